Context: an optimization exercise on an open-source flow, tuned for small area. The choices shown serve that exercise and are no tape-out recipe. Function was checked by simulation only, so behaviour that the tests miss may differ from the original. Runs are listed by start time; runs that overlapped did not see each other's results, and the first one shown may already differ from the original design. Some runs may be left out. An edit can pass the tests and still lose a function that they never use. Power and IR drop assume default switching activity.

`flow/config.mk`:
```
export PLATFORM = sky130hd
export DESIGN_NAME = top
export DESIGN_NICKNAME = top
export VERILOG_FILES = /design/flow/design.v
export SDC_FILE = /design/flow/constraint.sdc
export NUM_CORES = 4
export LEC_CHECK = 0
export CAP_MARGIN = 20
export CORE_MARGIN = 2
export CORE_UTILIZATION = 40
export SLEW_MARGIN = 20
```
`flow/constraint.sdc`:
```
create_clock -name core_clock -period 83.333 [get_ports {clk}]
set_input_delay 16.6666 -clock core_clock [delete_from_list [all_inputs] [get_ports {clk}]]
set_output_delay 16.6666 -clock core_clock [all_outputs]
set_load 0.01 [all_outputs]
```
`flow/design.v`:
```
module memory #(
    parameter CHANNEL = 0    
) (
    input logic clk,
    input logic rst,
    input logic [63:0] seed,
    input logic [5:0] read_address,
    input logic [63:0] next_state,
    output logic [63:0] curr_state,
    output logic [7:0] read_data,
    input logic write_board_state,
    input logic writing_board_done
);
    logic [7:0] memh_read [7:0];
    logic [63:0] t_curr_state;
    logic [7:0] mem [0:63];
    logic [5:0] write_board_counter;
    logic write_board_state_prev;
    generate
        if (CHANNEL == 0) begin : g_red
            initial $readmemh("red.hex", memh_read);
        end else if (CHANNEL == 1) begin : g_green
            initial $readmemh("green.hex", memh_read);
        end else begin : g_blue
            initial $readmemh("blue.hex", memh_read);
        end
    endgenerate
    always_ff @(posedge clk) begin
        if (rst) begin
            write_board_state_prev <= 1'b0;
            t_curr_state <= seed;
            write_board_counter <= 0;
        end
        else begin
            write_board_state_prev <= write_board_state;
            if (t_curr_state == 64'b0 && write_board_counter == 0) begin
                for (int i = 7; i >= 0; i--) begin
                    for (int j = 7; j >= 0; j--) begin
                        t_curr_state[i * 8 + j] <= memh_read[i][j];
                    end
                end
            end
            if (write_board_state_prev && !write_board_state) begin
                if (write_board_counter == 63) begin
                    t_curr_state <= next_state;
                    write_board_counter <= 0;
                end else begin
                    write_board_counter <= write_board_counter + 1;
                end
            end
        end
    end
    always_ff @(posedge clk) begin
        for (int i = 0; i < 64; i++) begin
            if (t_curr_state[i] == 1'b1) begin
                mem[i] <= 8'b11110000;
            end else begin
                mem[i] <= 8'b00000000;
            end
        end
        read_data <= mem[read_address];
    end
    assign curr_state = t_curr_state;
endmodule
module led_matrix (
    input logic clk, 
    input logic rst,
    input logic serial_in, 
    input logic transmit, 
    output logic ws2812b_out, 
    output logic shift
);
    localparam IDLE = 1'b0;
    localparam TRANSMITTING = 1'b1;
    localparam T0_CYCLE_COUNT = 4'd5;
    localparam T1_CYCLE_COUNT = 4'd10;
    localparam MAX_CYCLE_COUNT = 4'd15;
    logic state;
    logic [3:0] cycle_count;
    logic bit_being_sent;
    always_ff @(posedge clk) begin
        if (rst) begin
            state <= IDLE;
            cycle_count <= 4'd0;
            bit_being_sent <= 1'b0;
        end
        else begin
            case (state)
                IDLE:
                    if (transmit == 1'b1) begin
                        state <= TRANSMITTING;
                        cycle_count <= 4'd0;
                        bit_being_sent <= serial_in;
                    end
                TRANSMITTING:
                    if (transmit == 1'b0) begin
                        state <= IDLE;
                    end
                    else if (cycle_count == MAX_CYCLE_COUNT - 1) begin
                        cycle_count <= 4'd0;
                        bit_being_sent <= serial_in;
                    end
                    else begin
                        cycle_count <= cycle_count + 1;
                    end
            endcase
        end
    end
    always_comb begin
        if (state == TRANSMITTING)
            if (bit_being_sent == 1'b0)
                ws2812b_out = (cycle_count < T0_CYCLE_COUNT);
            else
                ws2812b_out = (cycle_count < T1_CYCLE_COUNT);
        else
            ws2812b_out = 1'b0;
    end
    assign shift = (state == TRANSMITTING) && (cycle_count == 4'd0);
endmodule
module controller (
    input logic clk, 
    input logic rst,
    output logic load_sreg, 
    output logic transmit_pixel, 
    output logic [5:0] pixel
);
    localparam TRANSMIT_FRAME       = 1'b0;
    localparam IDLE                 = 1'b1;
    localparam [2:0] READ_CH_VALS   = 3'b001;
    localparam [2:0] LOAD_SREG      = 3'b010;
    localparam [2:0] TRANSMIT_PIXEL = 3'b100;
    localparam [8:0] TRANSMIT_CYCLES    = 9'd360;        
    localparam [19:0] IDLE_CYCLES       = 20'd351832;    
    logic state;
    logic next_state;
    logic [2:0] transmit_phase;
    logic [2:0] next_transmit_phase;
    logic [5:0] pixel_counter;
    logic [8:0] transmit_counter;
    logic [19:0] idle_counter;
    logic transmit_pixel_done;
    logic idle_done;
    assign transmit_pixel_done = (transmit_counter == TRANSMIT_CYCLES - 1);
    assign idle_done = (idle_counter == IDLE_CYCLES - 1);
    always_ff @(posedge clk) begin
        if (rst) begin
            state <= IDLE;
            transmit_phase <= READ_CH_VALS;
        end
        else begin
            state <= next_state;
            transmit_phase <= next_transmit_phase;
        end
    end
    always_comb begin
        next_state = state;
        case (state)
            TRANSMIT_FRAME:
                if ((pixel_counter == 6'd0) && (transmit_pixel_done))
                    next_state = IDLE;
                else
                    next_state = TRANSMIT_FRAME;
            IDLE:
                if (idle_done)
                    next_state = TRANSMIT_FRAME;
                else
                    next_state = IDLE;
        endcase
    end
    always_comb begin
        next_transmit_phase = READ_CH_VALS;
        if (state == TRANSMIT_FRAME) begin
            case (transmit_phase)
                READ_CH_VALS:
                    next_transmit_phase = LOAD_SREG;
                LOAD_SREG:
                    next_transmit_phase = TRANSMIT_PIXEL;
                TRANSMIT_PIXEL:
                    next_transmit_phase = transmit_pixel_done ? READ_CH_VALS : TRANSMIT_PIXEL;
                default:
                    next_transmit_phase = READ_CH_VALS;
            endcase
        end
    end
    always_ff @(posedge clk) begin
        if (rst) begin
            pixel_counter <= 6'd63;
        end
        else if ((state == TRANSMIT_FRAME) && transmit_pixel_done) begin
            pixel_counter <= pixel_counter - 1;
        end
    end
    always_ff @(posedge clk) begin
        if (rst) begin
            transmit_counter <= 9'd0;
        end
        else if (transmit_phase == TRANSMIT_PIXEL) begin
            transmit_counter <= transmit_counter + 1;
        end
        else begin
            transmit_counter <= 9'd0;
        end
    end
    always_ff @(posedge clk) begin
        if (rst) begin
            idle_counter <= IDLE_CYCLES - 3;
        end
        else if (state == IDLE) begin
            idle_counter <= idle_counter + 1;
        end
        else begin
            idle_counter <= 20'd0;
        end
    end
    assign pixel = pixel_counter;
    assign load_sreg = (transmit_phase == LOAD_SREG);
    assign transmit_pixel = (transmit_phase == TRANSMIT_PIXEL);
endmodule
module game (
    input logic clk,
    input logic rst,
    input logic [63:0] board,
    input logic write_board_state,
    output logic [63:0] next_state,
    output logic writing_board_done
);
logic [63:0] t_next_state;
logic [2:0] above_row, below_row, left_col, right_col;
logic [2:0] row, col;
logic pos;
logic upper_left, upper_mid, upper_right,
      left, right, lower_left, lower_mid,
      lower_right;
logic [5:0] counter;
logic busy;
logic [3:0] neighbors;
assign row = counter[5:3];
assign col = counter[2:0];
always_comb begin
    above_row = (row == 0) ? 7 : row - 1;
    below_row = (row == 7) ? 0 : row + 1;
    left_col  = (col == 0) ? 7 : col - 1;
    right_col = (col == 7) ? 0 : col + 1;
    pos = board[counter];
    upper_left = board[above_row * 8 + left_col];
    upper_mid = board[above_row * 8 + col];
    upper_right = board[above_row * 8 + right_col];
    left = board[row * 8 + left_col];
    right = board[row * 8 + right_col];
    lower_left = board[below_row * 8 + left_col];
    lower_mid = board[below_row * 8 + col];
    lower_right = board[below_row * 8 + right_col];
    neighbors = upper_left + upper_mid + upper_right + left +
                right + lower_left + lower_mid + lower_right;
end
    always_ff @(posedge clk) begin
        if (rst) begin
            counter <= 6'd0;
            busy <= 1'b0;
            writing_board_done <= 1'b0;
            t_next_state <= 64'd0;
        end else if (busy) begin
            if ((((neighbors == 2 || neighbors == 3) && pos == 1'b1)) 
            ||  (((neighbors == 3) && pos == 1'b0))) begin
                    t_next_state[counter] <= 1'b1;
            end else if (neighbors < 4'd2 || neighbors >= 4'd4) begin
                    t_next_state[counter] <= 1'b0;
            end
            counter <= counter - 1;
            writing_board_done <= 1'b0;
            if (counter == 0)
                busy <= 1'b0;
        end else if (write_board_state) begin
            counter <= 63;
            busy <= 1'b1;
            writing_board_done <= 1'b1;
        end
    end
    assign next_state = t_next_state;
endmodule
module top(
    input logic         clk,
    input logic         rst,
    input logic [63:0]  seed_r,
    input logic [63:0]  seed_g,
    input logic [63:0]  seed_b,
    output logic        _48b, 
    output logic        _45a
);
    logic [7:0] red_data;
    logic [63:0] red_board;
    logic [63:0] next_red_board;
    logic [7:0] green_data;
    logic [63:0] green_board;
    logic [63:0] next_green_board;
    logic [7:0] blue_data;
    logic [63:0] blue_board;
    logic [63:0] next_blue_board;
    logic red_writing_board_done;
    logic green_writing_board_done;
    logic blue_writing_board_done;
    logic [5:0] pixel;
    logic [5:0] address;
    logic [23:0] shift_reg;
    logic load_sreg;
    logic transmit_pixel;
    logic shift;
    logic ws2812b_out;
    assign address = pixel;
    memory #(
        .CHANNEL        (0)
    ) red_memory (
        .clk            (clk), 
        .rst            (rst),
        .seed           (seed_r),
        .read_address   (address),
        .next_state     (next_red_board),
        .curr_state     (red_board),
        .read_data      (red_data),
        .write_board_state (transmit_pixel),
        .writing_board_done (red_writing_board_done)
    );
    memory #(
        .CHANNEL        (1)
    ) green_memory (
        .clk            (clk), 
        .rst            (rst),
        .seed           (seed_g),
        .read_address   (address),
        .next_state     (next_green_board),
        .curr_state     (green_board),
        .read_data      (green_data),
        .write_board_state (transmit_pixel),
        .writing_board_done (green_writing_board_done)
    );
    memory #(
        .CHANNEL        (2)
    ) blue_memory (
        .clk            (clk), 
        .rst            (rst),
        .seed           (seed_b),
        .read_address   (address),
        .next_state     (next_blue_board),
        .curr_state     (blue_board), 
        .read_data      (blue_data),
        .write_board_state (transmit_pixel),
        .writing_board_done (blue_writing_board_done)
    );
    led_matrix led_matrix_push (
        .clk            (clk), 
        .rst            (rst),
        .serial_in      (shift_reg[23]), 
        .transmit       (transmit_pixel), 
        .ws2812b_out    (ws2812b_out), 
        .shift          (shift)
    );
    controller main_controller (
        .clk            (clk), 
        .rst            (rst),
        .load_sreg      (load_sreg), 
        .transmit_pixel (transmit_pixel), 
        .pixel          (pixel)
    );
    game red_game (
        .clk (clk),
        .rst (rst),
        .board (red_board),
        .next_state (next_red_board),
        .write_board_state (transmit_pixel),
        .writing_board_done (red_writing_board_done)
    );
    game green_game (
        .clk (clk),
        .rst (rst),
        .board (green_board),
        .next_state (next_green_board),
        .write_board_state (transmit_pixel),
        .writing_board_done (green_writing_board_done)
    );
    game blue_game (
        .clk (clk),
        .rst (rst),
        .board (blue_board),
        .next_state (next_blue_board),
        .write_board_state (transmit_pixel),
        .writing_board_done (blue_writing_board_done)
    );
    always_ff @(posedge clk) begin
        if (rst) begin
            shift_reg <= 24'd0;
        end
        else if (load_sreg) begin
            shift_reg <= { green_data, red_data, blue_data };
        end
        else if (shift) begin
            shift_reg <= { shift_reg[22:0], 1'b0 };
        end
    end
    assign _48b = ws2812b_out;
    assign _45a = ~ws2812b_out;
endmodule
```
`flow/blue.hex`:
```
08
08
08
00
00
00
00
00
```
`flow/green.hex`:
```
00
00
00
00
00
70
00
00
```
`flow/red.hex`:
```
00
00
70
00
00
00
00
00
```
`flow/run.sh`:
```
#!/bin/bash
# synth_recipe.tcl (not shown) runs the flow's synth.tcl, then flattens the netlist and writes it again
# the make line also repeats each setting of config.mk as NAME=value (left out here)
make -C /OpenROAD-flow-scripts/flow DESIGN_CONFIG=/design/flow/config.mk WORK_HOME=/design/flow/orfs CLKGATE_MAP_FILE= SYNTH_SCRIPT=/design/flow/synth_recipe.tcl finish
```
==> results of run 1 <==
Yosys cell counts, types with 16 or more instances:
library cell               instances
sky130_fd_sc_hd__nand4_1          37
sky130_fd_sc_hd__nand2_1         399
sky130_fd_sc_hd__xnor2_1          30
sky130_fd_sc_hd__nand2b_1        182
sky130_fd_sc_hd__mux2i_1         311
sky130_fd_sc_hd__a211oi_1        120
sky130_fd_sc_hd__nor2b_1          33
sky130_fd_sc_hd__mux2_2           38
sky130_fd_sc_hd__xor2_1           29
sky130_fd_sc_hd__ha_1             55
sky130_fd_sc_hd__a31oi_1          61
sky130_fd_sc_hd__a22oi_1         166
sky130_fd_sc_hd__a21oi_1         130
sky130_fd_sc_hd__clkbuf_1        217
sky130_fd_sc_hd__nor4_1           52
sky130_fd_sc_hd__inv_1            70
sky130_fd_sc_hd__a221oi_1         19
sky130_fd_sc_hd__mux4_2          121
sky130_fd_sc_hd__nor2_1          149
sky130_fd_sc_hd__and3_1           30
sky130_fd_sc_hd__buf_1            16
sky130_fd_sc_hd__o21ai_0         246
sky130_fd_sc_hd__dfxtp_1         683
sky130_fd_sc_hd__nand3_1          69
sky130_fd_sc_hd__o211ai_1         34
sky130_fd_sc_hd__a21o_1           17
sky130_fd_sc_hd__and2_1           20
sky130_fd_sc_hd__buf_2            59
sky130_fd_sc_hd__nor3_1           95
cell usage in the layout, fill, tap and decap left out, types with 13 or more instances in the layout:
master and count:
sky130_fd_sc_hd__nand2b_1 181, sky130_fd_sc_hd__bufinv_16 13, sky130_fd_sc_hd__o21ai_0 246, sky130_fd_sc_hd__a311oi_1 13, sky130_fd_sc_hd__clkbuf_8 15, sky130_fd_sc_hd__clkbuf_16 79, sky130_fd_sc_hd__xor2_1 29, sky130_fd_sc_hd__a22oi_1 166
sky130_fd_sc_hd__o211ai_1 34, sky130_fd_sc_hd__and3_1 30, sky130_fd_sc_hd__nor3_1 95, sky130_fd_sc_hd__nor4_1 51, sky130_fd_sc_hd__mux2i_1 311, sky130_fd_sc_hd__nand3_1 68, sky130_fd_sc_hd__xnor2_1 30, sky130_fd_sc_hd__nand2_1 397
sky130_fd_sc_hd__a31oi_1 61, sky130_fd_sc_hd__mux2_2 38, sky130_fd_sc_hd__inv_1 70, sky130_fd_sc_hd__nand4_1 37, sky130_fd_sc_hd__a21oi_1 127, sky130_fd_sc_hd__buf_4 49, sky130_fd_sc_hd__and2_1 20, sky130_fd_sc_hd__dfxtp_1 682
sky130_fd_sc_hd__a211oi_1 120, sky130_fd_sc_hd__nor2b_1 33, sky130_fd_sc_hd__a21o_1 17, sky130_fd_sc_hd__ha_1 55, sky130_fd_sc_hd__clkinv_2 13, sky130_fd_sc_hd__nor2_1 147, sky130_fd_sc_hd__mux4_2 121, sky130_fd_sc_hd__a221oi_1 19
sky130_fd_sc_hd__clkdlybuf4s50_1 194
where the power goes:
group | total, mW | switching [mW] | internal (mW)
Combinational | 0.104 | 0.0597 | 0.0444
Sequential | 0.377 | 0.0291 | 0.347
Clock | 0.371 | 0.143 | 0.228
kinds of logic (layout without fill, tap and decap cells):
group | Yosys count | count (layout) | share of synthesized area
buf+inv | 385 | 457 | 0.0469
flops | 683 | 683 | 0.392
mux | 470 | 470 | 0.180
compound gates | 914 | 914 | 0.173
other cells | 0 | 1 | 0
xor+xnor | 59 | 59 | 0.0148
simple gates | 1153 | 1153 | 0.166
fa+ha+maj | 67 | 67 | 0.0266
metrics by stage:
step / util / std cells / power, mW / hold WS, ps / setup slack (ps)
after global routing: 0.464 / 4958 / 0.879 / 446 / 64220
after detailed placement: 0.432 / 4820 / 0.486 / 412 / 63850
final: 0.464 / 4959 / 0.851 / 431 / 64440
after floorplan: - / 3731 / 0.443 / 367 / 65160
after CTS: 0.464 / 4958 / 0.854 / 426 / 64410
after global placement: 0.432 / 4820 / 0.484 / 417 / 63880
layer usage:
metal	up-vias	GRT usage	wire length, um
li1	13763	-	-
met3	219	0.0395	8070
met2	1169	0.391	52600
met1	14267	0.346	49700
met4	0	0.0799	3610
met5	-	0	0
area by class of cell:
type | instances | share of cell area
Clock buffer | 101 | 0.0550
Timing Repair Buffer | 245 | 0.0584
Inverter | 74 | 0.00692
Multi-Input combinational cell | 2663 | 0.489
Antenna cell | 1 | 0.0000623
Tap cell | 1155 | 0.0360
Sequential cell | 683 | 0.340
Clock inverter | 37 | 0.0140
worst max path at each step:
| stage | startpoint | end | slack, ps | cells past startpoint |
|---|---|---|---|---|
| detailed placement | rst | main_controller.transmit_counter[1] | 63850 | 6 |
| floorplan | rst | blue_memory.write_board_counter[0] | 65160 | 6 |
| finish | led_matrix_push.cycle_count[0] | _48b | 64440 | 6 |
| global placement | rst | main_controller.transmit_counter[1] | 63880 | 6 |
| CTS | led_matrix_push.cycle_count[0] | _48b | 64410 | 6 |
| global route | rst | main_controller.transmit_counter[1] | 64220 | 6 |
==> insert_results.sql, run 1 <==
INSERT INTO impl_metrics (metric_group, metric, value, unit) VALUES
('flow_run', 'drv.max_cap_violation_count', '0', ''),
('detailed_routing', 'drt-total-wl', '114', 'mm'),
('detailed_routing', 'post_drt_wl_per_cell', '23.0', 'um'),
('detailed_routing', 'detail_route.first_pass.iterations', '6', ''),
('layout', 'fillers', '8276', ''),
('synth', 'synth.avg_cell_area', '9.34', 'um^2'),
('sta', 'layout_worst_path_cycle_share', '0.227', ''),
('synth', 'syn-cell-area', '34800', 'um^2'),
('die', 'floorplan.initialDensity', '0.403', ''),
('sta', 'timing_worst_slew_pin_value', '1090', 'ps'),
('worst_setup_path', 'rr_worst_depth', '22', ''),
('worst_setup_path', 'worst_path_slowest_cell', 'sky130_fd_sc_hd__clkdlybuf4s50_1', ''),
('worst_hold_path', 'timing.hold.worst_path_depth', '0', ''),
('cts', 'cts-root-buf', 'sky130_fd_sc_hd__clkbuf_16', ''),
('synth', 'synthesis.nets', '3992', ''),
('worst_setup_path', 'regToRegSetupSlack', '74540', 'ps'),
('placement', 'postPlaceCellArea', '37400', 'um^2'),
('worst_setup_path', 'timing.critical_path.slowest_cell_delay', '520', 'ps'),
('detailed_routing', 'via_count', '29418', ''),
('sta', 'timing.slew.headroom', '0.276', ''),
('layout', 'layout-area-overhead-vs-synth', '15.3', '%'),
('placement', 'routabilityCongestion', '0.913', ''),
('synth', 'cells_taking_the_most_area_after_synthesis', 'sky130_fd_sc_hd__dfxtp_1 39%, sky130_fd_sc_hd__mux2i_1 8.9%, sky130_fd_sc_hd__mux4_2 7.8%', ''),
('worst_setup_path', 'setup.worst_path.end_class', 'output port', ''),
('sta', 'fin_worst_skew', '33.6', 'ps'),
('worst_hold_path', 'hold_path.startpoint', 'blue_memory.t_curr_state[11]', ''),
('sta', 'final_period_minus_worst_setup_slack', '18890', 'ps'),
('worst_setup_path', 'worstPathCellList', 'or2_2 > a21oi_1 > a21oi_1 > nand2b_1 > inv_1 > clkdlybuf4s50_1', ''),
('worst_setup_path', 'worstSetupStartpointType', 'flip-flop', ''),
('synth', 'yosys_warnings', '10', ''),
('global_routing', 'global_route_wire_length_before_repair', '174', 'mm'),
('layout', 'design_area', '40200', 'um^2'),
('layout', 'multi_input_area', '19600', 'um^2'),
('worst_setup_path', 'worst_ep_arrival_time', '2220', 'ps'),
('global_routing', 'grt_total_ovfl', '0', ''),
('synth', 'ys_ff_latch', '683', ''),
('synth', 'synth_sequential_area_ratio', '0.392', ''),
('detailed_routing', 'antenna_left', '0', ''),
('sta', 'timing_max_transition_violations_final', '0', ''),
('cts', 'clk_pin_slew_worst_paths', '60', 'ps'),
('layout', 'number_of_nets_in_the_layout', '4005', ''),
('synth', 'synth_area_leader_cell', 'sky130_fd_sc_hd__dfxtp_1', ''),
('placement', 'detailedPlacementHpwl', '78.9', 'mm'),
('global_routing', 'global_route.usage.total', '0.247', ''),
('synth', 'yosys.area.top_type_share', '0.392', ''),
('cts', 'post_cts_buffers', '0', ''),
('global_routing', 'antenna_found_initial', '0', ''),
('sta', 'finalSetupViolCount', '0', ''),
('status', 'status', 'no timing/DRC/antenna violations', ''),
('die', 'row_count', '108', ''),
('sta', 'setup_repair_after_global_routing_missed_its_margin', 'false', ''),
('worst_setup_path', 'worst_ep_required_time', '66670', 'ps'),
('worst_setup_path', 'critical_path.reg2reg.startpoint', 'red_game.counter[1]', ''),
('worst_hold_path', 'worst_hold_path_type', 'reg -> reg', ''),
('synth', 'count_of_cell_types_in_the_netlist', '83', ''),
('worst_setup_path', 'critical_path_start_end_classification', 'reg -> out', ''),
('sta', 'tns', '0', 'ps'),
('synth', 'synth-async-reset-ratio', '0', ''),
('synth', 'syn-instance-count', '3731', ''),
('synth', 'synth-edff-count', '0', ''),
('layout', 'final_layout_size_suffix_gt1_frac', '0.102', ''),
('worst_setup_path', 'timing.critical_path.mode_cell', 'sky130_fd_sc_hd__a21oi_1', ''),
('sta', 'max_freq', '52.9', 'MHz'),
('die', 'dieWidth', '299', 'um'),
('global_routing', 'grt_start_max_net_pins', '257', ''),
('sta', 'finalHoldViolations', '0', ''),
('cts', 'number_of_buffers_created_by_cts', '77', ''),
('cts', 'cts_sinks', '683', ''),
('detailed_routing', 'first_iter_violations', '2943', ''),
('cts', 'clock_latency', '650', 'ps'),
('cts', 'cts.hold.buffers_added', '0', '');
==> inputs of run 2 (changes only) <==
==> flow/design.v (replaced) <==
module top(
    input  logic        clk,
    input  logic        rst,
    input  logic [63:0] seed_r,
    input  logic [63:0] seed_g,
    input  logic [63:0] seed_b,
    output logic        _48b,
    output logic        _45a
);
    logic [191:0] ring;
    logic [7:0]   ph;
    logic [8:0]   h;
    logic         s0;
    logic [7:0]   b0;
    logic [3:0]   j;         
    logic [4:0]   i;         
    logic [10:0]  k;         
    logic         p_r, p_g, p_b;
    logic         q_r, q_g, q_b;
    logic         acc, cmp;  
    logic [2:0]   f;         
    logic [5:0] q;
    logic [1:0] ch;
    logic [2:0] a, b;
    assign q  = ph[5:0];
    assign ch = ph[7:6];
    assign a  = ph[5:3];
    assign b  = ph[2:0];
    logic q_last, ph_last;
    assign q_last  = (q == 6'd63);
    assign ph_last = q_last & ch[1];
    logic a0, a7, b0c, b7;
    assign a0  = (a == 3'd0);
    assign a7  = (a == 3'd7);
    assign b0c = (b == 3'd0);
    assign b7  = (b == 3'd7);
    logic n1, n2, n3, n4, n5, n6, n7, n8;
    always_comb begin
        n1 = b0c ? ring[7] : h[0];
        n2 = b7  ? h[6]    : ring[1];
        n3 = a0  ? ring[56] : h[7];
        n4 = a0  ? (b0c ? ring[63] : ring[55]) : (b0c ? h[0] : h[8]);
        n5 = a0  ? (b7  ? ring[49] : ring[57]) : (b7  ? s0   : h[6]);
        n6 = a7  ? b0[0] : ring[8];
        n7 = a7  ? b0[7] : (b0c ? ring[15] : ring[7]);
        n8 = a7  ? b0[1] : (b7  ? ring[1]  : ring[9]);
    end
    logic [3:0] cnt;
    assign cnt = 4'(n1) + 4'(n2) + 4'(n3) + 4'(n4) + 4'(n5) + 4'(n6) + 4'(n7) + 4'(n8);
    logic life;
    assign life = (cnt == 4'd3) | (ring[0] & (cnt == 4'd2));
    logic pat;
    always_comb begin
        case (ch)
            2'd0:    pat = (q == 6'd41) | (q == 6'd42) | (q == 6'd43);
            2'd1:    pat = (q == 6'd17) | (q == 6'd18) | (q == 6'd19);
            default: pat = (q == 6'd44) | (q == 6'd52) | (q == 6'd60);
        endcase
    end
    logic f_cur;
    assign f_cur = (ch == 2'd0) ? f[0] : ((ch == 2'd1) ? f[1] : f[2]);
    logic ins;
    assign ins = cmp ? life : (ring[0] | (~acc & ~f_cur & pat));
    logic slot_end, frame_end, bit_end, gap;
    assign bit_end   = (j == 4'd14);
    assign gap       = (i == 5'd24);
    assign slot_end  = gap & (j == 4'd1);
    assign frame_end = (k == 11'd1035) & (i == 5'd21) & bit_end;
    logic trig;
    assign trig = (k == 11'd64);
    logic capt;
    assign capt = (q == k[5:0]) & (ch == (q_last ? 2'd1 : 2'd2)) & ~k[10];
    always_ff @(posedge clk) begin
        if (rst) begin
            for (int n = 0; n < 64; n++) begin
                ring[n]       <= seed_r[63 - n];
                ring[64 + n]  <= seed_g[63 - n];
                ring[128 + n] <= seed_b[63 - n];
            end
        end else begin
            ring <= {ins, ring[191:1]};
        end
    end
    always_ff @(posedge clk) begin
        h  <= {h[7:0], ring[0]};
        s0 <= b0c ? h[7] : s0;
        b0 <= {a0 ? ring[0] : b0[0], b0[7:1]};
    end
    always_ff @(posedge clk) begin
        if (rst) begin
            ph <= 8'd0;
        end else begin
            ph[5:0] <= q + 6'd1;
            if (q_last)
                ph[7:6] <= ch[1] ? 2'd0 : ch + 2'd1;
        end
    end
    always_ff @(posedge clk) begin
        if (rst) begin
            acc <= 1'b1;
            cmp <= 1'b0;
            f   <= 3'd0;
        end else begin
            if (ph_last) begin
                if (acc) begin
                    acc <= 1'b0;
                    cmp <= 1'b0;
                end else if (trig) begin
                    acc <= 1'b1;
                    cmp <= 1'b1;
                    f   <= 3'd0;
                end
            end
            if (acc && ins) begin
                if (ch == 2'd0) f[0] <= 1'b1;
                if (ch == 2'd1) f[1] <= 1'b1;
                if (ch == 2'd2) f[2] <= 1'b1;
            end
        end
    end
    always_ff @(posedge clk) begin
        if (rst) begin
            k <= 11'd1035;
            i <= 5'd21;
            j <= 4'd9;
        end else begin
            if (frame_end || slot_end) begin
                j <= 4'd0;
                i <= 5'd0;
            end else if (bit_end) begin
                j <= 4'd0;
                i <= i + 5'd1;
            end else begin
                j <= j + 4'd1;
            end
            if (frame_end)
                k <= 11'd0;
            else if (slot_end)
                k <= k + 11'd1;
        end
    end
    always_ff @(posedge clk) begin
        if (capt) begin
            q_r <= ring[65];
            q_g <= ring[129];
            q_b <= ring[1];
        end
    end
    always_ff @(posedge clk) begin
        if (rst) begin
            p_r <= seed_r[63];
            p_g <= seed_g[63];
            p_b <= seed_b[63];
        end else if (gap) begin
            p_r <= q_r;
            p_g <= q_g;
            p_b <= q_b;
        end
    end
    logic disp, bitv, out;
    assign disp = (k[10:6] == 5'd0) & ~gap;
    always_comb begin
        case (i[4:3])
            2'd0:    bitv = p_g;
            2'd1:    bitv = p_r;
            default: bitv = p_b;
        endcase
        bitv = bitv & ~i[2];
    end
    assign out = disp & ((j < 4'd5) | (bitv & (j < 4'd10)));
    assign _48b = out;
    assign _45a = ~out;
endmodule
removed: flow/blue.hex
removed: flow/green.hex
removed: flow/red.hex
==> run 2 against run 1 <==
  * Clock skew down 23 ps
  * Still clean
  * Critical endpoint unchanged
  * Cell count fell by 76%
  * Design area fell by 70%
  * Clock power decreased by 67%
==> insert_results.sql, run 2 <==
INSERT INTO impl_metrics (metric_group, metric, value, unit) VALUES
('status', 'status', 'no timing/DRC/antenna violations', ''),
('detailed_routing', 'detail_route.first_pass.iterations', '4', ''),
('global_routing', 'global_route_wire_length_before_repair', '31.1', 'mm'),
('placement', 'place.detailed.instances', '1149', ''),
('layout', 'design_area', '12000', 'um^2'),
('cts', 'number_of_buffers_created_by_cts', '27', ''),
('synth', 'ys_ff_latch', '249', ''),
('flow_run', 'drv.max_cap_violation_count', '0', ''),
('sta', 'timing_worst_slew_pin_value', '841', 'ps'),
('synth', 'syn-instance-count', '709', ''),
('power_and_ir_drop', 'total_leakage_power', '4.76', 'nW'),
('layout', 'largest-register', 'ring', ''),
('sta', 'setup_repair_after_global_routing_missed_its_margin', 'false', ''),
('synth', 'yosys.area.top_type_share', '0.538', ''),
('die', 'ioPinCount', '196', ''),
('worst_setup_path', 'worstSetupStartpointType', 'flip-flop', ''),
('detailed_routing', 'drt-vias-per-instance', '4.82', ''),
('synth', 'synth-async-reset-ratio', '0', ''),
('sta', 'finalSetupViolCount', '0', ''),
('placement', 'buffer_ports.inserted', '195', ''),
('layout', 'mostFrequentLayoutCell', 'sky130_fd_sc_hd__dfxtp_1', ''),
('global_routing', 'globalRouteMet3Util', '0.0724', ''),
('synth', 'synthMostInstantiatedCell', 'sky130_fd_sc_hd__dfxtp_1', ''),
('synth', 'count_of_cell_types_in_the_netlist', '53', ''),
('sta', 'timing.slew.headroom', '0.439', ''),
('die', 'dieWidth', '154', 'um'),
('synth', 'cells_taking_the_most_area_after_synthesis', 'sky130_fd_sc_hd__dfxtp_1 54%, sky130_fd_sc_hd__mux2_2 24%, sky130_fd_sc_hd__ha_1 2.5%', ''),
('die', 'die_height', '154', 'um'),
('layout', 'final_cell_mix', '242 x sky130_fd_sc_hd__dfxtp_1, 194 x sky130_fd_sc_hd__clkdlybuf4s50_1, 191 x sky130_fd_sc_hd__mux2_2', ''),
('worst_setup_path', 'path_max_fanout', '10', ''),
('cts', 'cts-root-buf', 'sky130_fd_sc_hd__clkbuf_16', ''),
('synth', 'synth-edff-count', '7', ''),
('sta', 'finalHoldViolations', '0', ''),
('layout', 'number_of_nets_in_the_layout', '1114', ''),
('power_and_ir_drop', 'pwr_density_cell', '24.1', 'nW/um^2'),
('sta', 'fin_worst_skew', '10.4', 'ps'),
('global_routing', 'groute.layer.met1.usage', '0.184', ''),
('layout', 'layout-area-overhead-vs-synth', '33.6', '%'),
('synth', 'synth.avg_cell_area', '12.7', 'um^2'),
('worst_hold_path', 'worst_hold_path_type', 'reg -> reg', ''),
('placement', 'detailedPlacementHpwl', '13.6', 'mm'),
('die', 'floorplan.initialDensity', '0.410', ''),
('layout', 'final_layout_size_suffix_gt1_frac', '0.267', ''),
('synth', 'dominantRegCellSynth', 'sky130_fd_sc_hd__dfxtp_1', ''),
('detailed_routing', 'first_iter_violations', '236', ''),
('cts', 'clockBufferDepth', '3', ''),
('global_routing', 'global_route.usage.total', '0.161', ''),
('cts', 'htree_num_levels', '1', ''),
('placement', 'routabilityCongestion', '0.803', ''),
('global_routing', 'first_global_vias', '6209', ''),
('layout', 'max_reg_flops', '192', ''),
('worst_setup_path', 'worst_ep_required_time', '66670', 'ps'),
('cts', 'post_cts_resized', '0', ''),
('global_routing', 'groute.layer.met2.usage', '0.270', ''),
('global_routing', 'grt_total_ovfl', '0', ''),
('placement', 'postPlaceCellArea', '11100', 'um^2'),
('cts', 'tritoncts_clock_tree', 'yes', ''),
('synth', 'syn-cell-area', '9010', 'um^2'),
('synth', 'synth_sequential_area_ratio', '0.561', ''),
('layout', 'final_core_utilization', '0.548', ''),
('die', 'die_area', '23700', 'um^2'),
('detailed_routing', 'drt-total-wl', '19.1', 'mm'),
('sta', 'timing_max_transition_violations_final', '0', ''),
('sta', 'holdWs', '325', 'ps'),
('sta', 'layout_worst_path_cycle_share', '0.230', ''),
('die', 'placeableCoreArea', '22000', 'um^2'),
('detailed_routing', 'remaining_drc_errors', '0', ''),
('worst_setup_path', 'critical_path_start_end_classification', 'reg -> out', ''),
('global_routing', 'grt_start_max_net_pins', '107', ''),
('placement', 'dpl_worst_slack', '64040', 'ps'),
('sta', 'final_period_minus_worst_setup_slack', '19150', 'ps'),
('detailed_routing', 'post_drt_wl_per_cell', '15.9', 'um'),
('cts', 'post_cts_buffers', '0', ''),
('cts', 'clock_latency', '530', 'ps'),
('detailed_routing', 'antenna_left', '0', ''),
('synth', 'yosys_warnings', '1', ''),
('power_and_ir_drop', 'power.ir.vdd_worst', '0.0136', 'mV'),
('synth', 'netlist_top_cells_count', '242 x sky130_fd_sc_hd__dfxtp_1, 191 x sky130_fd_sc_hd__mux2_2, 25 x sky130_fd_sc_hd__inv_1', ''),
('detailed_routing', 'via_count', '5764', ''),
('synth', 'synth_area_leader_cell', 'sky130_fd_sc_hd__dfxtp_1', ''),
('die', 'row_count', '54', ''),
('cts', 'cts_sinks', '249', ''),
('power_and_ir_drop', 'p_total', '290', 'uW'),
('global_routing', 'antenna_found_initial', '3', ''),
('cts', 'clk_pin_slew_worst_paths', '60', 'ps'),
('global_routing', 'layer_carrying_the_most_global_route_usage', 'met2', ''),
('cts', 'cts.hold.buffers_added', '0', ''),
('layout', 'final_cell_count_no_fill', '1197', ''),
('layout', 'largest_registers', 'ring (192), k (11), h (9)', ''),
('worst_setup_path', 'worst_ep_arrival_time', '2480', 'ps'),
('sta', 'max_freq', '52.2', 'MHz'),
('worst_setup_path', 'setup.worst_path.end_class', 'output port', ''),
('sta', 'tns', '0', 'ps'),
('sta', 'setup_slack', '64180', 'ps'),
('synth', 'synthesis.nets', '925', '');
## run 2: cell types whose count changed after synthesis, sizes merged, moves of 132 or more
cell    delta
mux2i    -306
mux2     +153
nor2     -132
clkbuf   -198
nand2b   -179
nand2    -377
o21ai    -229
a22oi    -166
dfxtp    -441
## run 2: layout make-up
| class | instances | area, um^2 |
|---|---|---|
| fillers | 1866 | 9920 |
| well taps | 280 | 350 |
| diodes | 2 | 5.00 |
| multi-input cells | 398 | 3650 |
| clock buffers | 38 | 778 |
| repair buffers | 197 | 1970 |
| clock inverters | 8 | 135 |
| inverters | 25 | 93.8 |
| flip-flops and latches | 249 | 5050 |
## run 2: power breakdown
group | switching [mW] | internal [mW] | leakage, nW
combinational | 0.0116 | 0.0212 | 2.21
clock | 0.0469 | 0.0744 | 0.450
sequential | 0.00419 | 0.131 | 2.10
## run 2: kinds of logic (layout without fill, tap and decap cells)
| kind of cell | Yosys count | in the layout | share of synthesized area |
|---|---|---|---|
| mux | 198 | 198 | 0.249 |
| xor+xnor | 23 | 23 | 0.0224 |
| compound gates | 49 | 49 | 0.0333 |
| fa+ha+maj | 22 | 22 | 0.0339 |
| flops | 249 | 249 | 0.561 |
| other cells | 0 | 2 | 0 |
| simple gates | 106 | 106 | 0.0662 |
| buf+inv | 62 | 268 | 0.0339 |
## run 2: metal layers
metal  vias up  routed length, um
met5         -                 26
met4         4                465
met3        42               1880
met2       158               9140
met1      2715               7550
li1       2845                  -
## run 2: path summary, 6_finish.rpt
check        startpoint    end  slack (ps)  depth (start not counted)
max                i[0]   _48b       64180                          6
min               b0[3]  b0[2]         320                          0
max reg2reg       ph[3]   f[2]       78220                         13
min reg2reg       b0[3]  b0[2]         320                          0
## run 2: critical path: stages (launching register included)
cell and delay, ps:
sky130_fd_sc_hd__dfxtp_1 430, sky130_fd_sc_hd__inv_1 70, sky130_fd_sc_hd__ha_1 220, sky130_fd_sc_hd__nand4b_2 270, sky130_fd_sc_hd__nand4_1 160, sky130_fd_sc_hd__o21ba_2 270
sky130_fd_sc_hd__clkdlybuf4s50_1 530
==> inputs of run 3 (changes only) <==
==> flow/flow/run.sh (new file) <==
#!/bin/bash
# Standard ORFS layout with two changes: the port buffers are buf_1 cells
# and the clock tree uses small buffers without dummy loads.
set -o pipefail
cp standard.sh standard_sh.log
export BUFFER_PORTS_ARGS="-buffer_cell sky130_fd_sc_hd__buf_1"
export CTS_ARGS="-sink_clustering_enable -repair_clock_nets -dont_use_dummy_load -buf_list sky130_fd_sc_hd__clkbuf_4"
bash standard.sh > standard.log 2>&1
==> flow/standard.sh (new file) <==
#!/bin/bash
# synth_recipe.tcl (not shown) runs the flow's synth.tcl, then flattens the netlist and writes it again
# the make line also repeats each setting of config.mk as NAME=value (left out here)
make -C /OpenROAD-flow-scripts/flow DESIGN_CONFIG=/design/flow/config.mk WORK_HOME=/design/flow/orfs CLKGATE_MAP_FILE= SYNTH_SCRIPT=/design/flow/synth_recipe.tcl "${@:-finish}"
removed: flow/run.sh
==> run 3 against run 2 <==
  * Clock power is 35% lower
  * Fmax is 1.9% higher
  * Still clean
  * Global-route usage is 1.0 points lower
  * Critical endpoint unchanged
  * Power is 17% lower
  * Highest routed layer unchanged
  * Design area is 14% lower
  * Cell count is 1.7% higher
  * Via count is 0.52% higher
  * Die area stayed put
  * Sequential power hardly changed
==> insert_results.sql, run 3 <==
INSERT INTO impl_metrics (metric_group, metric, value, unit) VALUES
('global_routing', 'global_route.usage.total', '0.151', ''),
('layout', 'final_layout_size_suffix_gt1_frac', '0.290', ''),
('layout', 'layout-area-overhead-vs-synth', '15.5', '%'),
('die', 'ioPinCount', '196', ''),
('die', 'row_count', '54', ''),
('global_routing', 'first_global_vias', '6008', ''),
('power_and_ir_drop', 'power.ir.vdd_worst', '0.0119', 'mV'),
('die', 'die_area', '23700', 'um^2'),
('layout', 'max_reg_flops', '192', ''),
('sta', 'timing.slew.headroom', '0.321', ''),
('detailed_routing', 'antenna_left', '0', ''),
('status', 'status', 'no timing/DRC/antenna violations', ''),
('detailed_routing', 'drt-total-wl', '17.6', 'mm'),
('worst_setup_path', 'worst_path_slowest_cell', 'sky130_fd_sc_hd__dfxtp_1', ''),
('cts', 'clockBufferDepth', '3', ''),
('power_and_ir_drop', 'pwr_density_cell', '23.0', 'nW/um^2'),
('power_and_ir_drop', 'total_leakage_power', '4.09', 'nW'),
('layout', 'final_core_utilization', '0.474', ''),
('cts', 'clock_latency', '630', 'ps'),
('sta', 'final_period_minus_worst_setup_slack', '18790', 'ps'),
('sta', 'finalSetupViolCount', '0', ''),
('synth', 'synth.avg_cell_area', '12.7', 'um^2'),
('synth', 'yosys.area.top_type_share', '0.538', ''),
('cts', 'cts.hold.buffers_added', '0', ''),
('detailed_routing', 'remaining_drc_errors', '0', ''),
('sta', 'timing_max_transition_violations_final', '0', ''),
('synth', 'dominantRegCellSynth', 'sky130_fd_sc_hd__dfxtp_1', ''),
('cts', 'clk_pin_slew_worst_paths', '50', 'ps'),
('flow_run', 'drv.max_cap_violation_count', '0', ''),
('worst_hold_path', 'hold_path.startpoint', 'b0[3]', ''),
('global_routing', 'global_route_wire_length_before_repair', '28.6', 'mm'),
('sta', 'fin_worst_skew', '51.8', 'ps'),
('synth', 'synth-async-reset-ratio', '0', ''),
('sta', 'layout_worst_path_cycle_share', '0.225', ''),
('worst_setup_path', 'critical_path.reg2reg.startpoint', 'ph[3]', ''),
('placement', 'routabilityCongestion', '0.782', ''),
('detailed_routing', 'amount_of_wire_on_met3_after_detailed_routing', '1.68', 'mm'),
('cts', 'htree_num_levels', '3', ''),
('cts', 'number_of_buffers_created_by_cts', '68', ''),
('layout', 'largest-register', 'ring', ''),
('cts', 'cts_sinks', '249', ''),
('synth', 'post_synth_fa_ha_maj_area_fraction', '0.0339', ''),
('worst_setup_path', 'worst_ep_arrival_time', '2120', 'ps'),
('synth', 'ys_ff_latch', '249', ''),
('global_routing', 'antenna_found_initial', '1', ''),
('synth', 'count_of_cell_types_in_the_netlist', '53', ''),
('worst_setup_path', 'timing.critical_path.slowest_cell_delay', '410', 'ps'),
('detailed_routing', 'dr.max_layer_used', 'met5', ''),
('worst_setup_path', 'timing.critical_path.max_delay_family', 'simple AND/OR/NAND/NOR gates', ''),
('worst_setup_path', 'worst_ep_required_time', '66670', 'ps'),
('worst_setup_path', 'worstPathCellList', 'inv_1 > ha_1 > nand4b_2 > nand4_1 > o21ba_2 > buf_1', ''),
('cts', 'cts-root-buf', 'sky130_fd_sc_hd__clkbuf_4', ''),
('die', 'die_height', '154', 'um'),
('detailed_routing', 'post_drt_wl_per_cell', '14.5', 'um'),
('detailed_routing', 'first_iter_violations', '201', ''),
('detailed_routing', 'drt-vias-per-instance', '4.76', ''),
('synth', 'netlist_top_cells_count', '242 x sky130_fd_sc_hd__dfxtp_1, 191 x sky130_fd_sc_hd__mux2_2, 25 x sky130_fd_sc_hd__inv_1', ''),
('synth', 'yosys_warnings', '1', ''),
('layout', 'mostFrequentLayoutCell', 'sky130_fd_sc_hd__dfxtp_1', ''),
('global_routing', 'grt_start_max_net_pins', '85', ''),
('synth', 'synth-compound-area-share', '0.0333', ''),
('sta', 'setup_repair_after_global_routing_missed_its_margin', 'false', ''),
('synth', 'synth-edff-count', '7', ''),
('synth', 'synth.area.mux_share', '0.249', ''),
('worst_setup_path', 'path_max_fanout', '10', ''),
('cts', 'tritoncts_clock_tree', 'yes', ''),
('synth', 'synth_sequential_area_ratio', '0.561', ''),
('die', 'placeableCoreArea', '22000', 'um^2'),
('detailed_routing', 'via_count', '5794', ''),
('layout', 'number_of_nets_in_the_layout', '1155', ''),
('placement', 'detailedPlacementHpwl', '12.2', 'mm'),
('synth', 'synth_xor_area_frac', '0.0224', ''),
('cts', 'post_cts_buffers', '0', ''),
('sta', 'timing_worst_slew_pin_value', '1020', 'ps'),
('synth', 'synth_top_family_by_area', 'multiplexers', ''),
('sta', 'tns', '0', 'ps'),
('sta', 'finalHoldViolations', '0', ''),
('detailed_routing', 'detail_route.first_pass.iterations', '4', ''),
('global_routing', 'grt_total_ovfl', '0', ''),
('synth', 'synthMostInstantiatedCell', 'sky130_fd_sc_hd__dfxtp_1', ''),
('worst_setup_path', 'setup.worst_path.end_class', 'output port', ''),
('layout', 'antennaDiodeCount', '0', ''),
('detailed_routing', 'met2WireLength', '7.94', 'mm'),
('worst_setup_path', 'setup.worst_path.start', 'i[0]', ''),
('worst_setup_path', 'critical_path_buf_inv_count', '2', ''),
('layout', 'largest_registers', 'ring (192), k (11), h (9)', ''),
('synth', 'syn-cell-area', '9010', 'um^2'),
('worst_hold_path', 'worst_hold_path_type', 'reg -> reg', ''),
('die', 'dieWidth', '154', 'um'),
('worst_setup_path', 'critical_path_start_end_classification', 'reg -> out', ''),
('worst_setup_path', 'worstSetupStartpointType', 'flip-flop', ''),
('synth', 'synthesis.nets', '925', ''),
('synth', 'synth_area_leader_cell', 'sky130_fd_sc_hd__dfxtp_1', ''),
('synth', 'synthSimpleGateAreaFrac', '0.0662', ''),
('synth', 'cells_taking_the_most_area_after_synthesis', 'sky130_fd_sc_hd__dfxtp_1 54%, sky130_fd_sc_hd__mux2_2 24%, sky130_fd_sc_hd__ha_1 2.5%', ''),
('placement', 'buffer_ports.inserted', '195', ''),
('synth', 'syn-instance-count', '709', ''),
('detailed_routing', 'route.layer.met1.wl', '7.48', 'mm'),
('cts', 'post_cts_resized', '0', ''),
('layout', 'fillers', '2064', ''),
('sta', 'max_freq', '53.2', 'MHz'),
('die', 'floorplan.initialDensity', '0.410', ''),
('layout', 'final_cell_mix', '242 x sky130_fd_sc_hd__dfxtp_1, 194 x sky130_fd_sc_hd__buf_1, 191 x sky130_fd_sc_hd__mux2_2', '');
-- run 3: cell count changes in the layout (fill, tap and decap cells not counted), sizes merged, moves of 3 or more --
cell | before | now
buf | 2 | 196
bufinv | 3 | 0
clkbuf | 39 | 69
clkdlybuf4s50 | 194 | 0
inv | 28 | 25
-- run 3: layer usage --
layer,track usage,vias up
met5,0,-
met4,0.0748,2
met3,0.0730,45
met2,0.233,172
met1,0.174,2641
li1,-,2934
-- run 3: final timing paths --
kind,endpoint,slack (ps),depth (start not counted)
worst max-delay path,_48b,64550,6
worst max register to register,f[2],78360,13
worst min register to register,b0[2],320,0
worst min-delay path,b0[2],320,0
-- run 3: power by group --
part	internal (mW)	switching (mW)	leakage [nW]	total, mW
logic	0.0152	0.0106	1.68	0.0258
registers	0.131	0.00407	2.10	0.135
clock network	0.0371	0.0416	0.313	0.0786
-- run 3: cell type report --
class	count	area [um^2]	area share
Tap cell	280	350	0.0337
Sequential cell	249	5050	0.486
Multi-Input combinational cell	398	3650	0.351
Timing Repair Buffer	197	751	0.0721
Inverter	25	93.8	0.00901
Clock buffer	68	510	0.0490
-- run 3: stage by stage --
stage	power (mW)	hold WS [ps]	cell area [um^2]	setup WS [ps]	instances
6_report	0.240	319	10400	64550	1217
3_3_place_gp	0.163	311	9900	64590	1149
2_1_floorplan	0.156	310	9010	65450	709
4_1_cts	0.245	320	10400	64490	1217
5_1_grt	0.254	330	10400	64390	1217
3_5_place_dp	0.164	313	9900	64610	1149
-- run 3: logic make-up (layout without fill, tap and decap cells) --
kind of cell,after synthesis,in the layout
DFF,249,249
muxes,198,198
and+or+nand+nor,106,106
buffers and inverters,62,290
AOI/OAI and AO/OA,49,49
xor gates and xnor gates,23,23
adders and majority gates,22,22
==> inputs of run 4 (changes only) <==
==> flow/design.v (replaced) <==
module top(
    input  logic        clk,
    input  logic        rst,
    input  logic [63:0] seed_r,
    input  logic [63:0] seed_g,
    input  logic [63:0] seed_b,
    output logic        _48b,
    output logic        _45a
);
    logic [191:0] rn;        
    logic [7:0]   ph;
    logic [8:0]   h;         
    logic         s0;
    logic [7:0]   b0;
    logic [3:0]   j;         
    logic [4:0]   i;         
    logic [5:0]   kl;        
    logic [4:0]   kh;        
    logic         p_r, p_g, p_b;    
    logic         q_r, q_g, q_b;    
    logic         acc, cmp;  
    logic [2:0]   f;         
    logic         nrst;
    logic [191:0] seedv;
    logic         ins_raw;
    always_comb
        for (int n = 0; n < 64; n++) begin
            seedv[n]       = seed_r[63 - n];
            seedv[64 + n]  = seed_g[63 - n];
            seedv[128 + n] = seed_b[63 - n];
        end
    rinv    u_rinv (.a(rst), .y(nrst));
    ringreg u_ring (.clk(clk), .rst(rst), .nrst(nrst), .seed(seedv), .ins(ins_raw), .rn(rn));
    logic [5:0] q;
    logic [1:0] ch;
    logic [2:0] a, b;
    logic       pp;
    assign q  = ph[5:0];
    assign ch = ph[7:6];
    assign a  = ph[5:3];
    assign b  = ph[2:0];
    assign pp = ~ph[0];
    logic q_last, ph_last;
    assign q_last  = (q == 6'd63);
    assign ph_last = q_last & ch[1];
    logic a0, a7, b0c, b7;
    assign a0  = (a == 3'd0);
    assign a7  = (a == 3'd7);
    assign b0c = (b == 3'd0);
    assign b7  = (b == 3'd7);
    logic n1, n2, n3, n4, n5, n6, n7, n8;
    always_comb begin
        n1 = b0c ? rn[7] : ~h[0];
        n2 = b7  ? ~h[6] : rn[1];
        n3 = a0  ? rn[56] : h[7];
        n4 = a0  ? (b0c ? rn[63] : rn[55]) : (b0c ? ~h[0] : ~h[8]);
        n5 = a0  ? (b7  ? rn[49] : rn[57]) : (b7  ? ~s0   : ~h[6]);
        n6 = a7  ? b0[0]  : rn[8];
        n7 = a7  ? ~b0[7] : (b0c ? rn[15] : rn[7]);
        n8 = a7  ? ~b0[1] : (b7  ? rn[1]  : rn[9]);
    end
    logic [3:0] cnt;
    assign cnt = 4'(n1) + 4'(n2) + 4'(n3) + 4'(n4) + 4'(n5) + 4'(n6) + 4'(n7) + 4'(n8);
    logic life;
    assign life = pp ? ((cnt == 4'd5) | (~rn[0] & (cnt == 4'd6)))
                     : ((cnt == 4'd3) | ( rn[0] & (cnt == 4'd2)));
    logic pat;
    always_comb begin
        case (ch)
            2'd0:    pat = (q == 6'd41) | (q == 6'd42) | (q == 6'd43);
            2'd1:    pat = (q == 6'd17) | (q == 6'd18) | (q == 6'd19);
            default: pat = (q == 6'd44) | (q == 6'd52) | (q == 6'd60);
        endcase
    end
    logic f_cur;
    assign f_cur = (ch == 2'd0) ? f[0] : ((ch == 2'd1) ? f[1] : f[2]);
    logic ins;
    assign ins     = cmp ? life : ((rn[0] ^ pp) | (~acc & ~f_cur & pat));
    assign ins_raw = ins ^ pp;
    localparam logic [3:0] J0 = 4'd1, J1 = 4'd2, J9 = 4'd11, J14 = 4'd8;
    localparam logic [4:0] K0 = 5'd1, K1 = 5'd2, K16 = 5'd24;
    logic j_lt5, j_lt10;
    always_comb begin
        case (j)
            4'd1, 4'd2, 4'd4, 4'd9, 4'd3:     begin j_lt5 = 1'b1; j_lt10 = 1'b1; end
            4'd6, 4'd13, 4'd10, 4'd5, 4'd11:  begin j_lt5 = 1'b0; j_lt10 = 1'b1; end
            default:                          begin j_lt5 = 1'b0; j_lt10 = 1'b0; end
        endcase
    end
    logic slot_end, frame_end, bit_end, gap, kl_last;
    assign bit_end   = (j == J14);
    assign gap       = (i == 5'd24);
    assign slot_end  = gap & (j == J1);
    assign kl_last   = (kl == 6'd63);
    assign frame_end = (kh == K16) & (kl == 6'd11) & (i == 5'd21) & bit_end;
    logic trig;
    assign trig = (kh == K1) & (kl == 6'd0);
    logic capt;
    assign capt = (q == kl) & (ch == (q_last ? 2'd1 : 2'd2)) & (kh != K16);
    always_ff @(posedge clk) begin
        h  <= {h[7:0], rn[0]};
        s0 <= b0c ? h[7] : s0;
        b0 <= {a0 ? rn[0] : b0[0], b0[7:1]};
    end
    always_ff @(posedge clk) begin
        if (rst) begin
            ph <= 8'd0;
        end else begin
            ph[5:0] <= q + 6'd1;
            if (q_last)
                ph[7:6] <= ch[1] ? 2'd0 : ch + 2'd1;
        end
    end
    always_ff @(posedge clk) begin
        if (rst) begin
            acc <= 1'b1;
            cmp <= 1'b0;
            f   <= 3'd0;
        end else begin
            if (ph_last) begin
                if (acc) begin
                    acc <= 1'b0;
                    cmp <= 1'b0;
                end else if (trig) begin
                    acc <= 1'b1;
                    cmp <= 1'b1;
                    f   <= 3'd0;
                end
            end
            if (acc && ins) begin
                if (ch == 2'd0) f[0] <= 1'b1;
                if (ch == 2'd1) f[1] <= 1'b1;
                if (ch == 2'd2) f[2] <= 1'b1;
            end
        end
    end
    always_ff @(posedge clk) begin
        if (rst) begin
            kh <= K16;
            kl <= 6'd11;
            i  <= 5'd21;
            j  <= J9;
        end else begin
            if (frame_end || slot_end) begin
                j <= J0;
                i <= 5'd0;
            end else begin
                j <= {j[2:0], j[3] ^ j[2]};
                if (bit_end)
                    i <= i + 5'd1;
            end
            if (frame_end) begin
                kh <= K0;
                kl <= 6'd0;
            end else if (slot_end) begin
                kl <= kl + 6'd1;
                if (kl_last)
                    kh <= {kh[3:0], kh[4] ^ kh[2]};
            end
        end
    end
    always_ff @(posedge clk) begin
        if (capt) begin
            q_r <= rn[65];
            q_g <= rn[129];
            q_b <= rn[1];
        end
    end
    always_ff @(posedge clk) begin
        if (rst) begin
            p_r <= seed_r[63];
            p_g <= seed_g[63];
            p_b <= seed_b[63];
        end else if (gap) begin
            p_r <= q_r;
            p_g <= q_g;
            p_b <= q_b;
        end
    end
    logic disp, bitv, out;
    assign disp = (kh == K0) & ~gap;
    always_comb begin
        case (i[4:3])
            2'd0:    bitv = p_g;
            2'd1:    bitv = p_r;
            default: bitv = p_b;
        endcase
        bitv = (bitv ^ kl[0]) & ~i[2];
    end
    assign out = disp & (j_lt5 | (bitv & j_lt10));
    assign _48b = out;
    assign _45a = ~out;
endmodule
module rinv (
    input  logic a,
    output logic y
);
    assign y = ~a;
endmodule
module ringreg (
    input  logic         clk,
    input  logic         rst,
    input  logic         nrst,
    input  logic [191:0] seed,
    input  logic         ins,
    output logic [191:0] rn
);
    logic [191:0] nxt;
    assign nxt = {ins, rn[191:1]};
    always_ff @(posedge clk)
        rn <= ~(({192{nrst}} | seed) & ({192{rst}} | nxt));
endmodule
==> flow/flow/run.sh (replaced) <==
#!/bin/bash
# Standard ORFS layout (standard.sh) with two changes: the port
# buffers are buf_1 cells, and the clock tree is built from clkbuf_4 cells
# in small sink clusters, without dummy loads.
set -o pipefail
export BUFFER_PORTS_ARGS="-buffer_cell sky130_fd_sc_hd__buf_1"
export CTS_ARGS="-sink_clustering_enable -repair_clock_nets -dont_use_dummy_load -buf_list sky130_fd_sc_hd__clkbuf_4 -sink_clustering_size 10 -sink_clustering_max_diameter 60"
bash standard.sh > standard.log 2>&1
--- a/flow/config.mk
+++ b/flow/config.mk
@@ -9,3 +9,5 @@
 export CORE_MARGIN = 2
 export CORE_UTILIZATION = 40
 export SLEW_MARGIN = 20
+export SYNTH_HIERARCHICAL = 1
+export SYNTH_MINIMUM_KEEP_SIZE = 0
==> run 4 against run 3 <==
  * Largest power group unchanged
  * Design area is 12% lower
  * Via count is 1.4% higher
  * Critical endpoint is now _45a
  * Highest routed layer is now met4
  * Clock skew is 4.8 ps lower
  * Power is 13% lower
  * Still clean
==> insert_results.sql, run 4 <==
INSERT INTO impl_metrics (metric_group, metric, value, unit) VALUES
('die', 'row_count', '52', ''),
('synth', 'yosys_warnings', '8', ''),
('layout', 'max_reg_flops', '192', ''),
('sta', 'max_freq', '51.9', 'MHz'),
('power_and_ir_drop', 'netSwitchingPower', '51.6', 'uW'),
('global_routing', 'grt_total_ovfl', '0', ''),
('power_and_ir_drop', 'power.share.switching', '0.247', ''),
('sta', 'fin_worst_skew', '47.0', 'ps'),
('worst_setup_path', 'worstSetupStartpointType', 'flip-flop', ''),
('power_and_ir_drop', 'share_comb_of_total_power', '0.113', ''),
('layout', 'largest-register', 'u_ring.rn', ''),
('die', 'ioPinCount', '196', ''),
('synth', 'yosys.area.top_type_share', '0.590', ''),
('synth', 'cells_taking_the_most_area_after_synthesis', 'sky130_fd_sc_hd__dfxtp_1 59%, sky130_fd_sc_hd__o22ai_1 15%, sky130_fd_sc_hd__buf_6 2.7%', ''),
('cts', 'clockBufferDepth', '3', ''),
('cts', 'number_of_buffers_created_by_cts', '29', ''),
('die', 'die_height', '147', 'um'),
('synth', 'synth-edff-count', '7', ''),
('layout', 'final_layout_size_suffix_gt1_frac', '0.0566', ''),
('detailed_routing', 'post_drt_wl_per_cell', '15.9', 'um'),
('status', 'status', 'no timing/DRC/antenna violations', ''),
('synth', 'syn-cell-area', '8210', 'um^2'),
('worst_setup_path', 'timing.critical_path.slowest_cell_delay', '650', 'ps'),
('worst_hold_path', 'worst_hold_path_type', 'reg -> reg', ''),
('sta', 'holdWs', '317', 'ps'),
('worst_setup_path', 'setup.worst_path.end_class', 'output port', ''),
('power_and_ir_drop', 'pwr-share-clk', '0.246', ''),
('layout', 'mostFrequentLayoutCell', 'sky130_fd_sc_hd__dfxtp_1', ''),
('synth', 'synth-async-reset-ratio', '0', ''),
('detailed_routing', 'drt-vias-per-instance', '5.08', ''),
('synth', 'count_of_cell_types_in_the_netlist', '56', ''),
('layout', 'largest_registers', 'u_ring.rn (192), h (9)', ''),
('flow_run', 'drv.max_cap_violation_count', '0', ''),
('cts', 'clock_latency', '620', 'ps'),
('global_routing', 'global_route.usage.total', '0.166', ''),
('cts', 'tritoncts_clock_tree', 'yes', ''),
('sta', 'setup_repair_after_global_routing_missed_its_margin', 'false', ''),
('power_and_ir_drop', 'power.ir.vdd_worst', '0.0150', 'mV'),
('global_routing', 'global_route_wire_length_before_repair', '29.2', 'mm'),
('die', 'floorplan.initialDensity', '0.407', ''),
('detailed_routing', 'via_count', '5878', ''),
('synth', 'netlist_top_cells_count', '242 x sky130_fd_sc_hd__dfxtp_1, 192 x sky130_fd_sc_hd__o22ai_1, 28 x sky130_fd_sc_hd__inv_1', ''),
('placement', 'buffer_ports.inserted', '195', ''),
('worst_setup_path', 'worstPathCellList', 'inv_1 > ha_1 > nand4b_2 > o21ai_0 > or4b_2 > a211o_1 > buf_1', ''),
('global_routing', 'grt_start_max_net_pins', '107', ''),
('power_and_ir_drop', 'total_leakage_power', '3.42', 'nW'),
('sta', 'finalHoldViolations', '0', ''),
('power_and_ir_drop', 'seq_power_share', '0.641', ''),
('synth', 'synthMostInstantiatedCell', 'sky130_fd_sc_hd__dfxtp_1', ''),
('cts', 'htree_num_levels', '1', ''),
('cts', 'post_cts_buffers', '0', ''),
('layout', 'final_cell_mix', '242 x sky130_fd_sc_hd__dfxtp_1, 194 x sky130_fd_sc_hd__buf_1, 192 x sky130_fd_sc_hd__o22ai_1', ''),
('worst_setup_path', 'worst_ep_required_time', '66670', 'ps'),
('detailed_routing', 'detail_route.first_pass.iterations', '4', ''),
('power_and_ir_drop', 'cell_internal_power', '158', 'uW'),
('synth', 'synthesis.nets', '926', ''),
('power_and_ir_drop', 'pwr_density_cell', '22.9', 'nW/um^2'),
('worst_setup_path', 'worst_path_slowest_cell', 'sky130_fd_sc_hd__or4b_2', ''),
('detailed_routing', 'drt-total-wl', '18.3', 'mm'),
('global_routing', 'antenna_found_initial', '2', ''),
('worst_setup_path', 'regToRegSetupSlack', '78110', 'ps'),
('worst_setup_path', 'path_max_fanout', '4', ''),
('synth', 'dominantRegCellSynth', 'sky130_fd_sc_hd__dfxtp_1', ''),
('sta', 'finalSetupViolCount', '0', ''),
('sta', 'tns', '0', 'ps'),
('cts', 'post_cts_resized', '0', ''),
('die', 'die_area', '21700', 'um^2'),
('die', 'placeableCoreArea', '20200', 'um^2'),
('die', 'dieWidth', '147', 'um'),
('synth', 'synth_area_leader_cell', 'sky130_fd_sc_hd__dfxtp_1', ''),
('layout', 'number_of_nets_in_the_layout', '1100', ''),
('sta', 'timing_worst_slew_pin_value', '1060', 'ps'),
('sta', 'timing_max_transition_violations_final', '0', ''),
('sta', 'layout_worst_path_cycle_share', '0.231', ''),
('global_routing', 'first_global_vias', '5810', ''),
('placement', 'routabilityCongestion', '0.769', ''),
('cts', 'cts-root-buf', 'sky130_fd_sc_hd__clkbuf_4', ''),
('synth', 'synth.avg_cell_area', '11.5', 'um^2'),
('worst_setup_path', 'worst_ep_arrival_time', '2590', 'ps'),
('synth', 'ys_ff_latch', '249', ''),
('cts', 'clk_pin_slew_worst_paths', '110', 'ps'),
('detailed_routing', 'antenna_left', '0', ''),
('cts', 'cts_sinks', '249', ''),
('placement', 'detailedPlacementHpwl', '12.3', 'mm'),
('sta', 'timing.slew.headroom', '0.293', ''),
('synth', 'synth_sequential_area_ratio', '0.616', ''),
('worst_setup_path', 'critical_path_start_end_classification', 'reg -> out', ''),
('synth', 'syn-instance-count', '712', ''),
('detailed_routing', 'first_iter_violations', '276', ''),
('layout', 'layout-area-overhead-vs-synth', '11.4', '%'),
('detailed_routing', 'remaining_drc_errors', '0', ''),
('sta', 'final_period_minus_worst_setup_slack', '19260', 'ps'),
('cts', 'cts.hold.buffers_added', '0', '');
==> run 4: cell count changes after synthesis, sizes merged, moves of 5 or more <==
cell    before  now
o21bai       1    6
buf         18   45
clkbuf      19   10
mux2       191    7
nand2       22   13
nor2b        3    8
o21ai       19    6
o22ai        0  192
nor4         8    1
==> run 4: path summary, 6_finish.rpt <==
check	end	cells after the start	startpoint
max	_45a	7	i[0]
min	h[3]	0	h[2]
max reg2reg	u_ring.rn[191]	15	ph[3]
min reg2reg	h[3]	0	h[2]
==> run 4: logic make-up after synthesis <==
group	count (synthesis)	share of synthesized area
flops	249	0.616
simple gates	90	0.0619
fa+ha+maj	21	0.0354
mux	17	0.0248
compound gates	232	0.181
buf+inv	83	0.0602
xor+xnor	20	0.0213
==> run 4: per-module statistics from Yosys, one instance, submodules excluded <==
module / flops+latches / cells inside / area (um^2) / times used
top: 57 / 285 / 2820 / 1
ringreg: 192 / 426 / 5380 / 1
rinv: 0 / 1 / 3.75 / 1
==> run 4: per-stage QoR <==
stage	utilization	setup slack [ps]	std cells	power, mW	cell area [um^2]
floorplan	-	64900	712	0.153	8210
global placement	0.442	64530	1125	0.160	8920
detailed placement	0.442	64510	1125	0.160	8920
CTS	0.453	63990	1154	0.213	9140
global route	0.453	63830	1155	0.222	9140
finish	0.453	64080	1156	0.209	9140
==> run 4: metal layers <==
layer	global-route usage	up-vias	share of wire
li1	-	2965	-
met1	0.216	2731	0.44
met2	0.253	148	0.44
met3	0.0637	34	0.088
met4	0.0567	0	0.024
met5	0	-	0
==> run 4: layout make-up <==
class,count,area [um^2]
sequential,249,5050
antenna,2,5.00
fill,2021,11000
inverter,28,110
tap,270,338
timing repair buffer,198,758
multi-input combinational,380,2660
clock buffer,29,218
==> run 4: power by group through the flow <==
stage / Clock, mW / Sequential [mW] / Combinational, mW
2_1_floorplan: 0 / 0.135 / 0.0182
3_3_place_gp: 0 / 0.137 / 0.0229
3_5_place_dp: 0 / 0.137 / 0.0238
4_1_cts: 0.0546 / 0.134 / 0.0239
5_1_grt: 0.0594 / 0.135 / 0.0270
6_report: 0.0513 / 0.134 / 0.0237
==> run 4: worst max-delay path: cells and delay by family, from the launching register on <==
family | cells | cell delay (ps)
AOI/OAI and AO/OA | 2 | 340
adders and majority gates | 1 | 210
DFF | 1 | 400
and+or+nand+nor | 2 | 770
buffers and inverters | 2 | 220
==> inputs of run 5 (changes only) <==
--- a/flow/design.v
+++ b/flow/design.v
@@ -59,11 +59,8 @@
         n7 = a7  ? ~b0[7] : (b0c ? rn[15] : rn[7]);
         n8 = a7  ? ~b0[1] : (b7  ? rn[1]  : rn[9]);
     end
-    logic [3:0] cnt;
-    assign cnt = 4'(n1) + 4'(n2) + 4'(n3) + 4'(n4) + 4'(n5) + 4'(n6) + 4'(n7) + 4'(n8);
     logic life;
-    assign life = pp ? ((cnt == 4'd5) | (~rn[0] & (cnt == 4'd6)))
-                     : ((cnt == 4'd3) | ( rn[0] & (cnt == 4'd2)));
+    gol u_gol(.n({n1,n2,n3,n4,n5,n6,n7,n8}), .c(rn[0]), .pp(pp), .life(life));
     logic pat;
     always_comb begin
         case (ch)
@@ -89,9 +86,9 @@
     end
     logic slot_end, frame_end, bit_end, gap, kl_last;
     assign bit_end   = (j == J14);
-    assign gap       = (i == 5'd24);
-    assign slot_end  = gap & (j == J1);
-    assign kl_last   = (kl == 6'd63);
+    assign gap       = i[4] & i[3];
+    assign slot_end  = gap & j[1];
+    assign kl_last   = &kl;
     assign frame_end = (kh == K16) & (kl == 6'd11) & (i == 5'd21) & bit_end;
     logic trig;
     assign trig = (kh == K1) & (kl == 6'd0);
@@ -135,29 +132,10 @@
         end
     end
     always_ff @(posedge clk) begin
-        if (rst) begin
-            kh <= K16;
-            kl <= 6'd11;
-            i  <= 5'd21;
-            j  <= J9;
-        end else begin
-            if (frame_end || slot_end) begin
-                j <= J0;
-                i <= 5'd0;
-            end else begin
-                j <= {j[2:0], j[3] ^ j[2]};
-                if (bit_end)
-                    i <= i + 5'd1;
-            end
-            if (frame_end) begin
-                kh <= K0;
-                kl <= 6'd0;
-            end else if (slot_end) begin
-                kl <= kl + 6'd1;
-                if (kl_last)
-                    kh <= {kh[3:0], kh[4] ^ kh[2]};
-            end
-        end
+        j  <= rst ? J9 : (slot_end ? J0 : {j[2:0], j[3] ^ j[2]});
+        i  <= rst ? 5'd21 : ((slot_end | frame_end) ? 5'd0 : i + 5'(bit_end));
+        kl <= rst ? 6'd11 : (frame_end ? 6'd0 : kl + 6'(slot_end));
+        kh <= rst ? K16 : (frame_end ? K0 : ((slot_end & kl_last) ? {kh[3:0], kh[4] ^ kh[2]} : kh));
     end
     always_ff @(posedge clk) begin
         if (capt) begin
@@ -210,3 +188,12 @@
     always_ff @(posedge clk)
         rn <= ~(({192{nrst}} | seed) & ({192{rst}} | nxt));
 endmodule
+module gol(input logic [7:0] n, input logic c, input logic pp, output logic life);
+    logic c1, s1, c2, s2, c3, s3, c4, s4, d1, e1;
+    assign {c1, s1} = 2'(n[0]) + 2'(n[1]) + 2'(n[2]);
+    assign {c2, s2} = 2'(n[3]) + 2'(n[4]) + 2'(n[5]);
+    assign {c3, s3} = 2'(n[6]) + 2'(n[7]) + 2'(pp);
+    assign {c4, s4} = 2'(s1) + 2'(s2) + 2'(s3);
+    assign {d1, e1} = 2'(c1) + 2'(c2) + 2'(c3);
+    assign life = (e1 ^ c4) & ~(d1 ^ pp) & ((s4 ^ pp) | (c ^ pp));
+endmodule
--- a/flow/config.mk
+++ b/flow/config.mk
@@ -7,7 +7,7 @@
 export LEC_CHECK = 0
 export CAP_MARGIN = 20
 export CORE_MARGIN = 2
-export CORE_UTILIZATION = 40
+export CORE_UTILIZATION = 70
 export SLEW_MARGIN = 20
 export SYNTH_HIERARCHICAL = 1
 export SYNTH_MINIMUM_KEEP_SIZE = 0
==> run 5 against run 4 <==
  * Still clean
  * Die area decreased by 42%
  * Sequential share of layout area increased by 1.6 points
  * Register-to-register slack improved by 920 ps
  * Clock skew increased by 34 ps
  * Non-clock buffer count unchanged
  * Worst hold slack improved by 19 ps
  * Cell count decreased by 13%
  * Critical path depth decreased by 2
  * Critical endpoint unchanged
==> insert_results.sql, run 5 <==
INSERT INTO impl_metrics (metric_group, metric, value, unit) VALUES
('sta', 'fin_worst_skew', '80.7', 'ps'),
('worst_hold_path', 'worst_hold_path_type', 'reg -> reg', ''),
('status', 'status', 'no timing/DRC/antenna violations', ''),
('synth', 'yosys.area.top_type_share', '0.596', ''),
('sta', 'finalHoldViolations', '0', ''),
('worst_setup_path', 'setup.worst_path.end_class', 'output port', ''),
('synth', 'syn-cell-area', '8130', 'um^2'),
('worst_setup_path', 'path_depth', '5', ''),
('sta', 'setup_repair_after_global_routing_missed_its_margin', 'false', ''),
('synth', 'synth_area_leader_cell', 'sky130_fd_sc_hd__dfxtp_1', ''),
('synth', 'synth-edff-count', '7', ''),
('detailed_routing', 'antenna_left', '0', ''),
('global_routing', 'first_global_vias', '5858', ''),
('worst_setup_path', 'worst_ep_required_time', '66670', 'ps'),
('cts', 'post_cts_resized', '0', ''),
('power_and_ir_drop', 'pwr_density_cell', '22.9', 'nW/um^2'),
('global_routing', 'global_route.usage.total', '0.272', ''),
('placement', 'dpl_worst_slack', '64020', 'ps'),
('worst_setup_path', 'rr_worst_depth', '17', ''),
('sta', 'timing_max_transition_violations_final', '0', ''),
('worst_setup_path', 'worst_path_slowest_cell', 'sky130_fd_sc_hd__dfxtp_1', ''),
('global_routing', 'antenna_found_initial', '0', ''),
('die', 'die_area', '12500', 'um^2'),
('cts', 'clk_pin_slew_worst_paths', '100', 'ps'),
('flow_run', 'drv.max_cap_violation_count', '0', ''),
('layout', 'mostFrequentLayoutCell', 'sky130_fd_sc_hd__dfxtp_1', ''),
('synth', 'ys_ff_latch', '249', ''),
('worst_setup_path', 'critical_path_buf_inv_count', '1', ''),
('global_routing', 'grt_start_max_net_pins', '121', ''),
('sta', 'tns', '0', 'ps'),
('sta', 'layout_worst_path_cycle_share', '0.225', ''),
('layout', 'number_of_nets_in_the_layout', '1077', ''),
('layout', 'layout-area-overhead-vs-synth', '9.30', '%'),
('cts', 'number_of_buffers_created_by_cts', '28', ''),
('detailed_routing', 'post_drt_wl_per_cell', '17.0', 'um'),
('worst_setup_path', 'timing.critical_path.slowest_cell_delay', '480', 'ps'),
('layout', 'final_core_utilization', '0.781', ''),
('detailed_routing', 'via_count', '5865', ''),
('cts', 'cts.hold.buffers_added', '0', ''),
('layout', 'largest_registers', 'u_ring.rn (192), h (9)', ''),
('synth', 'count_of_cell_types_in_the_netlist', '53', ''),
('layout', 'max_reg_flops', '192', ''),
('layout', 'design_area', '8880', 'um^2'),
('synth', 'syn-instance-count', '694', ''),
('placement', 'routabilityCongestion', '0.871', ''),
('synth', 'yosys_warnings', '8', ''),
('global_routing', 'globalRouteMet3Util', '0.0778', ''),
('detailed_routing', 'remaining_drc_errors', '0', ''),
('synth', 'synth.avg_cell_area', '11.7', 'um^2'),
('worst_setup_path', 'timing.critical_path.mode_cell', 'sky130_fd_sc_hd__mux2i_1', ''),
('cts', 'tritoncts_clock_tree', 'yes', ''),
('layout', 'seq_area', '5050', 'um^2'),
('worst_setup_path', 'worstSetupStartpointType', 'flip-flop', ''),
('layout', 'multi_input_area', '2610', 'um^2'),
('synth', 'dominantRegCellSynth', 'sky130_fd_sc_hd__dfxtp_1', ''),
('sta', 'timing_worst_slew_pin_value', '1020', 'ps'),
('global_routing', 'global_route_wire_length_before_repair', '28.1', 'mm'),
('sta', 'max_freq', '53.3', 'MHz'),
('power_and_ir_drop', 'total_leakage_power', '3.30', 'nW'),
('cts', 'htree_num_levels', '1', ''),
('die', 'die_height', '112', 'um'),
('die', 'dieWidth', '112', 'um'),
('sta', 'finalSetupViolCount', '0', ''),
('sta', 'final_period_minus_worst_setup_slack', '18750', 'ps'),
('placement', 'detailedPlacementHpwl', '11.6', 'mm'),
('power_and_ir_drop', 'power.ir.vdd_worst', '0.0158', 'mV'),
('cts', 'cts-root-buf', 'sky130_fd_sc_hd__clkbuf_4', ''),
('worst_setup_path', 'path_max_fanout', '6', ''),
('worst_setup_path', 'timing.critical_path.max_delay_family', 'flip-flops', ''),
('layout', 'fillers', '788', ''),
('detailed_routing', 'first_iter_violations', '346', ''),
('global_routing', 'groute.layer.met2.usage', '0.433', ''),
('worst_setup_path', 'worstPathCellList', 'mux2i_1 > o21ai_0 > mux2i_1 > a211o_1 > buf_1', ''),
('worst_hold_path', 'timing.hold.worst_path_depth', '0', ''),
('global_routing', 'grt_total_ovfl', '0', ''),
('synth', 'synthesis.nets', '904', ''),
('worst_setup_path', 'worst_ep_arrival_time', '2080', 'ps'),
('placement', 'buffer_ports.inserted', '195', ''),
('detailed_routing', 'drt-total-wl', '17.1', 'mm'),
('sta', 'timing.slew.headroom', '0.318', ''),
('global_routing', 'layer_carrying_the_most_global_route_usage', 'met2', ''),
('sta', 'setup_slack', '64590', 'ps'),
('global_routing', 'groute.layer.met1.usage', '0.364', ''),
('layout', 'largest-register', 'u_ring.rn', ''),
('placement', 'place.detailed.instances', '980', ''),
('die', 'ioPinCount', '196', ''),
('synth', 'netlist_top_cells_count', '242 x sky130_fd_sc_hd__dfxtp_1, 192 x sky130_fd_sc_hd__o22ai_1, 25 x sky130_fd_sc_hd__buf_2', ''),
('cts', 'clock_latency', '650', 'ps'),
('layout', 'final_cell_count_no_fill', '1008', ''),
('synth', 'cells_taking_the_most_area_after_synthesis', 'sky130_fd_sc_hd__dfxtp_1 60%, sky130_fd_sc_hd__o22ai_1 15%, sky130_fd_sc_hd__buf_6 2.9%', ''),
('cts', 'clockBufferDepth', '3', ''),
('synth', 'synth-async-reset-ratio', '0', ''),
('cts', 'post_cts_buffers', '0', ''),
('die', 'placeableCoreArea', '11400', 'um^2'),
('die', 'floorplan.initialDensity', '0.715', ''),
('layout', 'final_layout_size_suffix_gt1_frac', '0.0601', ''),
('power_and_ir_drop', 'p_total', '203', 'uW'),
('detailed_routing', 'detail_route.first_pass.iterations', '4', ''),
('die', 'row_count', '39', ''),
('cts', 'cts_sinks', '249', ''),
('worst_setup_path', 'critical_path_start_end_classification', 'reg -> out', ''),
('sta', 'holdWs', '337', 'ps'),
('placement', 'postPlaceCellArea', '8670', 'um^2'),
('detailed_routing', 'drt-vias-per-instance', '5.82', ''),
('synth', 'synthMostInstantiatedCell', 'sky130_fd_sc_hd__dfxtp_1', ''),
('layout', 'antennaDiodeCount', '0', ''),
('layout', 'final_cell_mix', '242 x sky130_fd_sc_hd__dfxtp_1, 194 x sky130_fd_sc_hd__buf_1, 192 x sky130_fd_sc_hd__o22ai_1', ''),
('synth', 'synth_sequential_area_ratio', '0.622', '');
-- run 5: changes by cell type in the layout (fill, tap and decap cells not counted), sizes merged, moves of 4 or more --
| cell | delta |
|---|---|
| xnor2 | -6 |
| o41ai | -4 |
| and3 | -4 |
| inv | -11 |
| ha | -5 |
| nand3 | +6 |
| xor2 | +5 |
| nor2 | -4 |
-- run 5: cells by family after synthesis --
| kind of cell | Yosys count | share of synthesized area |
|---|---|---|
| compound gates | 231 | 0.182 |
| mux | 18 | 0.0266 |
| flops | 249 | 0.622 |
| xor+xnor | 19 | 0.0205 |
| buf+inv | 72 | 0.0573 |
| fa+ha+maj | 16 | 0.0292 |
| simple gates | 89 | 0.0627 |
-- run 5: final timing paths --
kind | start | slack [ps] | to
max reg2reg | ph[0] | 79030 | u_ring.rn[191]
max | i[3] | 64590 | _45a
min reg2reg | h[1] | 340 | h[2]
min | h[1] | 340 | h[2]
-- run 5: area by class of cell --
class,count,share of cell area
Inverter,17,0.00746
Timing Repair Buffer,198,0.0862
Tap cell,143,0.0201
Sequential cell,249,0.569
Multi-Input combinational cell,373,0.294
Clock buffer,28,0.0237
-- run 5: metal layers --
layer | up-vias | wire length (um)
met2 | 192 | 8150
met1 | 2721 | 7210
met3 | 39 | 1250
met4 | 0 | 482
met5 | - | 0
li1 | 2913 | -
-- run 5: report_power, final --
part           switching, mW  internal, mW
clock                 0.0341        0.0154
sequential           0.00431         0.130
combinational        0.00974       0.00975
total                 0.0481         0.155
-- run 5: modules after synthesis (local to each module, per instance) --
module   flops+latches  cell area [um^2]  cells inside
ringreg            192              5380           426
top                 57              2590           252
gol                  0               153            15
rinv                 0              3.75             1

[afterwards: timing with drivers on the ports]
Ports are ideal in the flow. The routed layouts listed here were re-timed in OpenROAD.
Step 1 sets driving cells, clkbuf_16 on the clock port and buf_2 on the other inputs (assumed; they add their load-dependent delay and slew).
Step 2, shift: input delay + t, output delay - t, t = (earliest + latest rising clock arrival at the registers) / 2. This alone moves slack from input paths to output paths.
Three values: no drivers, after step 1, after step 2; two values: the first two.
run	t, ns	setup slack, ns	worst hold slack (ns)	clock arrival spread, ns
run 1	0.702	64.444 / 64.376 / 63.813	0.431 / 0.431 / 0.431	0.034 / 0.035
run 2	0.575	64.182 / 64.137 / 64.035	0.325 / 0.325 / 0.325	0.018 / 0.019
run 3	0.644	64.545 / 64.510 / 64.592	0.319 / 0.319 / 0.319	0.093 / 0.092
run 4	0.654	64.078 / 64.037 / 64.500	0.317 / 0.317 / 0.317	0.085 / 0.085
run 5	0.647	64.586 / 64.553 / 64.302	0.337 / 0.337 / 0.337	0.086 / 0.086
After both steps every run listed still meets setup and hold. For run 1, which loses most, drivers alone change the setup slack by -0.068 ns; drivers and shift together by -0.631 ns.
